This is an optimization exercise on Yosys and OpenROAD, whose aim is small area, not a production implementation. In this exercise RTL edits were held to simulation tests only and were not proved equivalent to the original. Order is by start time. A run may have started before the one above it ended, and the first run may already hold edits. Some runs may be left out. An edit can pass the tests and still lose a function that they never use. The clock cells of runs 5 to 14 come from the design's own scripts or RTL, not from TritonCTS. The clock input has no modelled driver; a real chip could not lean on it and would need a root buffer or a full tree. No activity file was given, so power comes from the tool's default toggle rates.

`flow/run.sh`:
```
#!/bin/bash
# synth_recipe.tcl (not shown) runs the flow's synth.tcl, then flattens the netlist and writes it again
# the make line also repeats each setting of config.mk as NAME=value (left out here)
make -C /OpenROAD-flow-scripts/flow DESIGN_CONFIG=/design/flow/config.mk WORK_HOME=/design/flow/orfs CLKGATE_MAP_FILE= SYNTH_SCRIPT=/design/flow/synth_recipe.tcl finish
```
`flow/config.mk`:
```
export PLATFORM = sky130hd
export DESIGN_NAME = uart_tx
export DESIGN_NICKNAME = uart_tx
export VERILOG_FILES = /design/flow/design.v
export SDC_FILE = /design/flow/constraint.sdc
export NUM_CORES = 4
export LEC_CHECK = 0
export CAP_MARGIN = 20
export CORE_MARGIN = 2
export CORE_UTILIZATION = 40
export CTS_BUF_LIST = sky130_fd_sc_hd__clkbuf_16
export SLEW_MARGIN = 20
```
`flow/constraint.sdc`:
```
create_clock -name core_clock -period 10.0 [get_ports {clk}]
set_input_delay 2.0000 -clock core_clock [delete_from_list [all_inputs] [get_ports {clk}]]
set_output_delay 2.0000 -clock core_clock [all_outputs]
set_load 0.01 [all_outputs]
```
`flow/design.v`:
```
module uart_tx (
    input wire clk,
    input wire rst,
    input wire send,
    input wire [7:0] data,
    output reg tx,
    output reg busy
);
    reg [12:0] baud_cnt;
    reg [3:0] bit_index;
    reg [7:0] tx_data;
    reg [1:0] state;  
    always @(posedge clk or posedge rst) begin
        if (rst) begin
            tx <= 1'b1;
            busy <= 0;
            baud_cnt <= 0;
            bit_index <= 0;
            state <= 0;
        end else begin
            case (state)
                0: begin  
                    tx <= 1'b1;
                    busy <= 0;
                    if (send) begin
                        tx_data <= data;
                        state <= 1;
                        busy <= 1;
                        baud_cnt <= 0;
                    end
                end
                1: begin  
                    tx <= 1'b0;
                    if (baud_cnt < 5207)
                        baud_cnt <= baud_cnt + 1;
                    else begin
                        baud_cnt <= 0;
                        state <= 2;
                        bit_index <= 0;
                    end
                end
                2: begin  
                    tx <= tx_data[bit_index];
                    if (baud_cnt < 5207)
                        baud_cnt <= baud_cnt + 1;
                    else begin
                        baud_cnt <= 0;
                        bit_index <= bit_index + 1;
                        if (bit_index == 7)
                            state <= 3;
                    end
                end
                3: begin  
                    tx <= 1'b1;
                    if (baud_cnt < 5207)
                        baud_cnt <= baud_cnt + 1;
                    else begin
                        baud_cnt <= 0;
                        state <= 0;
                        busy <= 0;
                    end
                end
            endcase
        end
    end
endmodule
```
==> qor.txt, run 1 <==
EDFF count, synth - 8
GR Util All Layers - 17.7%
yosys warns - 1
Achievable Freq - 283 MHz
Starting Density - 41.5%
Cells after Synth - 136
H-tree depth - 2
RSZ-0062 raised after global routing - false
final setup margin - 6.46 ns
sequential cell area fraction in the yosys report - 50.5%
status - complete, no violations
final setup violation count - 0
I/O pin count - 13
Main synth FF type - dfrtp_1
final hold viol count - 0
DRT Wirelength - 3080 um
min-delay worst type - register to register
Reg area - 767 sq um
vias in the first global route - 1236
ant diodes - 0
Unique masters post-synth - 42
DR vias - 1121
share of layout cells above drive strength 1 - 13.1%
post-synth net total - 153
Avg Cell Area, Syn - 11.2 sq um
Detail Route Antenna Nets - 0
clk slew on worst S/H paths - 0.05 ns
Buffers on Ports - 12
first-pass GRT wire length - 5620 um
number of remaining DRC errors - 0
Initial DRT Pass Iterations - 4
PostCTS Resize Cnt - 0
total CTS buffers - 5
Clock Skew - 0.00418 ns
TritonCTS clock tree - yes
Slew Viols, Final - 0
worst-case clock buffer depth - 2
post-route cell area - 1850 sq um
DIE HEIGHT - 65.7 um
worst-skew pair later-pin latency - 0.27 ns
slew at the pin with the worst max-slew slack - 0.827 ns
Syn-to-layout area delta - 21.8%
CP required - 9.94 ns
FP Rows - 22
Routability Congestion - 0.744
Hold Buf Count CTS - 0
# clock sinks - 29
fillcell total - 309
multi-input logic area - 719 sq um
Post-Syn Area - 1520 sq um
worst rel slew slack - 44.8%
Crit Path Max Fanout - 22
WP data arrival - 3.48 ns
ys async rst share - 72.4%
DR iter-0 viols - 58
vias per inst - 5.58
CP endpoint kind - register
total die area - 4310 sq um
Post-DP Area - 1690 sq um
initial antenna violation count - 0
DP HPWL - 2200 um
setup TNS - 0 ns
crit start category - input port
Clock Root Buffer - clkbuf_16
largest net degree at the start of global routing - 23
core area - 3660 sq um
WL per Instance - 15.3 um
Crit Path Class - input port to register
gr ovfl total - 0
Die X - 65.7 um
layout net count - 169
fin crit period - 3.54 ns
Final Cycle Share - 35.4%
number of max-cap violations - 0
setup bufs post-CTS - 0
dpl ws - 6.08 ns
Yosys reg bits - 29
layer usage:
metal  global-route usage [%]  vias to the layer above  part of all wire, %
li1                         -                      545                    -
met1                     22.2                      552                   47
met2                     27.3                       19                   48
met3                     5.82                        5                  4.0
met4                     8.85                        0                  1.8
met5                        0                        -                    0
sequential cells by signal, indices dropped and copies added (netlist names):
signal / count
tx: 1
baud_cnt: 13
state: 2
bit_index: 4
busy: 1
tx_data: 8
synth_stat cells (2+ instances only):
cell	n	area [sq um]
a221o_1	2	20.0
a22o_1	5	43.8
nor2_1	5	18.8
o21ai_2	2	17.5
and3_1	3	18.8
inv_1	5	18.8
nand4_1	3	18.8
o311ai_0	3	26.3
mux4_2	2	45.0
nor3_1	2	10.0
buf_2	3	15.0
o211ai_1	2	15.0
nand3_1	7	35.0
dfrtp_1	20	500
edfxtp_1	8	240
nand2_1	17	63.8
o21ai_0	7	35.0
o21ai_1	2	10.0
ha_1	6	75.1
a21oi_1	3	15.0
mux2i_1	3	30.0
mux2_2	3	33.8
and2_1	3	18.8
o21a_1	2	15.0
cell type report:
type                            instances  share of cell area (%)
Clock buffer                            5                    6.76
Clock inverter                          3                    2.23
Inverter                                5                    1.01
Multi-Input combinational cell         99                    38.9
Sequential cell                        29                    41.4
Tap cell                               48                    3.24
Timing Repair Buffer                   12                    6.49
kinds of logic after synthesis:
kind of cell	count (synthesis)	share of synthesized area (%)
AO/OA/AOI/OAI	36	18.3
XOR/XNOR	1	0.576
adder cells (fa/ha/maj)	6	4.94
buffers and inverters	8	2.22
flip-flops	29	50.5
multiplexers	8	7.16
AND/OR/NAND/NOR	48	16.4
placed cells by master, fill, tap and decap left out, drive strengths merged, types with 3 or more instances in the layout:
master	Yosys	final
clkbuf	0	5
o21ai	11	11
nand4	3	3
nand3	7	7
edfxtp	8	8
a21oi	4	4
nor2	5	5
and3	3	3
mux2i	3	3
clkdlybuf4s50	0	12
ha	6	6
o311ai	3	3
mux2	3	3
and2	3	3
a22o	5	5
inv	5	5
nand2	17	17
dfrtp	20	20
stage by stage:
step | hold WS, ns | std cells | utilization [%]
final | 0.526 | 201 | 50.6
after global routing | 0.555 | 201 | 50.6
after CTS | 0.531 | 201 | 50.6
after detailed placement | 0.514 | 193 | 46.0
after global placement | 0.506 | 193 | 46.0
after floorplan | 0.485 | 136 | -
critical path, cell delays in order:
cell	delay, ns
clkdlybuf4s50_1	0.39
inv_1	0.60
and3_1	0.48
path summary, 6_finish.rpt:
kind                              from      endpoint  slack (ns)  depth (start not counted)
setup / recovery                   rst    tx_data[5]        6.46                          3
hold / removal             baud_cnt[2]   baud_cnt[2]        0.53                          1
setup reg to reg              state[0]      state[1]        7.98                          7
hold reg to reg            baud_cnt[2]   baud_cnt[2]        0.53                          1
max in group asynchronous          rst  baud_cnt[11]        7.29                          2
min in group asynchronous          rst          busy        2.20                          2
Power of run 1 is not shown: the default activity estimate is doubtful for this run.
==> inputs of run 2 (changes only) <==
==> flow/design.v (replaced) <==
module uart_tx (
    input wire clk,
    input wire rst,
    input wire send,
    input wire [7:0] data,
    output reg tx,
    output reg busy
);
    localparam [12:0] START = 13'h0e97;
    localparam [12:0] LAST  = 13'h1c50;
    localparam [12:0] MASK  = 13'h01bd;  
    localparam [12:0] POL   = 13'h0aaa;
    reg  [12:0] q;
    wire [12:0] s    = q ^ POL;
    wire        fb   = s[12] ^ (s[3] & s[7]);
    wire        tick = ((s & MASK) == (LAST & MASK));
    wire        run  = busy & ~tick;
    always @(posedge clk)
        q <= (run ? {s[11:0], fb} : START) ^ POL;
    wire       load  = ~busy;         
    wire       shift = tick;          
    wire       hold  = run;           
    reg  [9:0] sr;
    always @(posedge clk)
        sr <= ({10{load}}  & {1'b1, data, 1'b0})
            | ({10{shift}} & {1'b0, sr[9:1]})
            | ({10{hold}}  & sr);
    always @(posedge clk or posedge rst)
        if (rst) begin
            tx   <= 1'b1;
            busy <= 1'b0;
        end else begin
            tx <= sr[0] | ~busy;
            if (!busy)
                busy <= send;
            else if (tick && sr[9:1] == 9'd0)
                busy <= 1'b0;
        end
endmodule
--- a/flow/config.mk
+++ b/flow/config.mk
@@ -6,7 +6,9 @@
 export NUM_CORES = 4
 export LEC_CHECK = 0
 export CAP_MARGIN = 20
-export CORE_MARGIN = 2
-export CORE_UTILIZATION = 40
-export CTS_BUF_LIST = sky130_fd_sc_hd__clkbuf_16
+export CORE_AREA = 2.3 2.72 63.7 63.28
+export CTS_BUF_LIST = sky130_fd_sc_hd__clkbuf_4
+export CTS_CLUSTER_DIAMETER = 100
+export CTS_CLUSTER_SIZE = 30
+export DIE_AREA = 0 0 66 66
 export SLEW_MARGIN = 20
==> qor.txt, run 2 <==
status - complete, no violations
ys async rst share - 8.00%
Crit Path Max Fanout - 9
Leak Pwr - 0.000442 uW
Post-DP Area - 1010 sq um
WL per Instance - 10.8 um
GR Util All Layers - 7.90%
yosys warns - 1
Final Cycle Share - 34.2%
Largest register FFs - 13
sequential cell area fraction in the yosys report - 60.2%
WHS - 0.377 ns
Reg with most FFs - q
RSZ-0062 raised after global routing - false
Starting Density - 23.2%
initial antenna violation count - 0
setup bufs post-CTS - 0
min-delay worst type - register to register
most common cell after layout, fill and taps aside - dfxtp_1
Cells after DPL - 136
ant diodes - 0
crit start category - register
Non-Filler Instances - 140
worst-case clock buffer depth - 2
area leader, netlist - dfxtp_1
Buffers on Ports - 12
vias per inst - 4.29
share of layout cells above drive strength 1 - 7.61%
H-tree depth - 1
Slew Viols, Final - 0
CP required - 8.00 ns
fin crit period - 3.42 ns
post-synth net total - 90
slowest cell delay on critical path - 0.59 ns
Syn-to-layout area delta - 22.5%
clk slew on worst S/H paths - 0.13 ns
FP Rows - 22
Initial DRT Pass Iterations - 4
final hold viol count - 0
Achievable Freq - 293 MHz
CP endpoint kind - output port
layout net count - 104
Hold Buf Count CTS - 0
final setup violation count - 0
Yosys reg bits - 25
Main synth FF type - dfxtp_1
TritonCTS clock tree - yes
CP Cell Sequence - clkdlybuf4s50_1
total die area - 4360 sq um
Seq pwr share - 62.6%
Detail Route Antenna Nets - 0
top-count cell post-synth - dfxtp_1
slowest stage cell, crit path - clkdlybuf4s50_1
Psw - 84.0 uW
core area - 3660 sq um
number of remaining DRC errors - 0
Clock Skew - 0.00621 ns
CP top delay family - buffers and inverters
DP HPWL - 1110 um
Avg Cell Area, Syn - 10.8 sq um
Routability Congestion - 0.769
Combinational Power Share - 21.7%
# clock sinks - 25
EDFF count, synth - 0
gr ovfl total - 0
Power Internal - 207 uW
DR vias - 601
slew at the pin with the worst max-slew slack - 0.581 ns
WP data arrival - 1.42 ns
total CTS buffers - 3
DIE HEIGHT - 66 um
share of Yosys cell area claimed by the top area cell type - 54.2%
fillcell total - 388
Unique masters post-synth - 23
largest net degree at the start of global routing - 14
synth cell count leaders - dfxtp_1, nor2_1, a221o_1, and3_1, nand2_1
Synth area leaders - dfxtp_1, a221o_1, and3_1
commonest non-fill, non-tap cells in the layout - dfxtp_1, clkdlybuf4s50_1, nor2_1
Clock Root Buffer - clkbuf_4
vias in the first global route - 601
worst-skew pair later-pin latency - 0.31 ns
Die X - 66 um
Crit Path Class - register to output port
DRT Wirelength - 1510 um
Cells after Synth - 79
Cell Pwr Density - 280 nW/um^2
maximum VDD drop - 0.112 mV
worst rel slew slack - 61.2%
PostCTS Resize Cnt - 0
number of max-cap violations - 0
I/O pin count - 13
sw frac - 28.8%
first-pass GRT wire length - 2640 um
biggest regs - q x13, sr x10
post-route cell area - 1040 sq um
Clk pwr share - 15.8%
DR iter-0 viols - 23
setup TNS - 0 ns
CP Buf/Inv Count - 1
Post-Syn Area - 850 sq um
## run 2: cell types whose count changed after synthesis, sizes merged, moves of 6 or more
cell    change
o21ai       -8
edfxtp      -8
nand2       -9
dfxtp      +23
dfrtp      -19
a221o       +6
ha          -6
## run 2: cell type report
cell class	count	area, sq um	share of cell area [%]
Sequential cell	25	512	49.2
Multi-Input combinational cell	49	312	29.9
Timing Repair Buffer	12	120	11.5
Tap cell	48	60.1	5.77
Clock buffer	4	30.0	2.88
Inverter	2	7.51	0.721
## run 2: stage by stage
stage	util [%]	worst slack [ns]	total power [uW]
global placement	27.6	6.98	246
finish	28.4	6.58	291
detailed placement	27.6	6.94	249
global route	28.4	6.50	314
CTS	28.4	6.57	295
floorplan	-	7.48	227
## run 2: worst paths after layout
check                      cells past startpoint  startpoint     to  slack, ns
min reg2reg                                    1        q[1]   q[2]       0.38
max                                            1        busy   busy       6.58
min in group asynchronous                      2         rst   busy       1.82
max reg2reg                                    3        q[8]  sr[4]       8.44
max in group asynchronous                      2         rst     tx       7.99
min                                            1        q[1]   q[2]       0.38
## run 2: cells by family (layout without fill, tap and decap cells)
kind of cell | Yosys count | in the layout | share of synthesized area, %
simple gates | 35 | 35 | 22.7
compound gates | 13 | 13 | 13.0
buf+inv | 5 | 18 | 3.09
xor+xnor | 1 | 1 | 1.03
flops | 25 | 25 | 60.2
## run 2: layer usage
layer / vias up / GRT usage, % / wire (um)
li1: 308 / - / -
met5: - / 0 / 0
met1: 279 / 10.7 / 742
met3: 0 / 4.09 / 90
met2: 14 / 11.6 / 672
met4: 0 / 0.765 / 0
## run 2: power by group through the flow
stage          clock, uW  sequential (uW)  combinational (uW)
2_1_floorplan          0              177                49.2
3_5_place_dp           0              185                64.4
3_3_place_gp           0              183                63.3
6_report            45.9              182                63.2
5_1_grt             51.5              189                73.8
4_1_cts             48.0              182                64.6
==> inputs of run 3 (changes only) <==
==> flow/flow/run.sh (new file) <==
#!/bin/bash
# Standard ORFS layout with two changes: ports are buffered with the smallest
# buffer, and clock tree synthesis inserts no dummy loads.
set -euo pipefail
export BUFFER_PORTS_ARGS="-buffer_cell sky130_fd_sc_hd__buf_1"
export CTS_ARGS="-sink_clustering_enable -repair_clock_nets -dont_use_dummy_load -buf_list sky130_fd_sc_hd__clkbuf_8 -sink_clustering_size 30 -sink_clustering_max_diameter 100"
bash standard.sh > standard.log 2>&1
==> flow/standard.sh (new file) <==
#!/bin/bash
# synth_recipe.tcl (not shown) runs the flow's synth.tcl, then flattens the netlist and writes it again
# the make line also repeats each setting of config.mk as NAME=value (left out here)
make -C /OpenROAD-flow-scripts/flow DESIGN_CONFIG=/design/flow/config.mk WORK_HOME=/design/flow/orfs CLKGATE_MAP_FILE= SYNTH_SCRIPT=/design/flow/synth_recipe.tcl "${@:-finish}"
--- a/flow/config.mk
+++ b/flow/config.mk
@@ -7,8 +7,9 @@
 export LEC_CHECK = 0
 export CAP_MARGIN = 20
 export CORE_AREA = 2.3 2.72 63.7 63.28
-export CTS_BUF_LIST = sky130_fd_sc_hd__clkbuf_4
+export CTS_BUF_LIST = sky130_fd_sc_hd__clkbuf_8
 export CTS_CLUSTER_DIAMETER = 100
 export CTS_CLUSTER_SIZE = 30
 export DIE_AREA = 0 0 66 66
+export PLACE_DENSITY = 0.9
 export SLEW_MARGIN = 20
removed: flow/run.sh
==> qor.txt, run 3 <==
status - complete, no violations
PostCTS Resize Cnt - 0
Reg with most FFs - q
crit start category - register
Cell Pwr Density - 306 nW/um^2
EDFF count, synth - 0
Crit Path Max Fanout - 9
WP data arrival - 0.94 ns
DRT Wirelength - 1550 um
core area - 3660 sq um
multi-input logic area - 312 sq um
Initial DRT Pass Iterations - 4
sequential cell area fraction in the yosys report - 60.2%
Slew Viols, Final - 0
Overall Power - 299 uW
CP top delay family - flip-flops
Syn-to-layout area delta - 15.0%
worst-skew pair later-pin latency - 0.26 ns
Unique masters post-synth - 23
Buffers on Ports - 12
WL per Instance - 11.1 um
slowest cell delay on critical path - 0.50 ns
Starting Density - 23.2%
ant diodes - 0
min-delay worst type - register to register
WHS - 0.364 ns
Clock Root Buffer - clkbuf_8
initial antenna violation count - 0
Crit Path Class - register to output port
Clock Skew - 0.00564 ns
GR Util All Layers - 7.57%
# clock sinks - 25
I/O pin count - 13
final setup violation count - 0
clk slew on worst S/H paths - 0.08 ns
slew at the pin with the worst max-slew slack - 0.581 ns
worst rel slew slack - 61.3%
biggest regs - q x13, sr x10
Synth area leaders - dfxtp_1, a221o_1, and3_1
post-synth net total - 90
Reg area - 512 sq um
layout net count - 104
gr ovfl total - 0
largest net degree at the start of global routing - 14
vias per inst - 4.47
fillcell total - 392
DR vias - 622
yosys warns - 1
setup TNS - 0 ns
CP Cell Sequence - buf_1
maximum VDD drop - 0.0797 mV
setup bufs post-CTS - 0
Util after Layout - 26.7%
number of max-cap violations - 0
Leak Pwr - 0.000412 uW
synth cell count leaders - dfxtp_1, nor2_1, a221o_1, and3_1, nand2_1
ys async rst share - 8.00%
Achievable Freq - 341 MHz
DR iter-0 viols - 37
Cells after Synth - 79
Avg Cell Area, Syn - 10.8 sq um
share of Yosys cell area claimed by the top area cell type - 54.2%
fin crit period - 2.94 ns
DP HPWL - 1140 um
CP Buf/Inv Count - 1
RSZ-0062 raised after global routing - false
share of layout cells above drive strength 1 - 6.59%
Post-Syn Area - 850 sq um
Routability Congestion - 0.804
slowest stage cell, crit path - dfrtp_1
total die area - 4360 sq um
vias in the first global route - 548
H-tree depth - 1
FP Rows - 22
TritonCTS clock tree - yes
worst-case clock buffer depth - 2
total CTS buffers - 3
commonest non-fill, non-tap cells in the layout - dfxtp_1, buf_1, nor2_1
final hold viol count - 0
area leader, netlist - dfxtp_1
CP endpoint kind - output port
first-pass GRT wire length - 2520 um
most common cell after layout, fill and taps aside - dfxtp_1
top-count cell post-synth - dfxtp_1
Largest register FFs - 13
Final Cycle Share - 29.4%
Hold Buf Count CTS - 0
Main synth FF type - dfxtp_1
Detail Route Antenna Nets - 0
Yosys reg bits - 25
DIE HEIGHT - 66 um
Die X - 66 um
CP required - 8.00 ns
number of remaining DRC errors - 0
-- run 3: cell counts after synthesis --
No cell type changed its count.
-- run 3: final cells by class --
type / count / share of cell area, %
sequential: 25 / 52.4
multi-input combinational: 49 / 31.9
tap: 48 / 6.15
timing repair buffer: 12 / 4.61
clock buffer: 3 / 4.23
inverter: 2 / 0.768
-- run 3: cell families after synthesis --
family | Yosys count | share of synthesized area [%]
compound gates | 13 | 13.0
xor+xnor | 1 | 1.03
buf+inv | 5 | 3.09
flops | 25 | 60.2
simple gates | 35 | 22.7
-- run 3: worst paths after layout --
path,start,to,slack [ns],depth (start not counted)
setup / recovery,busy,busy,7.06,1
hold / removal,q[1],q[2],0.36,1
setup reg to reg,q[8],sr[2],8.39,3
hold reg to reg,q[1],q[2],0.36,1
max in group asynchronous,rst,tx,8.25,2
min in group asynchronous,rst,busy,1.55,2
-- run 3: metrics by stage --
| step | std cells | cell area, sq um | worst slack, ns |
|---|---|---|---|
| 2_1_floorplan | 79 | 850 | 7.48 |
| 3_3_place_gp | 136 | 936 | 7.36 |
| 3_5_place_dp | 136 | 936 | 7.34 |
| 4_1_cts | 139 | 977 | 7.05 |
| 5_1_grt | 139 | 977 | 6.99 |
| 6_report | 139 | 977 | 7.06 |
-- run 3: power breakdown --
part | total [uW] | internal, uW | switching [uW]
Combinational | 59.5 | 33.6 | 25.9
Sequential | 184 | 151 | 33.4
Clock | 55.0 | 26.9 | 28.1
-- run 3: metal layers --
metal / vias to the layer above / routed length (um) / global-route usage [%]
met5: - / 0 / 0
met4: 0 / 0 / 0
met3: 0 / 130 / 4.09
met2: 25 / 663 / 10.9
met1: 290 / 754 / 10.6
li1: 307 / - / -
==> inputs of run 4 (changes only) <==
==> flow/run.sh (new file) <==
#!/bin/bash
# synth_recipe.tcl (not shown) runs the flow's synth.tcl, then flattens the netlist and writes it again
# the make line also repeats each setting of config.mk as NAME=value (left out here)
make -C /OpenROAD-flow-scripts/flow DESIGN_CONFIG=/design/flow/config.mk WORK_HOME=/design/flow/orfs CLKGATE_MAP_FILE= SYNTH_SCRIPT=/design/flow/synth_recipe.tcl finish
removed: flow/flow/run.sh
removed: flow/standard.sh
==> qor.txt, run 4 <==
status - complete, no violations
R2R Setup Slk - 8.36 ns
Synth area leaders - dfxtp_1, a221o_1, and3_1
total die area - 4360 sq um
Final Cycle Share - 33.5%
Clock Skew - 0.00218 ns
# clock sinks - 25
Routability Congestion - 0.774
Cells after DPL - 136
CP top delay family - buffers and inverters
Main synth FF type - dfxtp_1
Unique masters post-synth - 23
slew at the pin with the worst max-slew slack - 0.594 ns
total CTS buffers - 3
FP Rows - 22
met3 Usage GRT - 4.09%
Avg Cell Area, Syn - 10.8 sq um
TritonCTS clock tree - yes
layout net count - 104
share of Yosys cell area claimed by the top area cell type - 54.2%
Clock Root Buffer - clkbuf_8
yosys warns - 1
worst-case clock buffer depth - 2
Syn-to-layout area delta - 24.3%
Detail Route Antenna Nets - 0
CP Buf/Inv Count - 1
Buffers on Ports - 12
largest net degree at the start of global routing - 14
top-count cell post-synth - dfxtp_1
Yosys reg bits - 25
Worst Setup EP - busy
Leak Pwr - 0.000451 uW
H-tree depth - 1
Cell Pwr Density - 289 nW/um^2
Crit Path Class - register to output port
DR iter-0 viols - 31
fin crit period - 3.35 ns
core area - 3660 sq um
GRT Max-Usage Layer - met2
Slew Viols, Final - 0
slowest cell delay on critical path - 0.59 ns
CP required - 8.00 ns
RSZ-0062 raised after global routing - false
DIE HEIGHT - 66 um
reg2reg path depth - 3
biggest regs - q x13, sr x10
slowest stage cell, crit path - clkdlybuf4s50_1
Crit Path Max Fanout - 9
Largest register FFs - 13
Post-Syn Area - 850 sq um
most common cell after layout, fill and taps aside - dfxtp_1
fillcell total - 395
Reg with most FFs - q
Die X - 66 um
CP endpoint kind - output port
DR vias - 627
worst-skew pair later-pin latency - 0.26 ns
I/O pin count - 13
CP Cell Sequence - clkdlybuf4s50_1
GR Util met2 - 12.8%
WP data arrival - 1.35 ns
sequential cell area fraction in the yosys report - 60.2%
maximum VDD drop - 0.0996 mV
first-pass GRT wire length - 2640 um
share of layout cells above drive strength 1 - 6.52%
number of remaining DRC errors - 0
grt met1 use - 10.3%
final hold viol count - 0
vias in the first global route - 608
DRT Wirelength - 1630 um
setup TNS - 0 ns
Starting Density - 23.2%
worst rel slew slack - 60.4%
min-delay worst type - register to register
capturing point of the worst reg2reg path - sr[7]
synth cell count leaders - dfxtp_1, nor2_1, a221o_1, and3_1, nand2_1
Initial DRT Pass Iterations - 4
gr ovfl total - 0
post-synth net total - 90
number of max-cap violations - 0
initial antenna violation count - 0
Cells after Synth - 79
EDFF count, synth - 0
ys async rst share - 8.00%
clk slew on worst S/H paths - 0.08 ns
DP HPWL - 1150 um
Non-Filler Instances - 140
area leader, netlist - dfxtp_1
Hold Buf Count CTS - 0
PostCTS Resize Cnt - 0
setup bufs post-CTS - 0
vias per inst - 4.48
commonest non-fill, non-tap cells in the layout - dfxtp_1, clkdlybuf4s50_1, nor2_1
ant diodes - 0
GR Util All Layers - 8.32%
R2R Path Start - q[8]
final setup violation count - 0
CP Launch Point - busy
WL per Instance - 11.6 um
crit start category - register
Critical Path Stages - 1
Achievable Freq - 298 MHz
## run 4: worst min-delay path by stage
stage | start | to | slack, ns | depth (start not counted)
after floorplan | q[9] | q[10] | 0.34 | 1
after global placement | q[1] | q[2] | 0.35 | 1
after detailed placement | q[9] | q[10] | 0.36 | 1
after CTS | q[9] | q[10] | 0.37 | 1
after global routing | q[9] | q[10] | 0.39 | 1
final | q[9] | q[10] | 0.37 | 1
## run 4: where the power goes
group,total [uW],internal [uW],switching (uW),leakage [uW]
Clock,56.9,27.4,29.5,0.0000269
Sequential,184,151,33.4,0.000212
Combinational,64.1,38.4,25.7,0.000212
Total,305,217,88.7,0.000451
## run 4: layout make-up
cell class	instances	area, sq um	share of cell area [%]
sequential	25	512	48.5
multi-input combinational	49	312	29.5
clock buffer	3	41.3	3.91
tap	48	60.1	5.69
inverter	2	7.51	0.711
clock inverter	1	3.75	0.355
timing repair buffer	12	120	11.4
## run 4: layer usage
layer  up-vias  part of all wire, %
li1        309                    -
met1       299                   48
met2        17                   46
met3         2                  5.9
met4         0                 0.74
met5         -                    0
## run 4: kinds of logic after synthesis
| family | after synthesis | share of synthesized area [%] |
|---|---|---|
| xor gates and xnor gates | 1 | 1.03 |
| AOI/OAI and AO/OA | 13 | 13.0 |
| and+or+nand+nor | 35 | 22.7 |
| DFF | 25 | 60.2 |
| buffers and inverters | 5 | 3.09 |
## run 4: through the flow
stage | cell area, sq um | power [uW] | setup slack [ns] | hold slack (ns) | utilization (%)
2_1_floorplan | 850 | 227 | 7.48 | 0.343 | -
3_3_place_gp | 1010 | 246 | 6.96 | 0.347 | 27.6
3_5_place_dp | 1010 | 251 | 6.94 | 0.356 | 27.6
4_1_cts | 1060 | 308 | 6.64 | 0.375 | 28.8
5_1_grt | 1060 | 325 | 6.57 | 0.387 | 28.8
6_report | 1060 | 305 | 6.65 | 0.369 | 28.8
==> inputs of run 5 (changes only) <==
==> flow/flow/run.sh (new file) <==
#!/bin/bash
# Standard ORFS layout with two changes: ports are buffered with the smallest
# buffer, and the clock tree is a single clock buffer placed at the centre of
# the flip-flops (pre_cts.tcl) instead of TritonCTS's tree.
set -euo pipefail
here=$(pwd)
export BUFFER_PORTS_ARGS="-buffer_cell sky130_fd_sc_hd__buf_1"
export PRE_CTS_TCL="$here/flow/pre_cts.tcl"
export CLOCK_BUFFER_CELL="${CLOCK_BUFFER_CELL:-sky130_fd_sc_hd__clkbuf_16}"
bash standard.sh > standard.log 2>&1
==> flow/flow/pre_cts.tcl (new file) <==
# Runs inside ORFS's cts.tcl before clock_tree_synthesis: drive all clock
# sinks from one clock buffer at their centre, and skip TritonCTS.
set block [ord::get_db_block]
set dbu [$block getDbUnitsPerMicron]
set clknet [$block findNet clk]
set sx 0.0
set sy 0.0
set n 0
foreach it [$clknet getITerms] {
  set bbox [[$it getInst] getBBox]
  set sx [expr {$sx + ([$bbox xMin] + [$bbox xMax]) / 2.0}]
  set sy [expr {$sy + ([$bbox yMin] + [$bbox yMax]) / 2.0}]
  incr n
}
set x [expr {$sx / $n / $dbu}]
set y [expr {$sy / $n / $dbu}]
puts "clock sinks: $n, centre ($x, $y)"
insert_buffer -buffer_cell $::env(CLOCK_BUFFER_CELL) -net clk \
  -location [list $x $y] -buffer_name clkbuf_0_clk -net_name clknet_0_clk
set_propagated_clock [all_clocks]
proc clock_tree_synthesis {args} {
  puts "clock_tree_synthesis skipped: one clock buffer drives all sinks"
}
==> flow/standard.sh (new file) <==
#!/bin/bash
# synth_recipe.tcl (not shown) runs the flow's synth.tcl, then flattens the netlist and writes it again
# the make line also repeats each setting of config.mk as NAME=value (left out here)
make -C /OpenROAD-flow-scripts/flow DESIGN_CONFIG=/design/flow/config.mk WORK_HOME=/design/flow/orfs CLKGATE_MAP_FILE= SYNTH_SCRIPT=/design/flow/synth_recipe.tcl "${@:-finish}"
removed: flow/run.sh
==> qor.txt, run 5 <==
Combinational Power Share - 20.7%
DR iter-0 viols - 39
Hold Buf Count CTS - 0
slowest cell delay on critical path - 0.51 ns
Syn-to-layout area delta - 13.1%
biggest regs - q x13, sr x10
Crit Path Class - register to output port
Final Cycle Share - 28.5%
share of layout cells above drive strength 1 - 4.49%
top-count cell post-synth - dfxtp_1
DR vias - 594
dpl ws - 7.34 ns
RSZ-0062 raised after global routing - false
DRT Wirelength - 1540 um
DP HPWL - 1140 um
CP required - 8.00 ns
Post-Syn Area - 850 sq um
layout net count - 102
final hold viol count - 0
Clk pwr share - 14.9%
Achievable Freq - 351 MHz
Psw - 83.6 uW
Clock Skew - 0.00343 ns
met3 wire len - 74 um
final setup violation count - 0
FP Rows - 22
number of remaining DRC errors - 0
Reg with most FFs - q
crit start category - register
status - complete, no violations
WL per Instance - 11.2 um
Seq pwr share - 64.4%
fin crit period - 2.85 ns
Starting Density - 23.2%
Die X - 66 um
gr ovfl total - 0
initial antenna violation count - 0
post-synth net total - 90
first-pass GRT wire length - 2480 um
Crit Path Max Fanout - 9
setup bufs post-CTS - 0
ys async rst share - 8.00%
synth cell count leaders - dfxtp_1, nor2_1, a221o_1, and3_1, nand2_1
WP data arrival - 0.85 ns
Buffers on Ports - 12
CP Buf/Inv Count - 1
setup TNS - 0 ns
worst-skew pair later-pin latency - 0.16 ns
Cell Pwr Density - 298 nW/um^2
CP endpoint kind - output port
Yosys reg bits - 25
final setup margin - 7.15 ns
Initial DRT Pass Iterations - 4
EDFF count, synth - 0
I/O pin count - 13
clk slew on worst S/H paths - 0.09 ns
Routability Congestion - 0.804
Synth area leaders - dfxtp_1, a221o_1, and3_1
R2R Setup Slk - 8.40 ns
Met1 Routed Length - 828 um
core area - 3660 sq um
commonest non-fill, non-tap cells in the layout - dfxtp_1, buf_1, nor2_1
min-delay worst type - register to register
Detail Route Antenna Nets - 0
total die area - 4360 sq um
most common cell after layout, fill and taps aside - dfxtp_1
Largest register FFs - 13
Leak Pwr - 0.000403 uW
vias in the first global route - 531
number of max-cap violations - 0
slowest stage cell, crit path - dfrtp_1
vias per inst - 4.34
PostCTS Resize Cnt - 0
maximum VDD drop - 0.0767 mV
CP Cell Sequence - buf_1
Main synth FF type - dfxtp_1
Slew Viols, Final - 0
yosys warns - 1
CP top delay family - flip-flops
highest metal used - met3
sequential cell area fraction in the yosys report - 60.2%
share of Yosys cell area claimed by the top area cell type - 54.2%
Cells after Synth - 79
Unique masters post-synth - 23
DIE HEIGHT - 66 um
Avg Cell Area, Syn - 10.8 sq um
largest net degree at the start of global routing - 26
slew at the pin with the worst max-slew slack - 0.580 ns
worst rel slew slack - 61.3%
area leader, netlist - dfxtp_1
Power Internal - 203 uW
ant diodes - 0
Met2 Wirelength - 637 um
GR Util All Layers - 6.89%
sw frac - 29.2%
==> run 5: cell counts after synthesis <==
Identical to the previous run, type by type.
==> run 5: logic make-up (layout without fill, tap and decap cells) <==
family	after synthesis	count (layout)	share of synthesized area, %
and+or+nand+nor	35	35	22.7
DFF	25	25	60.2
AOI/OAI and AO/OA	13	13	13.0
buffers and inverters	5	15	3.09
xor gates and xnor gates	1	1	1.03
==> run 5: through the flow <==
| step | total power [uW] | hold WS (ns) | util (%) | cell area (sq um) | instances |
|---|---|---|---|---|---|
| finish | 286 | 0.368 | 26.2 | 961 | 137 |
| floorplan | 227 | 0.343 | - | 850 | 79 |
| detailed placement | 246 | 0.351 | 25.6 | 936 | 136 |
| CTS | 287 | 0.370 | 26.2 | 961 | 137 |
| global placement | 241 | 0.345 | 25.6 | 936 | 136 |
| global route | 304 | 0.390 | 26.2 | 961 | 137 |
==> run 5: layer usage <==
layer,up-vias,global-route usage (%)
met4,0,0
met1,277,11.0
li1,303,-
met2,14,10.6
met5,-,0
met3,0,0.681
==> run 5: layout make-up, clock buffers not listed <==
type                            instances  area (sq um)
Tap cell                               48          60.1
Inverter                                2          7.51
Multi-Input combinational cell         49           312
Fill cell                             391          2700
Timing Repair Buffer                   12          45.0
Sequential cell                        25           512
==> run 5: power by group through the flow <==
stage               Sequential (uW)  Clock [uW]  Combinational (uW)
floorplan                       177           0                49.2
global placement                184           0                57.4
detailed placement              185           0                60.6
CTS                             184        43.7                59.9
global route                    190        46.8                67.2
finish                          184        42.7                59.4
==> run 5: final timing paths <==
kind	startpoint	endpoint	cells after the start
worst min register to register	q[1]	q[2]	1
min in group asynchronous	rst	busy	2
worst min-delay path	q[1]	q[2]	1
worst max register to register	q[8]	sr[2]	3
worst max-delay path	busy	busy	1
max in group asynchronous	rst	tx	2
==> inputs of run 6 (changes only) <==
--- a/flow/flow/run.sh
+++ b/flow/flow/run.sh
@@ -6,5 +6,6 @@
 here=$(pwd)
 export BUFFER_PORTS_ARGS="-buffer_cell sky130_fd_sc_hd__buf_1"
 export PRE_CTS_TCL="$here/flow/pre_cts.tcl"
-export CLOCK_BUFFER_CELL="${CLOCK_BUFFER_CELL:-sky130_fd_sc_hd__clkbuf_16}"
+export CLOCK_BUFFER_CELL="${CLOCK_BUFFER_CELL:-sky130_fd_sc_hd__clkbuf_4}"
+export CLOCK_GROUPS="${CLOCK_GROUPS:-2}"
 bash standard.sh > standard.log 2>&1
==> flow/flow/pre_cts.tcl (replaced) <==
# Runs inside ORFS's cts.tcl before clock_tree_synthesis, in place of
# TritonCTS: the clock sinks are split into CLOCK_GROUPS groups of nearby
# flip-flops (k-means on their positions), and each group is driven by one
# clock buffer at its centre, fed straight from the clock port.
set block [ord::get_db_block]
set dbu [$block getDbUnitsPerMicron]
set clknet [$block findNet clk]
set k $::env(CLOCK_GROUPS)
set pins {}
set pts {}
foreach it [$clknet getITerms] {
  set bbox [[$it getInst] getBBox]
  lappend pins "[[$it getInst] getName]/[[$it getMTerm] getName]"
  lappend pts [list [expr {([$bbox xMin] + [$bbox xMax]) / 2.0 / $dbu}] \
                    [expr {([$bbox yMin] + [$bbox yMax]) / 2.0 / $dbu}]]
}
set n [llength $pts]
# initial centres: spread along x
set sorted [lsort -real -index 0 $pts]
set cs {}
for {set g 0} {$g < $k} {incr g} {
  lappend cs [lindex $sorted [expr {int(($g + 0.5) * $n / $k)}]]
}
for {set iter 0} {$iter < 20} {incr iter} {
  set asg {}
  foreach p $pts {
    set best 0
    set bd 1e30
    for {set g 0} {$g < $k} {incr g} {
      set c [lindex $cs $g]
      set d [expr {pow([lindex $p 0] - [lindex $c 0], 2) + pow([lindex $p 1] - [lindex $c 1], 2)}]
      if {$d < $bd} { set bd $d; set best $g }
    }
    lappend asg $best
  }
  set ncs {}
  for {set g 0} {$g < $k} {incr g} {
    set sx 0.0; set sy 0.0; set m 0
    foreach p $pts a $asg {
      if {$a == $g} { set sx [expr {$sx + [lindex $p 0]}]; set sy [expr {$sy + [lindex $p 1]}]; incr m }
    }
    if {$m > 0} { lappend ncs [list [expr {$sx / $m}] [expr {$sy / $m}]] } else { lappend ncs [lindex $cs $g] }
  }
  set cs $ncs
}
for {set g 0} {$g < $k} {incr g} {
  set loads {}
  foreach pin $pins a $asg { if {$a == $g} { lappend loads [get_pins $pin] } }
  if {[llength $loads] == 0} continue
  set c [lindex $cs $g]
  puts "clock group $g: [llength $loads] sinks, buffer at ($c)"
  insert_buffer -buffer_cell $::env(CLOCK_BUFFER_CELL) -net clk -load_pins $loads \
    -location $c -buffer_name clkbuf_0_clk_$g -net_name clknet_0_clk_$g
}
set_propagated_clock [all_clocks]
proc clock_tree_synthesis {args} {
  puts "clock_tree_synthesis skipped: clock buffers inserted by pre_cts.tcl"
}
==> qor.txt, run 6 <==
fin crit period - 2.88 ns
min-delay worst type - register to register
Achievable Freq - 347 MHz
FP Rows - 22
largest net degree at the start of global routing - 14
CP endpoint kind - output port
slowest stage cell, crit path - dfrtp_1
Yosys reg bits - 25
status - complete, no violations
final setup violation count - 0
Initial DRT Pass Iterations - 5
sequential cell area fraction in the yosys report - 60.2%
ant diodes - 0
ys async rst share - 8.00%
hold endpoint - q[2]
EDFF count, synth - 0
DR iter-0 viols - 36
Post-Syn Area - 850 sq um
first-pass GRT wire length - 2560 um
most common cell after layout, fill and taps aside - dfxtp_1
PostCTS Resize Cnt - 0
worst-skew pair later-pin latency - 0.18 ns
Reg with most FFs - q
capturing point of the worst reg2reg path - sr[2]
Hold Buf Count CTS - 0
Worst Hold Path Cells - 1
Buffers on Ports - 12
Cells after Synth - 79
R2R Path Start - q[8]
core area - 3660 sq um
Avg Cell Area, Syn - 10.8 sq um
R2R Setup Slk - 8.37 ns
WL per Instance - 11.2 um
number of max-cap violations - 0
vias in the first global route - 559
Unique masters post-synth - 23
worst rel slew slack - 59.3%
Detail Route Antenna Nets - 0
Slew Viols, Final - 0
Syn-to-layout area delta - 11.9%
Leak Pwr - 0.000400 uW
RSZ-0062 raised after global routing - false
reg2reg path depth - 3
Final Cycle Share - 28.8%
synth cell count leaders - dfxtp_1, nor2_1, a221o_1, and3_1, nand2_1
WP data arrival - 0.88 ns
setup bufs post-CTS - 0
yosys warns - 1
layout net count - 103
slowest cell delay on critical path - 0.51 ns
CP Buf/Inv Count - 1
GR Util All Layers - 7.10%
slew at the pin with the worst max-slew slack - 0.611 ns
Crit Path Class - register to output port
Largest register FFs - 13
gr ovfl total - 0
CP required - 8.00 ns
CP top delay family - flip-flops
Critical Path Stages - 1
area leader, netlist - dfxtp_1
Routability Congestion - 0.804
I/O pin count - 13
maximum VDD drop - 0.0773 mV
DIE HEIGHT - 66 um
setup TNS - 0 ns
initial antenna violation count - 0
crit start category - register
DP HPWL - 1140 um
post-synth net total - 90
beginning of the worst hold path - q[1]
Synth area leaders - dfxtp_1, a221o_1, and3_1
Starting Density - 23.2%
share of layout cells above drive strength 1 - 5.56%
CP Cell Sequence - buf_1
DR vias - 622
DRT Wirelength - 1550 um
Crit Path Max Fanout - 9
top-count cell post-synth - dfxtp_1
total die area - 4360 sq um
clk slew on worst S/H paths - 0.12 ns
Main synth FF type - dfxtp_1
biggest regs - q x13, sr x10
vias per inst - 4.51
number of remaining DRC errors - 0
share of Yosys cell area claimed by the top area cell type - 54.2%
Cell Pwr Density - 291 nW/um^2
Die X - 66 um
Clock Skew - 0.00782 ns
commonest non-fill, non-tap cells in the layout - dfxtp_1, buf_1, nor2_1
final hold viol count - 0
Overall Power - 277 uW
-- run 6: layout make-up, clock buffers not listed --
cell class / instances / area, sq um
fill: 389 / 2710
inverter: 2 / 7.51
sequential: 25 / 512
timing repair buffer: 12 / 45.0
multi-input combinational: 49 / 312
tap: 48 / 60.1
-- run 6: metal layers --
metal  GRT usage, %  routed length (um)  vias up
li1               -                   -      309
met1           10.9                 768      282
met2           11.1                 633       29
met3          0.852                 133        2
met4          0.510                  10        0
met5              0                   0        -
-- run 6: logic make-up (layout without fill, tap and decap cells) --
logic type      count (synthesis)  count (layout)  share of synthesized area [%]
flops                          25              25                           60.2
simple gates                   35              35                           22.7
buf+inv                         5              16                           3.09
xor+xnor                        1               1                           1.03
compound gates                 13              13                           13.0
-- run 6: where the power goes --
group	internal [uW]	leakage, uW	switching, uW	total [uW]
sequential	151	0.000212	33.4	184
combinational	33.6	0.000179	26.1	59.7
clock	9.64	0.00000920	23.8	33.4
-- run 6: stage by stage --
stage,utilization [%],area (sq um),hold WS [ns],worst slack (ns),instances
after floorplan,-,850,0.343,7.48,79
after global placement,25.6,936,0.345,7.36,136
after detailed placement,25.6,936,0.351,7.34,136
after CTS,26.0,951,0.378,7.11,138
after global routing,26.0,951,0.389,7.04,138
final,26.0,951,0.376,7.12,138
-- run 6: how the worst max path moves through the flow --
stage	start	end	slack (ns)
finish	busy	busy	7.12
global route	busy	busy	7.04
CTS	busy	busy	7.11
detailed placement	busy	busy	7.34
global placement	busy	busy	7.36
floorplan	tx	tx	7.48
==> inputs of run 7 (changes only) <==
==> flow/flow/run.sh (replaced) <==
#!/bin/bash
# The standard ORFS layout (standard.sh) with three changes:
#  - synthesis maps the logic with an area-oriented ABC script (synth.tcl,
#    abc_area.script); the registers are the standard synthesis's;
#  - ports are buffered with the smallest buffer (buf_1);
#  - the clock tree is a few clock buffers, each at the centre of a group of
#    nearby flip-flops and fed from the clock port (pre_cts.tcl), instead of
#    TritonCTS's tree.
# Every tool's output is in standard.log and in orfs/logs.
set -euo pipefail
here=$(pwd)
export FLOW_SYNTH_TCL="$here/synth_recipe.tcl"
export AREA_ABC_SCRIPT="$here/flow/abc_area.script"
export BUFFER_PORTS_ARGS="-buffer_cell sky130_fd_sc_hd__buf_1"
export PRE_CTS_TCL="$here/flow/pre_cts.tcl"
export CLOCK_BUFFER_CELL="${CLOCK_BUFFER_CELL:-sky130_fd_sc_hd__clkbuf_4}"
export CLOCK_GROUPS="${CLOCK_GROUPS:-3}"
bash standard.sh "SYNTH_SCRIPT=$here/flow/synth.tcl" finish > standard.log 2>&1
==> flow/flow/abc_area.script (new file) <==
strash
dc2
dch -f
amap -m -F 4 -A 8
topo
==> flow/flow/synth.tcl (new file) <==
# The standard synthesis (synth_recipe.tcl in the work folder), with the
# technology mapping done by an area-oriented ABC script (abc_area.script)
# instead of ORFS's speed script. Registers are mapped before ABC runs, so
# they are exactly the standard synthesis's.
trace add variable ::abc_script write {apply {args {
  set ::abc_script $::env(AREA_ABC_SCRIPT)
}}}
source $::env(FLOW_SYNTH_TCL)
==> qor.txt, run 7 <==
Detail Route Antenna Nets - 0
DR iter-0 viols - 46
Largest register FFs - 13
share of Yosys cell area claimed by the top area cell type - 60.8%
min-delay worst type - register to register
Post-Syn Area - 757 sq um
CP Buf/Inv Count - 1
GR Util All Layers - 6.44%
number of remaining DRC errors - 0
Reg with most FFs - q
Post-DP Area - 870 sq um
RSZ-0062 raised after global routing - false
Cells after Synth - 69
Crit Path Max Fanout - 1
Clock Skew - 0.00465 ns
initial antenna violation count - 0
top-count cell post-synth - dfxtp_1
vias in the first global route - 545
number of max-cap violations - 0
gr ovfl total - 0
yosys warns - 1
biggest regs - q x13, sr x10
worst rel slew slack - 37.6%
DP HPWL - 1020 um
slew at the pin with the worst max-slew slack - 0.932 ns
Syn-to-layout area delta - 17.9%
Synth area leaders - dfxtp_1, a222oi_1, clkinv_1
slowest stage cell, crit path - dfstp_2
fin crit period - 2.81 ns
Crit Path Class - register to output port
Avg Cell Area, Syn - 11.0 sq um
Cells after DPL - 130
share of layout cells above drive strength 1 - 5.88%
Starting Density - 20.7%
WL per Instance - 10.0 um
Unique masters post-synth - 15
synth cell count leaders - dfxtp_1, clkinv_1, nor2_1, a222oi_1, nand2_1
layout net count - 98
ys async rst share - 8.00%
CP required - 8.00 ns
CP top delay family - flip-flops
slowest cell delay on critical path - 0.52 ns
final setup violation count - 0
EDFF count, synth - 0
vias per inst - 4.10
Main synth FF type - dfxtp_1
Yosys reg bits - 25
Non-Filler Instances - 133
PostCTS Resize Cnt - 0
first-pass GRT wire length - 2300 um
worst-skew pair later-pin latency - 0.15 ns
status - complete, no violations
Final Cycle Share - 28.1%
post-route cell area - 892 sq um
crit start category - register
Cell Pwr Density - 293 nW/um^2
setup TNS - 0 ns
Hold Buf Count CTS - 0
DR vias - 545
Util after Layout - 24.4%
largest net degree at the start of global routing - 17
final hold viol count - 0
Routability Congestion - 0.711
Slew Viols, Final - 0
Reg area - 512 sq um
clk slew on worst S/H paths - 0.08 ns
FP Rows - 22
I/O pin count - 13
maximum VDD drop - 0.0537 mV
WHS - 0.370 ns
WP data arrival - 0.81 ns
ant diodes - 0
commonest non-fill, non-tap cells in the layout - dfxtp_1, buf_1, clkinv_1
Die X - 66 um
total die area - 4360 sq um
Initial DRT Pass Iterations - 4
most common cell after layout, fill and taps aside - dfxtp_1
fillcell total - 385
core area - 3660 sq um
CP Cell Sequence - buf_1
Achievable Freq - 356 MHz
Buffers on Ports - 12
CP endpoint kind - output port
area leader, netlist - dfxtp_1
DRT Wirelength - 1340 um
DIE HEIGHT - 66 um
sequential cell area fraction in the yosys report - 67.6%
multi-input logic area - 204 sq um
post-synth net total - 80
Leak Pwr - 0.000345 uW
setup bufs post-CTS - 0
==> run 7: changes by cell type after synthesis, moves of 2 or more <==
cell      previous run  this run
clkinv_1             0        11
a221o_1              8         0
a222oi_1             0         8
and3_1               8         0
nand2_1              8         5
clkbuf_1             2         0
inv_1                2         0
nand3_1              2         0
nor4_1               1         3
==> run 7: cell families after synthesis <==
logic type	count (synthesis)	share of synthesized area [%]
AOI/OAI and AO/OA	13	15.4
buffers and inverters	11	5.45
DFF	25	67.6
and+or+nand+nor	20	11.6
==> run 7: per-stage QoR <==
stage / power [uW] / worst slack, ns
global route: 284 / 7.15
global placement: 223 / 7.36
floorplan: 210 / 7.47
finish: 262 / 7.19
CTS: 265 / 7.17
detailed placement: 229 / 7.32
==> run 7: per-layer routing <==
metal	vias to the layer above	global-route usage [%]	share of wire, %
li1	282	-	-
met2	10	11.5	45
met5	-	0	0
met4	0	1.53	0.90
met1	250	7.97	48
met3	3	1.19	6.5
==> run 7: worst paths after layout <==
kind	startpoint	endpoint	slack, ns	cells after the start
worst max-delay path	tx	tx	7.19	1
worst min-delay path	q[1]	q[2]	0.37	1
worst max register to register	busy	q[12]	7.84	4
worst min register to register	q[1]	q[2]	0.37	1
max in group asynchronous	rst	tx	8.17	2
min in group asynchronous	rst	busy	1.65	2
==> run 7: layout make-up, clock buffers not listed <==
class | instances | share of cell area [%]
sequential | 25 | 57.4
multi-input combinational | 33 | 22.9
tap | 48 | 6.73
timing repair buffer | 13 | 5.89
inverter | 11 | 4.63
==> run 7: power breakdown <==
| group | internal [uW] | leakage (uW) | switching, uW |
|---|---|---|---|
| Combinational | 24.3 | 0.000119 | 24.6 |
| Sequential | 150 | 0.000212 | 27.1 |
| Clock | 14.3 | 0.0000138 | 21.5 |
| Total | 189 | 0.000345 | 73.2 |
==> inputs of run 8 (changes only) <==
--- a/flow/config.mk
+++ b/flow/config.mk
@@ -7,9 +7,7 @@
 export LEC_CHECK = 0
 export CAP_MARGIN = 20
 export CORE_AREA = 2.3 2.72 63.7 63.28
-export CTS_BUF_LIST = sky130_fd_sc_hd__clkbuf_8
-export CTS_CLUSTER_DIAMETER = 100
-export CTS_CLUSTER_SIZE = 30
 export DIE_AREA = 0 0 66 66
+export GPL_TIMING_DRIVEN = 0
 export PLACE_DENSITY = 0.9
 export SLEW_MARGIN = 20
==> qor.txt, run 8 <==
status - complete, no violations
DRT Wirelength - 1350 um
CP Launch Point - tx
WHS - 0.379 ns
Initial DRT Pass Iterations - 4
Starting Density - 20.7%
share of Yosys cell area claimed by the top area cell type - 60.8%
Yosys reg bits - 25
worst-skew pair later-pin latency - 0.18 ns
RSZ-0062 raised after global routing - false
largest net degree at the start of global routing - 17
Crit Path Class - register to output port
CP required - 8.00 ns
Reg with most FFs - q
crit start category - register
fin crit period - 2.81 ns
area leader, netlist - dfxtp_1
share of layout cells above drive strength 1 - 7.06%
I/O pin count - 13
Cell Pwr Density - 294 nW/um^2
Worst Hold Path Cells - 1
most common cell after layout, fill and taps aside - dfxtp_1
yosys warns - 1
R2R Setup Slk - 7.88 ns
layout net count - 98
EDFF count, synth - 0
slew at the pin with the worst max-slew slack - 0.971 ns
largest family of logic cells by synthesized area - compound AO/OA/AOI/OAI gates
Syn-to-layout area delta - 18.7%
Synth area leaders - dfxtp_1, a222oi_1, clkinv_1
gr ovfl total - 0
DP HPWL - 1000 um
Unique masters post-synth - 15
number of max-cap violations - 0
Routability Congestion - 0.739
final setup violation count - 0
CP Cell Sequence - buf_1
Clock Skew - 0.0567 ns
commonest non-fill, non-tap cells in the layout - dfxtp_1, buf_1, clkinv_1
adder-cell share of the synthesized area - 0%
core area - 3660 sq um
capturing point of the worst reg2reg path - q[6]
top-count cell post-synth - dfxtp_1
sequential cell area fraction in the yosys report - 67.6%
Cells after Synth - 69
PostCTS Resize Cnt - 0
biggest regs - q x13, sr x10
CP Buf/Inv Count - 1
Largest register FFs - 13
Buffers on Ports - 12
complex-gate fraction of the synthesized area - 15.4%
Achievable Freq - 356 MHz
XOR/XNOR Fraction of Synth Area - 0%
DR vias - 550
Main synth FF type - dfxtp_1
clk slew on worst S/H paths - 0.12 ns
Avg Cell Area, Syn - 11.0 sq um
synth cell count leaders - dfxtp_1, clkinv_1, nor2_1, a222oi_1, nand2_1
setup bufs post-CTS - 0
slowest stage cell, crit path - dfstp_2
first-pass GRT wire length - 2300 um
Slew Viols, Final - 0
ant diodes - 0
final hold viol count - 0
Final Cycle Share - 28.1%
Die X - 66 um
total die area - 4360 sq um
Hold Buf Count CTS - 0
Critical Path Stages - 1
R2R Path Start - busy
Worst Setup EP - tx
Detail Route Antenna Nets - 0
vias per inst - 4.14
mux cell area share after synthesis - 0%
min-delay worst type - register to register
reg2reg path depth - 4
initial antenna violation count - 0
worst rel slew slack - 35.1%
setup TNS - 0 ns
vias in the first global route - 536
post-synth net total - 80
ys async rst share - 8.00%
number of remaining DRC errors - 0
WL per Instance - 10.2 um
WP data arrival - 0.81 ns
maximum VDD drop - 0.0606 mV
Crit Path Max Fanout - 1
beginning of the worst hold path - q[1]
GR Util All Layers - 6.36%
CP endpoint kind - output port
slowest cell delay on critical path - 0.52 ns
simple-gate share of the synthesized area - 11.6%
FP Rows - 22
DIE HEIGHT - 66 um
Leak Pwr - 0.000345 uW
Post-Syn Area - 757 sq um
CP top delay family - flip-flops
DR iter-0 viols - 74
[run 8: cell counts after synthesis]
No cell type changed its count.
[run 8: area by class of cell, clock buffers not listed]
type / count / area [sq um]
multi-input combinational: 33 / 210
fill: 389 / 2760
tap: 48 / 60.1
inverter: 11 / 41.3
timing repair buffer: 13 / 52.6
sequential: 25 / 512
[run 8: report_power, final]
part	switching [uW]	internal (uW)
Sequential	28.0	150
Combinational	24.3	24.6
Clock	23.4	14.2
Total	75.8	189
[run 8: kinds of logic after synthesis]
logic type             Yosys count
DFF                             25
AOI/OAI and AO/OA               13
buffers and inverters           11
and+or+nand+nor                 20
[run 8: layer usage]
layer,wire length [um],vias to the layer above,GRT usage (%)
met5,0,-,0
met4,8,0,0.765
met3,104,2,1.36
met2,621,14,11.0
met1,616,252,8.37
li1,-,282,-
[run 8: worst min path at each step]
stage,end,slack [ns]
after detailed placement,q[2],0.35
after floorplan,q[10],0.34
after global routing,q[12],0.41
after CTS,q[2],0.38
final,q[2],0.38
after global placement,q[2],0.35
[run 8: stage by stage]
step           std cells  setup slack [ns]  utilization, %  total power, uW  cell area, sq um
2_1_floorplan         69              7.47               -              210               757
3_3_place_gp         129              7.07            23.5              222               862
3_5_place_dp         130              7.33            23.9              229               876
4_1_cts              133              7.19            24.5              266               898
5_1_grt              133              7.17            24.5              286               898
6_report             133              7.19            24.5              264               898
==> inputs of run 9 (changes only) <==
--- a/flow/design.v
+++ b/flow/design.v
@@ -18,7 +18,7 @@
     always @(posedge clk)
         q <= (run ? {s[11:0], fb} : START) ^ POL;
     wire       load  = ~busy;         
-    wire       shift = tick;          
+    wire       shift = busy & tick;   
     wire       hold  = run;           
     reg  [9:0] sr;
     always @(posedge clk)
--- a/flow/config.mk
+++ b/flow/config.mk
@@ -7,7 +7,9 @@
 export LEC_CHECK = 0
 export CAP_MARGIN = 20
 export CORE_AREA = 2.3 2.72 63.7 63.28
+export CTS_BUF_LIST = sky130_fd_sc_hd__clkbuf_8
+export CTS_CLUSTER_DIAMETER = 100
+export CTS_CLUSTER_SIZE = 30
 export DIE_AREA = 0 0 66 66
-export GPL_TIMING_DRIVEN = 0
 export PLACE_DENSITY = 0.9
 export SLEW_MARGIN = 20
==> qor.txt, run 9 <==
status - complete, no violations
layout net count - 99
number of remaining DRC errors - 0
setup TNS - 0 ns
R2R Path Start - q[7]
Synth area leaders - dfxtp_1, a222oi_1, clkinv_1
Crit Path Max Fanout - 1
slowest stage cell, crit path - dfstp_2
CP Cell Sequence - buf_1
Detail Route Antenna Nets - 0
Hold Buf Count CTS - 0
share of layout cells above drive strength 1 - 4.65%
Die X - 66 um
DRT Wirelength - 1330 um
initial antenna violation count - 0
worst-skew pair later-pin latency - 0.16 ns
share of Yosys cell area claimed by the top area cell type - 60.3%
multi-input logic area - 210 sq um
Slew Viols, Final - 0
CP Buf/Inv Count - 1
Starting Density - 20.8%
worst rel slew slack - 60.9%
GR Util All Layers - 6.69%
DR vias - 571
Cells after Synth - 71
dpl ws - 7.37 ns
Post-DP Area - 868 sq um
final setup margin - 7.18 ns
DP HPWL - 1000 um
yosys warns - 1
largest net degree at the start of global routing - 16
Cell Pwr Density - 305 nW/um^2
maximum VDD drop - 0.0918 mV
area leader, netlist - dfxtp_1
top-count cell post-synth - dfxtp_1
Main synth FF type - dfxtp_1
CP Launch Point - tx
commonest non-fill, non-tap cells in the layout - dfxtp_1, buf_1, clkinv_1
DR iter-0 viols - 41
Worst Hold Path Cells - 1
Avg Cell Area, Syn - 10.7 sq um
clk slew on worst S/H paths - 0.10 ns
Worst Setup EP - tx
CP required - 8.00 ns
Clock Skew - 0.0203 ns
slowest cell delay on critical path - 0.52 ns
CP top delay family - flip-flops
DIE HEIGHT - 66 um
Buffers on Ports - 12
final setup violation count - 0
WL per Instance - 9.93 um
beginning of the worst hold path - q[6]
Yosys reg bits - 25
number of max-cap violations - 0
total die area - 4360 sq um
vias in the first global route - 547
Crit Path Class - register to output port
Achievable Freq - 355 MHz
CP endpoint kind - output port
fillcell total - 399
Post-Syn Area - 763 sq um
Syn-to-layout area delta - 16.7%
reg2reg path depth - 6
setup bufs post-CTS - 0
core area - 3660 sq um
sequential cell area fraction in the yosys report - 67.0%
Final Cycle Share - 28.2%
capturing point of the worst reg2reg path - sr[6]
Largest register FFs - 13
vias per inst - 4.26
gr ovfl total - 0
EDFF count, synth - 0
Routability Congestion - 0.749
PostCTS Resize Cnt - 0
I/O pin count - 13
Reg area - 512 sq um
FP Rows - 22
ant diodes - 0
final hold viol count - 0
Util after Layout - 24.3%
synth cell count leaders - dfxtp_1, clkinv_1, nor2_1, a222oi_1, nand2_1
first-pass GRT wire length - 2440 um
most common cell after layout, fill and taps aside - dfxtp_1
post-synth net total - 82
WP data arrival - 0.82 ns
biggest regs - q x13, sr x10
R2R Setup Slk - 7.70 ns
Leak Pwr - 0.000343 uW
slew at the pin with the worst max-slew slack - 0.585 ns
Unique masters post-synth - 16
RSZ-0062 raised after global routing - false
crit start category - register
fin crit period - 2.82 ns
min-delay worst type - register to register
Reg with most FFs - q
post-route cell area - 891 sq um
ys async rst share - 8.00%
Initial DRT Pass Iterations - 4
Critical Path Stages - 1
## run 9: cell types whose count changed in the layout (fill, tap and decap cells not counted)
cell,previous run,this run
a21oi_1,1,0
buf_4,1,0
nand2_1,5,8
nor3_1,0,1
nor4_1,2,1
nor4_2,1,0
or4_1,0,1
## run 9: final cells by class, clock buffers not listed
type,instances,area share [%]
multi-input combinational,35,23.6
inverter,11,4.63
timing repair buffer,12,5.06
sequential,25,57.4
tap,48,6.74
## run 9: worst min-delay path by stage
| stage | to | slack, ns |
|---|---|---|
| 2_1_floorplan | q[10] | 0.34 |
| 4_1_cts | q[7] | 0.37 |
| 5_1_grt | q[7] | 0.38 |
| 3_5_place_dp | q[10] | 0.35 |
| 3_3_place_gp | q[2] | 0.34 |
| 6_report | q[7] | 0.36 |
## run 9: report_power, final
group / switching, uW / leakage [uW] / internal [uW]
sequential: 28.6 / 0.000212 / 152
clock: 22.6 / 0.0000138 / 14.3
combinational: 25.0 / 0.000117 / 29.2
total: 76.2 / 0.000343 / 196
## run 9: cell families (layout without fill, tap and decap cells)
logic type	after synthesis	in the layout	share of synthesized area [%]
AO/OA/AOI/OAI	12	12	14.6
flip-flops	25	25	67.0
buffers and inverters	11	26	5.41
AND/OR/NAND/NOR	23	23	13.0
## run 9: layer usage
layer  global-route usage (%)  vias up  routed length (um)
li1                         -      283                   -
met1                     9.57      269                 626
met2                     11.1       19                 596
met3                     1.02        0                 108
met4                    0.510        0                   0
met5                        0        -                   0
## run 9: per-stage QoR
| step | power (uW) | std cells | hold WS (ns) |
|---|---|---|---|
| 2_1_floorplan | 219 | 71 | 0.343 |
| 3_3_place_gp | 232 | 131 | 0.345 |
| 3_5_place_dp | 238 | 131 | 0.347 |
| 4_1_cts | 274 | 134 | 0.365 |
| 5_1_grt | 295 | 134 | 0.384 |
| 6_report | 272 | 134 | 0.358 |
==> inputs of run 10 (changes only) <==
--- a/flow/flow/run.sh
+++ b/flow/flow/run.sh
@@ -14,5 +14,5 @@
 export BUFFER_PORTS_ARGS="-buffer_cell sky130_fd_sc_hd__buf_1"
 export PRE_CTS_TCL="$here/flow/pre_cts.tcl"
 export CLOCK_BUFFER_CELL="${CLOCK_BUFFER_CELL:-sky130_fd_sc_hd__clkbuf_4}"
-export CLOCK_GROUPS="${CLOCK_GROUPS:-3}"
+export CLOCK_GROUPS="${CLOCK_GROUPS:-2}"
 bash standard.sh "SYNTH_SCRIPT=$here/flow/synth.tcl" finish > standard.log 2>&1
==> qor.txt, run 10 <==
sw frac - 28.5%
Routability Congestion - 0.749
layout net count - 98
ys async rst share - 8.00%
vias in the first global route - 530
DRT Wirelength - 1280 um
Cells after Synth - 71
WP data arrival - 0.84 ns
Crit Path Class - register to output port
DIE HEIGHT - 66 um
Final Cycle Share - 28.4%
reg2reg path depth - 6
Detail Route Antenna Nets - 0
Leak Pwr - 0.000338 uW
vias per inst - 4.29
EDFF count, synth - 0
crit start category - register
WL per Instance - 9.65 um
Achievable Freq - 352 MHz
Starting Density - 20.8%
core area - 3660 sq um
slew at the pin with the worst max-slew slack - 0.586 ns
PostCTS Resize Cnt - 0
RSZ-0062 raised after global routing - false
largest net degree at the start of global routing - 16
Clk pwr share - 12.1%
sequential cell area fraction in the yosys report - 67.0%
Post-Syn Area - 763 sq um
Reg with most FFs - q
commonest non-fill, non-tap cells in the layout - dfxtp_1, buf_1, clkinv_1
CP Buf/Inv Count - 1
Worst Hold Path Cells - 1
DP HPWL - 1000 um
Avg Cell Area, Syn - 10.7 sq um
CP required - 8.00 ns
area leader, netlist - dfxtp_1
Synth area leaders - dfxtp_1, a222oi_1, clkinv_1
clk slew on worst S/H paths - 0.12 ns
most common cell after layout, fill and taps aside - dfxtp_1
share of Yosys cell area claimed by the top area cell type - 60.3%
Critical Path Stages - 1
final setup violation count - 0
maximum VDD drop - 0.0913 mV
Combinational Power Share - 20.3%
Psw - 75.9 uW
ant diodes - 0
number of remaining DRC errors - 0
slowest cell delay on critical path - 0.53 ns
yosys warns - 1
Buffers on Ports - 12
first-pass GRT wire length - 2450 um
biggest regs - q x13, sr x10
share of layout cells above drive strength 1 - 3.53%
Cell Pwr Density - 302 nW/um^2
Slew Viols, Final - 0
Yosys reg bits - 25
Largest register FFs - 13
Main synth FF type - dfxtp_1
worst rel slew slack - 60.8%
post-synth net total - 82
worst-skew pair later-pin latency - 0.17 ns
Seq pwr share - 67.7%
GR Util All Layers - 6.73%
fin crit period - 2.84 ns
Crit Path Max Fanout - 1
I/O pin count - 13
DR iter-0 viols - 34
initial antenna violation count - 0
CP top delay family - flip-flops
slowest stage cell, crit path - dfstp_2
CP Cell Sequence - buf_1
synth cell count leaders - dfxtp_1, clkinv_1, nor2_1, a222oi_1, nand2_1
Initial DRT Pass Iterations - 4
Power Internal - 191 uW
Syn-to-layout area delta - 15.7%
number of max-cap violations - 0
DR vias - 570
Clock Skew - 0.00598 ns
setup bufs post-CTS - 0
Overall Power - 267 uW
Die X - 66 um
top-count cell post-synth - dfxtp_1
gr ovfl total - 0
total die area - 4360 sq um
Hold Buf Count CTS - 0
status - complete, no violations
CP endpoint kind - output port
Unique masters post-synth - 16
min-delay worst type - register to register
setup TNS - 0 ns
final hold viol count - 0
FP Rows - 22
## run 10: final cells by class, clock buffers not listed
class	count	area, sq um
fill	400	2780
sequential	25	512
multi-input combinational	35	210
tap	48	60.1
timing repair buffer	12	45.0
inverter	11	41.3
## run 10: layer usage
metal / wire length, um / global-route usage, %
met4: 0 / 0
met5: 0 / 0
met2: 569 / 11.0
met1: 628 / 9.99
met3: 86 / 1.02
## run 10: logic make-up after synthesis
logic type,after synthesis,synth area share (%)
AOI/OAI and AO/OA,12,14.6
buffers and inverters,11,5.41
and+or+nand+nor,23,13.0
DFF,25,67.0
## run 10: worst register-to-register path, delay by kind of cell, from the launching register on
family | cells | cell delay, ns
DFF | 1 | 0.39
AOI/OAI and AO/OA | 1 | 0.47
and+or+nand+nor | 3 | 0.80
buffers and inverters | 2 | 0.50
## run 10: power by group through the flow
stage                     combinational (uW)  clock [uW]  sequential [uW]
after floorplan                         43.5           0              175
after global placement                  51.2           0              180
after detailed placement                55.7           0              182
after CTS                               55.6        33.3              180
after global routing                    64.6        39.5              187
final                                   54.0        32.2              180
## run 10: path summary, 6_finish.rpt
check / start / endpoint / slack (ns)
worst max-delay path: tx / tx / 7.16
worst min-delay path: q[9] / q[10] / 0.37
worst max register to register: q[7] / sr[6] / 7.73
worst min register to register: q[9] / q[10] / 0.37
max in group asynchronous: rst / tx / 8.18
min in group asynchronous: rst / busy / 1.63
## run 10: through the flow
stage / worst slack [ns] / instance area [sq um] / hold WS (ns) / utilization [%] / std cells
2_1_floorplan: 7.48 / 763 / 0.343 / - / 71
3_3_place_gp: 7.37 / 868 / 0.345 / 23.7 / 131
3_5_place_dp: 7.37 / 868 / 0.347 / 23.7 / 131
4_1_cts: 7.15 / 883 / 0.376 / 24.1 / 133
5_1_grt: 7.10 / 883 / 0.399 / 24.1 / 133
6_report: 7.16 / 883 / 0.375 / 24.1 / 133
==> inputs of run 11 (changes only) <==
--- a/flow/flow/run.sh
+++ b/flow/flow/run.sh
@@ -12,6 +12,7 @@
 export FLOW_SYNTH_TCL="$here/synth_recipe.tcl"
 export AREA_ABC_SCRIPT="$here/flow/abc_area.script"
 export BUFFER_PORTS_ARGS="-buffer_cell sky130_fd_sc_hd__buf_1"
+export IO_CONSTRAINTS="$here/flow/io.tcl"
 export PRE_CTS_TCL="$here/flow/pre_cts.tcl"
 export CLOCK_BUFFER_CELL="${CLOCK_BUFFER_CELL:-sky130_fd_sc_hd__clkbuf_4}"
 export CLOCK_GROUPS="${CLOCK_GROUPS:-2}"
==> flow/flow/io.tcl (new file) <==
# Keep all ports together in the middle of the bottom edge, so that the cells
# are placed close together.
set_io_pin_constraint -pin_names {clk rst send data[0] data[1] data[2] data[3] data[4] data[5] data[6] data[7] tx busy} -region bottom:20-46
--- a/flow/config.mk
+++ b/flow/config.mk
@@ -11,5 +11,5 @@
 export CTS_CLUSTER_DIAMETER = 100
 export CTS_CLUSTER_SIZE = 30
 export DIE_AREA = 0 0 66 66
-export PLACE_DENSITY = 0.9
+export PLACE_DENSITY = 0.95
 export SLEW_MARGIN = 20
==> qor.txt, run 11 <==
Post-Syn Area - 763 sq um
DP HPWL - 889 um
min-delay worst type - register to register
Die X - 66 um
Achievable Freq - 351 MHz
Hold Buf Count CTS - 0
beginning of the worst hold path - q[1]
Initial DRT Pass Iterations - 4
Psw - 75.4 uW
WP data arrival - 0.85 ns
DIE HEIGHT - 66 um
initial antenna violation count - 0
ys async rst share - 8.00%
Cell Pwr Density - 301 nW/um^2
yosys warns - 1
vias per inst - 4.17
Buffers on Ports - 12
Leak Pwr - 0.000338 uW
CP required - 8.00 ns
setup bufs post-CTS - 0
sw frac - 28.3%
FP Rows - 22
Clk pwr share - 12.2%
I/O pin count - 13
Overall Power - 266 uW
Crit Path Max Fanout - 1
GR Util All Layers - 5.78%
Starting Density - 20.8%
worst-skew pair later-pin latency - 0.17 ns
Yosys reg bits - 25
worst rel slew slack - 61.5%
DR vias - 554
top-count cell post-synth - dfxtp_1
hold endpoint - q[2]
CP top delay family - flip-flops
Routability Congestion - 0.847
Avg Cell Area, Syn - 10.7 sq um
capturing point of the worst reg2reg path - sr[6]
reg2reg path depth - 6
CP Buf/Inv Count - 1
Seq pwr share - 67.9%
Synth area leaders - dfxtp_1, a222oi_1, clkinv_1
Slew Viols, Final - 0
RSZ-0062 raised after global routing - false
Reg with most FFs - q
slowest cell delay on critical path - 0.53 ns
Met1 Routed Length - 550 um
most common cell after layout, fill and taps aside - dfxtp_1
CP endpoint kind - output port
PostCTS Resize Cnt - 0
layout net count - 98
slowest stage cell, crit path - dfstp_2
status - complete, no violations
fin crit period - 2.85 ns
EDFF count, synth - 0
share of Yosys cell area claimed by the top area cell type - 60.3%
Unique masters post-synth - 16
Crit Path Class - register to output port
Largest register FFs - 13
commonest non-fill, non-tap cells in the layout - dfxtp_1, buf_1, clkinv_1
total die area - 4360 sq um
largest net degree at the start of global routing - 16
final setup violation count - 0
share of layout cells above drive strength 1 - 3.53%
maximum VDD drop - 0.110 mV
final setup margin - 7.15 ns
Syn-to-layout area delta - 15.7%
Met2 Wirelength - 625 um
Final Cycle Share - 28.5%
Power Internal - 191 uW
biggest regs - q x13, sr x10
ant diodes - 0
number of max-cap violations - 0
DRT Wirelength - 1230 um
gr ovfl total - 0
sequential cell area fraction in the yosys report - 67.0%
met3 wire len - 30 um
WHS - 0.382 ns
slew at the pin with the worst max-slew slack - 0.576 ns
Cells after Synth - 71
DR iter-0 viols - 60
area leader, netlist - dfxtp_1
final hold viol count - 0
Combinational Power Share - 19.9%
highest metal used - met4
Clock Skew - 0.00488 ns
vias in the first global route - 498
synth cell count leaders - dfxtp_1, clkinv_1, nor2_1, a222oi_1, nand2_1
first-pass GRT wire length - 2130 um
setup TNS - 0 ns
R2R Setup Slk - 7.77 ns
Worst Hold Path Cells - 1
core area - 3660 sq um
WL per Instance - 9.22 um
CP Cell Sequence - buf_1
number of remaining DRC errors - 0
R2R Path Start - q[7]
Detail Route Antenna Nets - 0
crit start category - register
Main synth FF type - dfxtp_1
post-synth net total - 82
clk slew on worst S/H paths - 0.12 ns
dpl ws - 7.37 ns
run 11: cell type report, clock buffers not listed:
class | instances | area [sq um]
fill | 379 | 2780
inverter | 11 | 41.3
tap | 48 | 60.1
timing repair buffer | 12 | 45.0
sequential | 25 | 512
multi-input combinational | 35 | 210
run 11: worst max-delay path by stage:
stage,start,cells past startpoint,endpoint
2_1_floorplan,tx,0,tx
5_1_grt,tx,1,tx
4_1_cts,tx,1,tx
3_3_place_gp,tx,1,tx
3_5_place_dp,tx,1,tx
6_report,tx,1,tx
run 11: cells by family after synthesis:
group	Yosys count	share of synthesized area [%]
and+or+nand+nor	23	13.0
DFF	25	67.0
buffers and inverters	11	5.41
AOI/OAI and AO/OA	12	14.6
run 11: metrics by stage:
stage	util [%]	cells	area, sq um
3_3_place_gp	23.7	131	868
3_5_place_dp	23.7	131	868
2_1_floorplan	-	71	763
4_1_cts	24.1	133	883
5_1_grt	24.1	133	883
6_report	24.1	133	883
run 11: power by group through the flow:
stage / logic, uW / registers (uW) / clock network [uW]
global route: 63.0 / 187 / 38.6
floorplan: 43.5 / 175 / 0
CTS: 54.3 / 180 / 33.4
finish: 52.9 / 181 / 32.5
global placement: 51.2 / 180 / 0
detailed placement: 54.4 / 182 / 0
run 11: metal layers:
metal  up-vias  track usage, %
met1       265            8.03
met3         2           0.511
met2         6            9.97
met5         -               0
met4         0           0.765
li1        281               -
==> inputs of run 12 (changes only) <==
--- a/flow/design.v
+++ b/flow/design.v
@@ -6,10 +6,10 @@
     output reg tx,
     output reg busy
 );
-    localparam [12:0] START = 13'h0e97;
-    localparam [12:0] LAST  = 13'h1c50;
-    localparam [12:0] MASK  = 13'h01bd;  
-    localparam [12:0] POL   = 13'h0aaa;
+    localparam [12:0] START = 13'h14bb;
+    localparam [12:0] LAST  = 13'h0287;
+    localparam [12:0] MASK  = 13'h0de8;  
+    localparam [12:0] POL   = 13'h1555;
     reg  [12:0] q;
     wire [12:0] s    = q ^ POL;
     wire        fb   = s[12] ^ (s[3] & s[7]);
--- a/flow/flow/run.sh
+++ b/flow/flow/run.sh
@@ -12,7 +12,6 @@
 export FLOW_SYNTH_TCL="$here/synth_recipe.tcl"
 export AREA_ABC_SCRIPT="$here/flow/abc_area.script"
 export BUFFER_PORTS_ARGS="-buffer_cell sky130_fd_sc_hd__buf_1"
-export IO_CONSTRAINTS="$here/flow/io.tcl"
 export PRE_CTS_TCL="$here/flow/pre_cts.tcl"
 export CLOCK_BUFFER_CELL="${CLOCK_BUFFER_CELL:-sky130_fd_sc_hd__clkbuf_4}"
 export CLOCK_GROUPS="${CLOCK_GROUPS:-2}"
==> flow/config.mk (replaced) <==
export PLATFORM = sky130hd
export DESIGN_NAME = uart_tx
export DESIGN_NICKNAME = uart_tx
export VERILOG_FILES = /design/flow/design.v
export SDC_FILE = /design/flow/constraint.sdc
export NUM_CORES = 4
export LEC_CHECK = 0
export CAP_MARGIN = 20
export CORE_AREA = 2.3 2.72 63.7 63.28
export DIE_AREA = 0 0 66 66
export PLACE_DENSITY = 0.9
export SLEW_MARGIN = 20
removed: flow/flow/io.tcl
==> qor.txt, run 12 <==
number of max-cap violations - 0
vias per inst - 4.24
Reg with most FFs - q
setup TNS - 0 ns
Largest register FFs - 13
CP endpoint kind - output port
Post-Syn Area - 762 sq um
WP data arrival - 0.84 ns
first-pass GRT wire length - 2240 um
Crit Path Class - register to output port
commonest non-fill, non-tap cells in the layout - dfxtp_1, buf_1, clkinv_1
Hold Buf Count CTS - 0
post-synth net total - 81
post-route cell area - 882 sq um
CP top delay family - flip-flops
sequential cell area fraction in the yosys report - 67.2%
GR Util All Layers - 6.32%
Slew Viols, Final - 0
maximum VDD drop - 0.131 mV
Overall Power - 265 uW
Post-DP Area - 867 sq um
Final Cycle Share - 28.4%
Util after Layout - 24.1%
CP Buf/Inv Count - 1
Cell Pwr Density - 300 nW/um^2
Initial DRT Pass Iterations - 5
Avg Cell Area, Syn - 10.9 sq um
gr ovfl total - 0
Crit Path Max Fanout - 1
EDFF count, synth - 0
share of Yosys cell area claimed by the top area cell type - 60.4%
Cells after DPL - 130
synth cell count leaders - dfxtp_1, clkinv_1, a222oi_1, nand2_1, nor2_1
number of remaining DRC errors - 0
Synth area leaders - dfxtp_1, a222oi_1, clkinv_1
WL per Instance - 10.1 um
yosys warns - 1
worst-skew pair later-pin latency - 0.17 ns
DR vias - 560
slowest stage cell, crit path - dfstp_2
biggest regs - q x13, sr x10
Die X - 66 um
layout net count - 97
slowest cell delay on critical path - 0.54 ns
DR iter-0 viols - 54
Buffers on Ports - 12
Yosys reg bits - 25
I/O pin count - 13
Cells after Synth - 70
ys async rst share - 8.00%
most common cell after layout, fill and taps aside - dfxtp_1
Routability Congestion - 0.727
total die area - 4360 sq um
Achievable Freq - 352 MHz
DIE HEIGHT - 66 um
min-delay worst type - register to register
Main synth FF type - dfxtp_1
fin crit period - 2.84 ns
CP required - 8.00 ns
vias in the first global route - 531
Leak Pwr - 0.000336 uW
PostCTS Resize Cnt - 0
area leader, netlist - dfxtp_1
Non-Filler Instances - 132
share of layout cells above drive strength 1 - 3.57%
DP HPWL - 1030 um
Detail Route Antenna Nets - 0
clk slew on worst S/H paths - 0.11 ns
initial antenna violation count - 0
final hold viol count - 0
Starting Density - 20.8%
Clock Skew - 0.00617 ns
CP Cell Sequence - buf_1
top-count cell post-synth - dfxtp_1
final setup violation count - 0
DRT Wirelength - 1330 um
worst rel slew slack - 57.9%
largest net degree at the start of global routing - 17
slew at the pin with the worst max-slew slack - 0.629 ns
Unique masters post-synth - 16
ant diodes - 0
RSZ-0062 raised after global routing - false
crit start category - register
core area - 3660 sq um
FP Rows - 22
status - complete, no violations
Syn-to-layout area delta - 15.8%
setup bufs post-CTS - 0
## run 12: layer usage
metal | vias up | part of all wire, % | GRT usage [%] | wire length [um]
li1 | 280 | - | - | -
met1 | 262 | 47 | 8.58 | 632
met2 | 18 | 46 | 11.2 | 612
met3 | 0 | 6.5 | 0.852 | 86
met4 | 0 | 0 | 0.255 | 0
met5 | - | 0 | 0 | 0
## run 12: layout make-up, clock buffers not listed
class / count / area (sq um)
flip-flops and latches: 25 / 512
well taps: 48 / 60.1
multi-input cells: 34 / 209
repair buffers: 12 / 45.0
inverters: 11 / 41.3
fillers: 407 / 2780
## run 12: final timing paths
path / startpoint / end / slack [ns] / cells after the start
setup / recovery: tx / tx / 7.16 / 1
min in group asynchronous: rst / busy / 1.62 / 2
hold / removal: q[0] / q[1] / 0.37 / 1
setup reg to reg: q[7] / sr[5] / 7.74 / 6
max in group asynchronous: rst / tx / 8.19 / 2
hold reg to reg: q[0] / q[1] / 0.37 / 1
## run 12: kinds of logic (layout without fill, tap and decap cells)
| kind of cell | count (synthesis) | count (layout) | synth area share, % |
|---|---|---|---|
| AOI/OAI and AO/OA | 12 | 12 | 14.6 |
| and+or+nand+nor | 22 | 22 | 12.8 |
| buffers and inverters | 11 | 25 | 5.42 |
| DFF | 25 | 25 | 67.2 |
## run 12: worst reg2reg max path, delay by kind of cell, from the launching register on
kind / cells / cell delay, ns
AOI/OAI and AO/OA: 1 / 0.48
and+or+nand+nor: 3 / 0.77
buffers and inverters: 2 / 0.50
DFF: 1 / 0.41
## run 12: metrics by stage
| stage | hold slack, ns | setup WS [ns] |
|---|---|---|
| 6_report | 0.375 | 7.16 |
| 5_1_grt | 0.391 | 7.12 |
| 4_1_cts | 0.378 | 7.15 |
| 3_5_place_dp | 0.351 | 7.36 |
| 3_3_place_gp | 0.344 | 7.37 |
| 2_1_floorplan | 0.343 | 7.48 |
## run 12: power by group
| group | switching (uW) | leakage, uW | internal [uW] |
|---|---|---|---|
| sequential | 28.1 | 0.000213 | 151 |
| clock | 23.1 | 0.00000920 | 9.64 |
| combinational | 24.3 | 0.000114 | 28.5 |
==> inputs of run 13 (changes only) <==
--- a/flow/flow/run.sh
+++ b/flow/flow/run.sh
@@ -14,5 +14,5 @@
 export BUFFER_PORTS_ARGS="-buffer_cell sky130_fd_sc_hd__buf_1"
 export PRE_CTS_TCL="$here/flow/pre_cts.tcl"
 export CLOCK_BUFFER_CELL="${CLOCK_BUFFER_CELL:-sky130_fd_sc_hd__clkbuf_4}"
-export CLOCK_GROUPS="${CLOCK_GROUPS:-2}"
+export CLOCK_GROUPS="${CLOCK_GROUPS:-3}"
 bash standard.sh "SYNTH_SCRIPT=$here/flow/synth.tcl" finish > standard.log 2>&1
==> qor.txt, run 13 <==
RSZ-0062 raised after global routing - false
dpl ws - 7.36 ns
final setup violation count - 0
final hold viol count - 0
commonest non-fill, non-tap cells in the layout - dfxtp_1, buf_1, clkinv_1
Cell Pwr Density - 301 nW/um^2
number of max-cap violations - 0
R2R Setup Slk - 7.78 ns
worst-skew pair later-pin latency - 0.16 ns
biggest regs - q x13, sr x10
slowest cell delay on critical path - 0.53 ns
total die area - 4360 sq um
Clock Skew - 0.0316 ns
Routability Congestion - 0.727
initial antenna violation count - 0
Starting Density - 20.8%
Synth area leaders - dfxtp_1, a222oi_1, clkinv_1
GR Util All Layers - 6.29%
setup TNS - 0 ns
sequential cell area fraction in the yosys report - 67.2%
clk slew on worst S/H paths - 0.10 ns
yosys warns - 1
area leader, netlist - dfxtp_1
core area - 3660 sq um
FP Rows - 22
Detail Route Antenna Nets - 0
CP required - 8.00 ns
beginning of the worst hold path - q[0]
number of remaining DRC errors - 0
final setup margin - 7.17 ns
Achievable Freq - 353 MHz
Leak Pwr - 0.000340 uW
Slew Viols, Final - 0
Non-Filler Instances - 133
CP Buf/Inv Count - 1
CP top delay family - flip-flops
setup bufs post-CTS - 0
Hold Buf Count CTS - 0
worst rel slew slack - 57.0%
DR vias - 570
reg2reg path depth - 6
top-count cell post-synth - dfxtp_1
Main synth FF type - dfxtp_1
share of Yosys cell area claimed by the top area cell type - 60.4%
I/O pin count - 13
DIE HEIGHT - 66 um
EDFF count, synth - 0
Critical Path Stages - 1
vias per inst - 4.29
slowest stage cell, crit path - dfstp_2
Buffers on Ports - 12
Crit Path Class - register to output port
DRT Wirelength - 1320 um
CP endpoint kind - output port
Post-Syn Area - 762 sq um
ant diodes - 0
crit start category - register
Worst Hold Path Cells - 1
PostCTS Resize Cnt - 0
most common cell after layout, fill and taps aside - dfxtp_1
Syn-to-layout area delta - 16.7%
maximum VDD drop - 0.107 mV
status - complete, no violations
largest net degree at the start of global routing - 17
DR iter-0 viols - 53
Reg with most FFs - q
ys async rst share - 8.00%
capturing point of the worst reg2reg path - sr[6]
Initial DRT Pass Iterations - 5
WHS - 0.372 ns
hold endpoint - q[1]
vias in the first global route - 520
min-delay worst type - register to register
Unique masters post-synth - 16
slew at the pin with the worst max-slew slack - 0.643 ns
Die X - 66 um
fin crit period - 2.83 ns
Yosys reg bits - 25
fillcell total - 411
Avg Cell Area, Syn - 10.9 sq um
first-pass GRT wire length - 2230 um
CP Cell Sequence - buf_1
R2R Path Start - q[7]
layout net count - 98
post-synth net total - 81
Cells after DPL - 130
Crit Path Max Fanout - 1
WP data arrival - 0.83 ns
WL per Instance - 9.94 um
share of layout cells above drive strength 1 - 4.71%
Cells after Synth - 70
Largest register FFs - 13
synth cell count leaders - dfxtp_1, clkinv_1, a222oi_1, nand2_1, nor2_1
gr ovfl total - 0
Final Cycle Share - 28.3%
DP HPWL - 1030 um
## run 13: cell counts after synthesis
Identical to the previous run, type by type.
## run 13: final cells by class, clock buffers not listed
type,count,area (sq um),area share (%)
inverter,11,41.3,4.64
tap,48,60.1,6.75
multi-input combinational,34,209,23.5
sequential,25,512,57.5
timing repair buffer,12,45.0,5.06
## run 13: worst max-delay path by stage
| stage | startpoint | endpoint | slack, ns |
|---|---|---|---|
| after floorplan | tx | tx | 7.48 |
| after global placement | tx | tx | 7.37 |
| after detailed placement | tx | tx | 7.36 |
| after CTS | tx | tx | 7.16 |
| after global routing | tx | tx | 7.13 |
| final | tx | tx | 7.17 |
## run 13: cell families (layout without fill, tap and decap cells)
family	after synthesis	count (layout)	synth area share, %
flops	25	25	67.2
buf+inv	11	26	5.42
simple gates	22	22	12.8
compound gates	12	12	14.6
## run 13: worst reg2reg max path: stages, from the launching register on
cell and delay, ns:
dfxtp_1 0.38, nand4_1 0.09, or4_1 0.46, nand2_1 0.21, clkinv_1 0.38, a222oi_1 0.48
clkinv_1 0.10
## run 13: through the flow
stage | utilization [%] | area [sq um] | total power, uW
floorplan | - | 762 | 217
finish | 24.3 | 890 | 268
global route | 24.3 | 890 | 289
global placement | 23.7 | 867 | 229
CTS | 24.3 | 890 | 271
detailed placement | 23.7 | 867 | 235
## run 13: where the power goes
group,switching [uW],internal (uW)
registers,27.6,151
logic,23.9,28.5
clock network,22.5,14.3
## run 13: routing by layer
layer / share of wire (%) / routed length, um / track usage [%]
met3: 7.0 / 93 / 0.852
met5: 0 / 0 / 0
met4: 2.0 / 27 / 1.28
met2: 44 / 587 / 10.4
met1: 46 / 613 / 8.78
==> inputs of run 14 (changes only) <==
==> flow/flow/run.sh (replaced) <==
#!/bin/bash
# The standard ORFS layout (standard.sh) with three changes:
#  - synthesis maps the logic with an area-oriented ABC script (synth.tcl,
#    abc_area.script); the registers are the standard synthesis's;
#  - ports are buffered with the smallest buffer (buf_1);
#  - the clock tree is CLOCK_GROUPS clock buffers, each at the centre of a
#    group of nearby flip-flops and fed from the clock port (pre_cts.tcl),
#    instead of TritonCTS's tree.
# Every tool's output is in standard.log and in orfs/logs.
set -euo pipefail
here=$(pwd)
export FLOW_SYNTH_TCL="$here/synth_recipe.tcl"
export AREA_ABC_SCRIPT="$here/flow/abc_area.script"
export BUFFER_PORTS_ARGS="-buffer_cell sky130_fd_sc_hd__buf_1"
export PRE_CTS_TCL="$here/flow/pre_cts.tcl"
export CLOCK_BUFFER_CELL="${CLOCK_BUFFER_CELL:-sky130_fd_sc_hd__clkbuf_4}"
export CLOCK_GROUPS="${CLOCK_GROUPS:-2}"
bash standard.sh "SYNTH_SCRIPT=$here/flow/synth.tcl" finish > standard.log 2>&1
==> qor.txt, run 14 <==
Hold Buf Count CTS - 0
GR Util All Layers - 6.32%
ys async rst share - 8.00%
setup TNS - 0 ns
Crit Path Max Fanout - 1
sequential cell area fraction in the yosys report - 67.2%
most common cell after layout, fill and taps aside - dfxtp_1
vias in the first global route - 531
WP data arrival - 0.84 ns
CP Buf/Inv Count - 1
Initial DRT Pass Iterations - 5
Final Cycle Share - 28.4%
total die area - 4360 sq um
Achievable Freq - 352 MHz
Routability Congestion - 0.727
RSZ-0062 raised after global routing - false
worst rel slew slack - 57.9%
core area - 3660 sq um
PostCTS Resize Cnt - 0
setup bufs post-CTS - 0
slew at the pin with the worst max-slew slack - 0.629 ns
Overall Power - 265 uW
number of remaining DRC errors - 0
DR iter-0 viols - 54
maximum VDD drop - 0.131 mV
initial antenna violation count - 0
crit start category - register
largest net degree at the start of global routing - 17
Die X - 66 um
min-delay worst type - register to register
Yosys reg bits - 25
FP Rows - 22
Buffers on Ports - 12
I/O pin count - 13
slowest stage cell, crit path - dfstp_2
first-pass GRT wire length - 2240 um
top-count cell post-synth - dfxtp_1
Syn-to-layout area delta - 15.8%
Detail Route Antenna Nets - 0
WL per Instance - 10.1 um
gr ovfl total - 0
layout net count - 97
DP HPWL - 1030 um
share of Yosys cell area claimed by the top area cell type - 60.4%
DR vias - 560
final setup violation count - 0
share of layout cells above drive strength 1 - 3.57%
CP Cell Sequence - buf_1
Unique masters post-synth - 16
Starting Density - 20.8%
commonest non-fill, non-tap cells in the layout - dfxtp_1, buf_1, clkinv_1
Crit Path Class - register to output port
DRT Wirelength - 1330 um
Slew Viols, Final - 0
Post-Syn Area - 762 sq um
Util after Layout - 24.1%
yosys warns - 1
Synth area leaders - dfxtp_1, a222oi_1, clkinv_1
biggest regs - q x13, sr x10
Leak Pwr - 0.000336 uW
CP endpoint kind - output port
synth cell count leaders - dfxtp_1, clkinv_1, a222oi_1, nand2_1, nor2_1
final hold viol count - 0
CP top delay family - flip-flops
ant diodes - 0
Cells after Synth - 70
Reg with most FFs - q
CP required - 8.00 ns
worst-skew pair later-pin latency - 0.17 ns
Cell Pwr Density - 300 nW/um^2
slowest cell delay on critical path - 0.54 ns
fin crit period - 2.84 ns
Largest register FFs - 13
clk slew on worst S/H paths - 0.11 ns
DIE HEIGHT - 66 um
Clock Skew - 0.00617 ns
vias per inst - 4.24
Avg Cell Area, Syn - 10.9 sq um
status - complete, no violations
number of max-cap violations - 0
EDFF count, synth - 0
area leader, netlist - dfxtp_1
post-synth net total - 81
Main synth FF type - dfxtp_1
-- run 14: final timing paths --
check	startpoint	end	slack, ns	cells after the start
max in group asynchronous	rst	tx	8.19	2
worst max-delay path	tx	tx	7.16	1
min in group asynchronous	rst	busy	1.62	2
worst min-delay path	q[0]	q[1]	0.37	1
worst min register to register	q[0]	q[1]	0.37	1
worst max register to register	q[7]	sr[5]	7.74	6
-- run 14: logic make-up after synthesis --
group | Yosys count | synth area share, %
DFF | 25 | 67.2
buffers and inverters | 11 | 5.42
AOI/OAI and AO/OA | 12 | 14.6
and+or+nand+nor | 22 | 12.8
-- run 14: routing by layer --
metal  vias up  GRT usage, %  part of all wire, %  wire [um]
li1        280             -                    -          -
met1       262          8.58                   47        632
met2        18          11.2                   46        612
met3         0         0.852                  6.5         86
met4         0         0.255                    0          0
met5         -             0                    0          0
-- run 14: through the flow --
step / std cells / hold slack, ns / area (sq um) / worst slack (ns)
floorplan: 70 / 0.343 / 762 / 7.48
global placement: 130 / 0.344 / 867 / 7.37
detailed placement: 130 / 0.351 / 867 / 7.36
CTS: 132 / 0.378 / 882 / 7.15
global route: 132 / 0.391 / 882 / 7.12
finish: 132 / 0.375 / 882 / 7.16
-- run 14: final cells by class, clock buffers not listed --
class,instances,area (sq um)
fillers,407,2780
inverters,11,41.3
multi-input cells,34,209
flip-flops and latches,25,512
well taps,48,60.1
repair buffers,12,45.0
-- run 14: where the power goes --
| group | switching, uW | internal [uW] | leakage (uW) |
|---|---|---|---|
| registers | 28.1 | 151 | 0.000213 |
| logic | 24.3 | 28.5 | 0.000114 |
| clock network | 23.1 | 9.64 | 0.00000920 |

-- static timing again, ports no longer ideal --
No port has a modelled driver above. Below, the same layouts with a new extraction and two added sets of constraints. Step 1: set_driving_cell puts a clkbuf_16 on clk and a buf_2 on each other input, an assumption about the parent block. Step 2 adds t to the input delays and takes it off the output delays; t is the mean of the earliest and latest rising clock arrival at the registers after step 1. Input paths then give back, and output paths get back, about the clock's delay inside the block. a / b / c = ideal ports / drivers / drivers and shift; a / b = the first two.
run	shift t [ns]	setup WS [ns]	hold WS [ns]	worst data-port slew with drivers (ns)
run 1	0.302	6.462 / 6.468 / 6.166	0.526 / 0.526 / 0.526	0.03
run 2	0.327	6.581 / 6.563 / 6.890	0.377 / 0.377 / 0.377	0.03
run 3	0.278	7.064 / 7.043 / 7.320	0.364 / 0.364 / 0.364	0.03
run 4	0.285	6.649 / 6.626 / 6.911	0.369 / 0.369 / 0.369	0.03
run 5	0.180	7.152 / 7.125 / 7.306	0.368 / 0.368 / 0.368	0.03
run 6	0.202	7.120 / 7.092 / 7.294	0.376 / 0.376 / 0.376	0.03
run 7	0.176	7.191 / 7.159 / 7.327	0.370 / 0.370 / 0.370	0.04
run 8	0.181	7.194 / 7.161 / 7.302	0.379 / 0.379 / 0.379	0.04
run 9	0.177	7.182 / 7.152 / 7.329	0.358 / 0.358 / 0.358	0.03
run 10	0.195	7.158 / 7.133 / 7.328	0.375 / 0.375 / 0.375	0.03
run 11	0.196	7.151 / 7.126 / 7.322	0.382 / 0.382 / 0.382	0.03
run 12	0.197	7.155 / 7.130 / 7.327	0.375 / 0.375 / 0.375	0.03
run 13	0.178	7.168 / 7.135 / 7.313	0.372 / 0.372 / 0.372	0.03
run 14	0.197	7.155 / 7.130 / 7.327	0.375 / 0.375 / 0.375	0.03
After both steps setup and hold are still met in every run listed. The setup slack of run 1, which loses most, moves by +0.006 ns with the drivers and by -0.296 ns with both steps.
